From an optimization exercise on the open Yosys and OpenROAD flow, aimed at small area; shortcuts taken in it are not production practice.
Only simulation tests tie the RTL to the original design; equivalence was not proved.
The runs stand in the order in which they began. Some may have run side by side, so a run need not build on the results above it, and the first need not be the original design.
The series may have gaps, and a smaller design here may also do less where the tests do not look.
Power and IR drop assume default switching activity.

--- flow/design.v ---
	`default_nettype none
module gpr (
	input wire clk,
	input wire reset,
	input wire[4:0] rd_addr_0,
	output wire[31:0] rd_data_0,
	input wire[4:0] rd_addr_1,
	output wire[31:0] rd_data_1,
	input wire we_,
	input wire[4:0] wr_addr,
	input wire[31:0] wr_data
);
reg [31:0] regs [32-1 : 0];
integer i;
assign rd_data_0 = ( (we_ == 1'b0) && (wr_addr == rd_addr_0) ) ? wr_data : regs[rd_addr_0];
assign rd_data_1 = ( (we_ == 1'b0) && (wr_addr == rd_addr_1) ) ? wr_data : regs[rd_addr_1];
always @( posedge clk or posedge reset )
begin
	if(reset == 1'b1)
	begin
		for(i=0; i<32; i=i+1)
		begin
			regs[i] <= 32'h0;
		end
	end
	else
	begin
		if(we_ == 1'b0)
		begin
			regs[wr_addr] <= wr_data;
		end
	end
end
endmodule
--- flow/config.mk ---
export PLATFORM = sky130hd
export DESIGN_NAME = gpr
export DESIGN_NICKNAME = gpr
export VERILOG_FILES = /design/flow/design.v
export SDC_FILE = /design/flow/constraint.sdc
export NUM_CORES = 4
export LEC_CHECK = 0
export CAP_MARGIN = 20
export CORE_MARGIN = 2
export CORE_UTILIZATION = 25
export SLEW_MARGIN = 20
--- flow/constraint.sdc ---
create_clock -name core_clock -period 9.0 [get_ports {clk}]
set_input_delay 1.8000 -clock core_clock [delete_from_list [all_inputs] [get_ports {clk}]]
set_output_delay 1.8000 -clock core_clock [all_outputs]
set_load 0.01 [all_outputs]
--- flow/run.sh ---
#!/bin/bash
# synth_recipe.tcl (not shown) runs the flow's synth.tcl, then flattens the netlist and writes it again
# the make line also repeats each setting of config.mk as NAME=value (left out here)
make -C /OpenROAD-flow-scripts/flow DESIGN_CONFIG=/design/flow/config.mk WORK_HOME=/design/flow/orfs CLKGATE_MAP_FILE= SYNTH_SCRIPT=/design/flow/synth_recipe.tcl finish
==> results of run 1 <==
[tightest hold or removal path, stage by stage (launching register included)]
cell and delay [ns]:
dfrtp_1 0.35, nand2_1 0.05, o21ai_0 0.06
[layout make-up]
cell class	instances	area share [%]
tap	2788	5.677
clock inverter	47	1.012
multi-input combinational	3293	40.48
inverter	15	0.09774
antenna	29	0.1181
timing repair buffer	355	5.457
sequential	1024	41.70
clock buffer	162	5.459
[cell usage in the layout (no fill, tap or decap), types with 14 or more instances in the layout]
cell type	instances
dfrtp_1	1024
mux2_2	766
a22oi_1	700
nand2_1	392
o21ai_0	311
and3_1	209
buf_4	207
nand4_1	127
clkbuf_16	115
clkdlybuf4s50_1	99
nand3_1	91
nor2_1	77
nor2_4	62
nor4_1	56
a2111oi_0	43
a21oi_1	41
a221oi_1	32
nand2_2	30
a22o_1	30
clkbuf_8	30
buf_12	30
diode_2	29
nor3_1	25
a31oi_1	24
a2111oi_2	21
o31ai_1	21
nand2b_1	19
clkinv_2	19
clkbuf_1	17
or3_1	16
inv_1	14
buf_2	14
[power groups by stage]
stage | combinational [mW] | clock, mW | sequential (mW)
floorplan | 1.26 | 0 | 6.07
global placement | 1.90 | 0 | 6.48
detailed placement | 1.96 | 0 | 6.50
CTS | 1.96 | 5.06 | 6.42
global route | 2.12 | 5.23 | 6.54
finish | 2.00 | 5.05 | 6.52
[worst max-delay path by stage]
stage                 startpoint                     end  slack (ns)
floorplan                  reset  regs[0][0]$_DFFE_PP0P_       -6.91
CTS                 rd_addr_1[4]            rd_data_1[1]        0.93
detailed placement  rd_addr_1[4]            rd_data_1[1]        0.97
global route        rd_addr_1[4]           rd_data_1[10]        0.76
finish              rd_addr_1[4]           rd_data_1[10]        0.65
global placement    rd_addr_1[4]            rd_data_1[1]        0.94
[cell families (layout without fill, tap and decap cells)]
family          after synthesis  after routing  synth area share, %
mux                         778            778                16.73
buf+inv                     493            579                4.271
xor+xnor                     10             10               0.1675
simple gates               1204           1204                12.20
other cells                   0             29                    0
compound gates             1301           1301                17.64
flops                      1024           1024                49.00
[stage by stage]
stage | setup WS (ns) | cell area, µm²
floorplan | -6.914 | 52300
global placement | 0.9410 | 57270
detailed placement | 0.9716 | 57410
CTS | 0.9293 | 61380
global route | 0.7616 | 61390
finish | 0.6536 | 61450
[routing by layer]
layer  track usage (%)  wire (µm)  up-vias
met5            0.4363        311        -
met4             19.82      26690       38
met3             10.84      42300     1670
met2             38.69     121600     4860
met1             33.45     109800    24795
li1                  -          -    18296
==> impl_metrics.toml, run 1 <==
[status]
status = "no timing/DRC/antenna violations"

[clocking]
h-tree-depth = 3
path_clk_slew_ns = 0.06
cts.sinks = 1024
tritoncts = "done"
cts_buffers = 114
cts_hold_buffers = 0
clockBufferDepth = 3
post_cts_buffers = 0
ctsResizeCount = 0
root_buffer = "clkbuf_16"
clock_latency_ns = 0.78

[synth]
synth-edff-count = 0
synthFlopType = "dfrtp_1"
syn_inst = 4810
synthArstFlopShare_pct = 100.0
synth_top_area_cell = "dfrtp_1"
synth_nets = 4860
ys_top_cells_by_count = "dfrtp_1 (1024), mux2_2 (766), a22oi_1 (700)"
ys_seq_area_share_pct = 49.00
yosys_warnings = 2
synth_top_area_share_pct = 49.00
syn-cell-area_um2 = 52300
synthMostInstantiatedCell = "dfrtp_1"
synth_area_leaders = "dfrtp_1 (49%), mux2_2 (16%), a22oi_1 (10%)"
ys_seq_elements = 1024
avgSynthCellArea_um2 = 10.87
ys_types = 78

[drt]
drt_pass1_iterations = 9
wl_per_cell_um = 38.98
route.vias.total = 49659
routed_wl_mm = 300.7
route.detailed.drc = 0
via_per_inst = 6.438
ant_nets = 0
drt-initial-drc-count = 9630

[timing]
relSlewSlack_pct = 6.014
worst_slew_pin_slew_ns = 1.407
post-route-period-util_pct = 92.74
hold_viol = 0
rsz0062_at_grt = "false"
setup_viol = 0
fin_hold_ws_ns = 0.4964
max_freq_mhz = 119.8
setup-tns-final_ns = 0
drv_slew = 0
finalCriticalPeriod_ns = 8.346
fin_skew_ns = 0

[finish]
largest_reg_flops = 1024
reg_top3 = "regs: 1024 flops"
nNetsFinal = 4853
instances_no_fill = 7713
final_core_util_pct = 29.62
regArea_um2 = 25620
syn2layout_area_growth_pct = 17.50
drive_gt1_share_pct = 27.98
top_register = "regs"
fillers = 21307
multi_input_area_um2 = 24870

[hold_path]
min_path_cells = 2
min_path_type = "reg -> reg"
min_to = "regs[0][31]$_DFFE_PP0P_"
holdCritStartpoint = "regs[0][31]$_DFFE_PP0P_"

[floorplan]
core_um2 = 207500
dieWidth_um = 461.4
die_area_um2 = 212900
initial_core_util_pct = 25.21
row_count = 167
die_h_um = 461.4
ios = 114

[power_and_ir_drop]
p_sw_share_pct = 30.96
internal-power_mw = 9.369
seqPwrFrac_pct = 48.0
ir_worst_vdd_mv = 0.1546
p_switching_mw = 4.201
power_mw = 13.57
leakage_nw = 26.39
p_clk_share_pct = 37.3
power.density_nw_per_um2 = 220.8
combPwrFrac_pct = 14.7

[grt]
grt_remaining_overflow = 0
grt_start_max_net_pins = 161
grt_pass1_wl_mm = 403.7
grtUsageTotal_pct = 27.35
antenna_found_initial = 33
grt_pass1_vias = 47152

[placed_design]
globalplace.congestion = 1.008
port_buffers = 113
dp_cells = 7474
dp_hpwl_mm = 184.2

[setup_path]
cp_num_cells = 10
crit_chain = "clkdlybuf4s50_1 > buf_4 > or2_1 > nor2_4 > buf_4 > a22oi_1 > nand4_1 > nor4_1 > o22ai_1 > clkdlybuf4s50_1"
rrSetupSlack_ns = 8.07
crit_fanout = 19
crit_type = "in -> out"
cp-end-kind = "output port"
r2r-end = "regs[30][24]$_DFFE_PP0P_"
slowest_delay_ns = 1.15
critPathSlowestCell = "nor2_4"
required_ns = 7.20
start_kind = "input port"
reg2regPathDepth = 1
critPathBufInv = 4
critPathArrivalTime_ns = 6.55
crit_family = "buffers and inverters"
r2r-start = "regs[30][24]$_DFFE_PP0P_"

[flow_run]
maxCapViolCount = 0
==> run 2: changes to the inputs <==
==> flow/design.v (replaced) <==
	`default_nettype none
module gpr (
	input wire clk,
	input wire reset,
	input wire[4:0] rd_addr_0,
	output wire[31:0] rd_data_0,
	input wire[4:0] rd_addr_1,
	output wire[31:0] rd_data_1,
	input wire we_,
	input wire[4:0] wr_addr,
	input wire[31:0] wr_data
);
localparam N = 32;
localparam W = 32;
wire wen = (we_ == 1'b0);
reg [N*W-1:0] regs;
reg [N-1:0] valid;
wire byp_0 = wen && (wr_addr == rd_addr_0);
wire byp_1 = wen && (wr_addr == rd_addr_1);
wire [N:0] sel_0 = {byp_0, ({{(N-1){1'b0}}, 1'b1} << rd_addr_0) & valid & {N{~byp_0}}};
wire [N:0] sel_1 = {byp_1, ({{(N-1){1'b0}}, 1'b1} << rd_addr_1) & valid & {N{~byp_1}}};
wire [N-1:0] row_we;
wire [N-1:0] row_hold;
genvar r, b;
generate
	for (r = 0; r < N; r = r + 1) begin : g_row
		assign row_we[r] = wen && (wr_addr == r);
		assign row_hold[r] = ~row_we[r];
		for (b = 0; b < W; b = b + 1) begin : g_bit
			wire d;
			gpr_ao22 u_hold (.a1(row_we[r]), .a2(wr_data[b]), .b1(row_hold[r]), .b2(regs[r*W+b]), .y(d));
			always @(posedge clk) regs[r*W+b] <= d;
		end
		always @(posedge clk or posedge reset) begin
			if (reset == 1'b1) valid[r] <= 1'b0;
			else if (row_we[r]) valid[r] <= 1'b1;
		end
	end
	for (b = 0; b < W; b = b + 1) begin : g_col
		wire [N:0] col;
		for (r = 0; r < N; r = r + 1) begin : g_c
			assign col[r] = regs[r*W+b];
		end
		assign col[N] = wr_data[b];
		gpr_rdbit u_rd0 (.sel(sel_0), .d(col), .y(rd_data_0[b]));
		gpr_rdbit u_rd1 (.sel(sel_1), .d(col), .y(rd_data_1[b]));
	end
endgenerate
endmodule
module gpr_rdbit (
	input wire [32:0] sel,
	input wire [32:0] d,
	output wire y
);
	wire [10:0] n;
	genvar g;
	generate
		for (g = 0; g < 11; g = g + 1) begin : g_aoi
			gpr_aoi222 u (.a1(sel[3*g]), .a2(d[3*g]), .b1(sel[3*g+1]), .b2(d[3*g+1]),
			              .c1(sel[3*g+2]), .c2(d[3*g+2]), .y(n[g]));
		end
	endgenerate
	wire o0, o1, o2;
	gpr_nand4 u_n0 (.a(n[0]), .b(n[1]), .c(n[2]), .d(n[3]), .y(o0));
	gpr_nand4 u_n1 (.a(n[4]), .b(n[5]), .c(n[6]), .d(n[7]), .y(o1));
	gpr_nand3 u_n2 (.a(n[8]), .b(n[9]), .c(n[10]), .y(o2));
	gpr_or3 u_o (.a(o0), .b(o1), .c(o2), .y(y));
endmodule
module gpr_aoi222 (input wire a1, a2, b1, b2, c1, c2, output wire y);
	assign y = ~((a1 & a2) | (b1 & b2) | (c1 & c2));
endmodule
module gpr_ao22 (input wire a1, a2, b1, b2, output wire y);
	assign y = (a1 & a2) | (b1 & b2);
endmodule
module gpr_nand4 (input wire a, b, c, d, output wire y);
	assign y = ~(a & b & c & d);
endmodule
module gpr_nand3 (input wire a, b, c, output wire y);
	assign y = ~(a & b & c);
endmodule
module gpr_or3 (input wire a, b, c, output wire y);
	assign y = a | b | c;
endmodule
--- a/flow/config.mk
+++ b/flow/config.mk
@@ -8,4 +8,6 @@
 export CAP_MARGIN = 20
 export CORE_MARGIN = 2
-export CORE_UTILIZATION = 25
+export CORE_UTILIZATION = 50
 export SLEW_MARGIN = 20
+export SYNTH_HIERARCHICAL = 1
+export SYNTH_MINIMUM_KEEP_SIZE = 0
==> run 2 against run 1 <==
  * Still clean
  * Register-to-register slack improved by 0.21 ns
  * Synthesized area decreased by 23%
  * First-iteration DRC count increased by 12%
  * Flip-flop and latch count increased by 32
  * Worst hold slack got worse by 0.0014 ns
  * Clock skew unchanged
  * Synthesized cell count decreased by 31%
  * Non-clock buffer count decreased by 62
  * Via count decreased by 16%
  * Core utilization increased by 31 points
  * Final area decreased by 21%
  * Die area decreased by 61%
  * Critical path type unchanged
  * Highest routed layer unchanged
==> impl_metrics.toml, run 2 <==
[setup_path]
worst_path_most_repeated_cell = "clkdlybuf4s50_1"
critPathSlowestCell = "clkdlybuf4s50_1"
critPathArrivalTime_ns = 6.43
slowest_delay_ns = 0.81
crit_fanout = 17
crit_type = "in -> out"
start_kind = "input port"
crit_family = "simple AND/OR/NAND/NOR gates"
required_ns = 7.20
crit_chain = "clkdlybuf4s50_1 > xnor2_1 > nand4_2 > nor3_4 > nor3_2 > buf_4 > a222oi_1 > nand4_1 > or3_1 > clkdlybuf4s50_1"
cp-end-kind = "output port"
critPathBufInv = 3

[synth]
syn_inst = 3338
synth-adder-area-share_pct = 0
yosys_warnings = 7
synthFlopType = "dfxtp_1"
ys_seq_elements = 1056
synthXorXnorAreaFrac_pct = 0.2166
syn-cell-area_um2 = 40430
synth_top_area_share_pct = 50.70
synth_simple_gate_area_share_pct = 6.830
ys_seq_area_share_pct = 52.68
ys_top_cells_by_count = "a22o_1 (1024), dfxtp_1 (1024), a222oi_1 (704)"
synth_top_family_by_area = "compound AO/OA/AOI/OAI gates"
synth_compound_area_share_pct = 39.61
synthArstFlopShare_pct = 3.030
ys_types = 29
synth_top_area_cell = "dfxtp_1"
synth_area_leaders = "dfxtp_1 (51%), a22o_1 (22%), a222oi_1 (17%)"
synth-edff-count = 0
synthMuxAreaShare_pct = 0
avgSynthCellArea_um2 = 12.11
synth_nets = 3388

[clocking]
path_clk_slew_ns = 0.06
h-tree-depth = 3
cts_buffers = 110
tritoncts = "done"
root_buffer = "clkbuf_16"
cts.sinks = 1056
ctsResizeCount = 0
post_cts_buffers = 0
clock_latency_ns = 0.69
cts_hold_buffers = 0
clockBufferDepth = 3

[flow_run]
maxCapViolCount = 0

[finish]
top_register = "regs"
instances_no_fill = 4880
reg_top3 = "regs: 1024 flops, valid: 32 flops"
fillers = 6526
nNetsFinal = 3771
syn2layout_area_growth_pct = 19.69
drive_gt1_share_pct = 11.70
layout_common_cells = "a22o_1 (1024), dfxtp_1 (1024), a222oi_1 (704), buf_4 (175), nand4_1 (132)"
largest_reg_flops = 1024

[timing]
fin_skew_ns = 0
setup_viol = 0
hold_viol = 0
post-route-period-util_pct = 91.49
relSlewSlack_pct = 23.78
fin_hold_ws_ns = 0.4951
finalCriticalPeriod_ns = 8.234
setup-tns-final_ns = 0
layout_setup_ws_ns = 0.7659
max_freq_mhz = 121.4
worst_slew_pin_slew_ns = 1.137
drv_slew = 0
rsz0062_at_grt = "false"

[drt]
route.vias.total = 41899
routed_wl_mm = 203.7
wl_per_cell_um = 41.75
via_per_inst = 8.586
ant_nets = 0
route.detailed.drc = 0
drt_pass1_iterations = 14
drt-initial-drc-count = 10756

[grt]
grt_pass1_vias = 39942
grt_start_max_net_pins = 53
antenna_found_initial = 13
grtUsageTotal_pct = 46.82
grt_remaining_overflow = 0
grt_pass1_wl_mm = 284.0

[status]
status = "no timing/DRC/antenna violations"

[placed_design]
pre_cts_slack_ns = 1.023
dp_hpwl_mm = 118.6
port_buffers = 113
dp_cells = 4666
globalplace.congestion = 1.012

[floorplan]
initial_core_util_pct = 50.36
dieWidth_um = 288.4
ios = 114
die_area_um2 = 83150
core_um2 = 80290
die_h_um = 288.4
row_count = 104

[hold_path]
min_path_type = "reg -> reg"

[power_and_ir_drop]
leakage_nw = 19.60
ir_worst_vdd_mv = 0.1771
power.density_nw_per_um2 = 262.3
==> run 2: kinds of logic (layout without fill, tap and decap cells) <==
kind of cell | after synthesis | after routing
buf+inv | 55 | 530
other cells | 0 | 7
xor+xnor | 10 | 10
flops | 1056 | 1056
compound gates | 1728 | 1728
simple gates | 489 | 489
==> run 2: path summary, 6_finish.rpt <==
| kind | start | endpoint | slack, ns | cells past startpoint |
|---|---|---|---|---|
| worst max register to register | valid[25]$_DFFE_PP0P_ | valid[25]$_DFFE_PP0P_ | 8.28 | 1 |
| min in group asynchronous | reset | valid[11]$_DFFE_PP0P_ | 1.55 | 3 |
| max in group asynchronous | reset | valid[28]$_DFFE_PP0P_ | 7.08 | 3 |
| worst min-delay path | regs[809]$_DFF_P_ | regs[809]$_DFF_P_ | 0.50 | 1 |
| worst min register to register | regs[809]$_DFF_P_ | regs[809]$_DFF_P_ | 0.50 | 1 |
| worst max-delay path | rd_addr_0[0] | rd_data_0[16] | 0.77 | 10 |
==> run 2: final cells by class <==
cell class / instances / area [µm²] / share of cell area, %
clock inverters: 35 / 361.6 / 0.7472
flip-flops and latches: 1056 / 21300 / 44.02
diodes: 7 / 17.52 / 0.03620
clock buffers: 169 / 3421 / 7.069
multi-input cells: 2227 / 19300 / 39.89
well taps: 1060 / 1326 / 2.741
inverters: 33 / 123.9 / 0.2560
repair buffers: 293 / 2540 / 5.249
==> run 2: through the flow <==
step	util, %	total power [mW]	area [µm²]
after CTS	60.18	12.58	48320
after global routing	60.25	13.03	48380
after detailed placement	55.47	7.903	44530
after floorplan	-	7.144	40430
final	60.27	12.69	48390
after global placement	55.46	7.790	44530
==> run 2: metal layers <==
metal	vias to the layer above	wire length (µm)	global-route usage, %
met5	-	37	0
met4	6	16970	32.23
met3	936	35290	19.54
met2	4288	81560	65.43
met1	20348	69860	58.37
li1	16321	-	-
==> run 2: modules after synthesis, one instance, submodules excluded, a selection <==
| module | times used | cells | cell area [µm²] | flip-flops and latches |
|---|---|---|---|---|
| gpr_nand4 | 128 | 1 | 6.256 | 0 |
| gpr | 1 | 1354 | 22890 | 1056 |
| gpr_aoi222 | 704 | 1 | 10.01 | 0 |
| gpr_ao22 | 1024 | 1 | 8.758 | 0 |
| gpr_or3 | 64 | 1 | 6.256 | 0 |
| gpr_nand3 | 64 | 1 | 5.005 | 0 |
==> run 2: power breakdown <==
part	switching [mW]	internal, mW
clock	1.98	2.78
combinational	0.731	0.814
sequential	0.770	5.62
total	3.48	9.22
==> run 3: changes to the inputs <==
==> flow/flow/run.sh (new file) <==
#!/bin/bash
# The standard layout, with two changes:
#  - ports are buffered with the smallest buffer (buf_1);
#  - clock tree synthesis uses small clock buffers and inserts no dummy loads.
set -euo pipefail
bash standard.sh \
  BUFFER_PORTS_ARGS="-buffer_cell sky130_fd_sc_hd__buf_1" \
  CTS_ARGS="-sink_clustering_enable -repair_clock_nets -dont_use_dummy_load -buf_list {sky130_fd_sc_hd__clkbuf_4 sky130_fd_sc_hd__clkbuf_8}" \
  finish > standard_flow.log 2>&1
==> flow/standard.sh (new file) <==
#!/bin/bash
# synth_recipe.tcl (not shown) runs the flow's synth.tcl, then flattens the netlist and writes it again
# the make line also repeats each setting of config.mk as NAME=value (left out here)
make -C /OpenROAD-flow-scripts/flow DESIGN_CONFIG=/design/flow/config.mk WORK_HOME=/design/flow/orfs CLKGATE_MAP_FILE= SYNTH_SCRIPT=/design/flow/synth_recipe.tcl "${@:-finish}"
removed: flow/run.sh
==> run 3 against run 2 <==
  * Total power fell by 11%
  * Combinational power fell by 6%
  * Flip-flop and latch count did not move
  * Highest routed layer unchanged
  * Largest cell class unchanged
  * Critical endpoint is now rd_data_1[15]
  * Clock skew did not move
  * Still clean on timing, DRC and antenna
  * Sequential power barely moved
  * Routed wire length fell by 0.87%
  * Largest power group unchanged
==> impl_metrics.toml, run 3 <==
[setup_path]
r2r-start = "valid[0]$_DFFE_PP0P_"
cp-end-kind = "output port"
critPathArrivalTime_ns = 5.85
r2r-end = "valid[0]$_DFFE_PP0P_"
crit_type = "in -> out"
required_ns = 7.20
start_kind = "input port"
reg2regPathDepth = 1
crit_fanout = 40
rrSetupSlack_ns = 8.27

[clocking]
cts.sinks = 1056
clockBufferDepth = 3
tritoncts = "done"
ctsResizeCount = 0
root_buffer = "clkbuf_8"
clock_latency_ns = 0.83
cts_buffers = 171
cts_hold_buffers = 0
post_cts_buffers = 0
path_clk_slew_ns = 0.06
h-tree-depth = 4

[timing]
layout_setup_ws_ns = 1.352
setup-tns-final_ns = 0
relSlewSlack_pct = 19.23
max_freq_mhz = 130.8
setup_viol = 0
post-route-period-util_pct = 84.98
fin_skew_ns = 0
worst_slew_pin_slew_ns = 1.207
drv_slew = 0
rsz0062_at_grt = "false"
finalCriticalPeriod_ns = 7.648
hold_viol = 0

[finish]
largest_reg_flops = 1024
nNetsFinal = 3814
drive_gt1_share_pct = 11.86
layout_common_cells = "a22o_1 (1024), dfxtp_1 (1024), a222oi_1 (704), clkbuf_8 (171), buf_4 (159)"
reg_top3 = "regs: 1024 flops, valid: 32 flops"
regArea_um2 = 21300
fillers = 6705
top_register = "regs"
instances_no_fill = 4829
syn2layout_area_growth_pct = 14.14
multi_input_area_um2 = 19290

[grt]
grtUsageTotal_pct = 46.59
grt_pass1_vias = 40371
grt_start_max_net_pins = 41
grt_pass1_wl_mm = 281.9
antenna_found_initial = 21
grt_remaining_overflow = 0

[drt]
ant_nets = 0
wl_per_cell_um = 41.82
via_per_inst = 8.637
route.vias.total = 41710
drt_pass1_iterations = 22
routed_wl_mm = 201.9
route.detailed.drc = 0
drt-initial-drc-count = 10214

[floorplan]
die_h_um = 288.4
ios = 114
dieWidth_um = 288.4
row_count = 104
core_um2 = 80290
die_area_um2 = 83150
initial_core_util_pct = 50.36

[hold_path]
min_to = "valid[31]$_DFFE_PP0P_"
min_path_cells = 1
holdCritStartpoint = "valid[31]$_DFFE_PP0P_"
min_path_type = "reg -> reg"

[synth]
ys_types = 29
ys_top_cells_by_count = "a22o_1 (1024), dfxtp_1 (1024), a222oi_1 (704)"
synth_top_area_share_pct = 50.70
synth_top_family_by_area = "compound AO/OA/AOI/OAI gates"
synth-edff-count = 0
synth_compound_area_share_pct = 39.61
synthXorXnorAreaFrac_pct = 0.2166
synth_nets = 3388
ys_seq_elements = 1056
ys_seq_area_share_pct = 52.68
synthMuxAreaShare_pct = 0
synth_simple_gate_area_share_pct = 6.830
yosys_warnings = 7
avgSynthCellArea_um2 = 12.11
synth_area_leaders = "dfxtp_1 (51%), a22o_1 (22%), a222oi_1 (17%)"
synthArstFlopShare_pct = 3.030
syn-cell-area_um2 = 40430
synthFlopType = "dfxtp_1"
syn_inst = 3338
synth_top_area_cell = "dfxtp_1"
synth-adder-area-share_pct = 0

[power_and_ir_drop]
power.density_nw_per_um2 = 244.4
ir_worst_vdd_mv = 0.1612
leakage_nw = 18.68

[status]
status = "no timing/DRC/antenna violations"

[placed_design]
globalplace.congestion = 0.9748
dp_cells = 4649
port_buffers = 113
dp_hpwl_mm = 112.2
pre_cts_slack_ns = 1.583

[flow_run]
maxCapViolCount = 0
## run 3: cell counts after synthesis
No cell type changed its count.
## run 3: metal layers
metal  GRT usage [%]  vias to the layer above  routed length, µm
met1           57.91                    20256              71110
met2           65.87                     4232              81470
li1                -                    16261                  -
met5          0.3409                        -                 42
met3           19.03                      955              33830
met4           31.49                        6              15490
## run 3: critical path, cell delays in order
cell	delay, ns
buf_1	0.06
buf_4	0.28
xnor2_1	0.17
nand4_1	0.17
nor3_4	0.30
buf_4	0.41
buf_4	0.61
nor4b_4	0.10
buf_4	0.33
a222oi_1	0.44
nand3_1	0.48
or3_1	0.49
buf_1	0.14
## run 3: area by class of cell
| cell class | instances | share of cell area [%] |
|---|---|---|
| Antenna cell | 7 | 0.03796 |
| Clock buffer | 171 | 5.100 |
| Inverter | 33 | 0.2684 |
| Multi-Input combinational cell | 2227 | 41.81 |
| Sequential cell | 1056 | 46.16 |
| Tap cell | 1060 | 2.874 |
| Timing Repair Buffer | 275 | 3.758 |
## run 3: modules after synthesis, one instance, submodules excluded, excerpt
module      area, µm²  copies in the design  flops+latches
gpr_or3         6.256                    64              0
gpr_aoi222      10.01                   704              0
gpr_ao22        8.758                  1024              0
gpr             22890                     1           1056
gpr_nand3       5.005                    64              0
gpr_nand4       6.256                   128              0
## run 3: power breakdown
part	switching, mW	internal [mW]	total, mW
logic	0.708	0.732	1.44
clock network	1.78	1.67	3.45
registers	0.768	5.62	6.39
## run 3: cell families (layout without fill, tap and decap cells)
kind of cell	Yosys count	after routing
DFF	1056	1056
xor gates and xnor gates	10	10
and+or+nand+nor	489	489
AOI/OAI and AO/OA	1728	1728
other	0	7
buffers and inverters	55	479
## run 3: metrics by stage
stage	hold WS (ns)	power [mW]	cell area, µm²	util, %
finish	0.4915	11.28	46150	57.48
global route	0.5067	11.63	46140	57.47
CTS	0.4917	11.18	46070	57.39
detailed placement	0.4745	7.806	43720	54.45
global placement	0.4672	7.692	43690	54.42
floorplan	0.4483	7.144	40430	-
## run 3: worst max-delay path by stage
| stage | startpoint | to | slack (ns) | cells after the start |
|---|---|---|---|---|
| final | rd_addr_1[0] | rd_data_1[15] | 1.35 | 13 |
| after global routing | rd_addr_1[0] | rd_data_1[15] | 1.30 | 13 |
| after CTS | rd_addr_0[0] | rd_data_0[5] | 1.56 | 11 |
| after detailed placement | rd_addr_0[0] | rd_data_0[5] | 1.58 | 11 |
| after global placement | rd_addr_0[0] | rd_data_0[9] | 1.62 | 11 |
| after floorplan | rd_addr_1[2] | rd_data_1[0] | 1.67 | 7 |
==> run 4: changes to the inputs <==
==> flow/flow/run.sh (replaced) <==
#!/bin/bash
# The standard layout, with two changes:
#  - ports are buffered with the smallest buffer (buf_1);
#  - clock tree synthesis uses larger sink clusters and inserts no dummy loads.
set -euo pipefail
bash standard.sh \
  BUFFER_PORTS_ARGS="-buffer_cell sky130_fd_sc_hd__buf_1" \
  CTS_ARGS="-sink_clustering_enable -repair_clock_nets -dont_use_dummy_load -buf_list sky130_fd_sc_hd__clkbuf_16 -sink_clustering_size 24 -sink_clustering_max_diameter 80" \
  finish > standard_flow.log 2>&1
--- a/flow/config.mk
+++ b/flow/config.mk
@@ -6,8 +6,8 @@
 export NUM_CORES = 4
 export LEC_CHECK = 0
-export CAP_MARGIN = 20
+export CAP_MARGIN = 0
 export CORE_MARGIN = 2
 export CORE_UTILIZATION = 50
-export SLEW_MARGIN = 20
+export SLEW_MARGIN = 0
 export SYNTH_HIERARCHICAL = 1
 export SYNTH_MINIMUM_KEEP_SIZE = 0
==> run 4 against run 3 <==
  * Still clean
  * Combinational power about the same
  * Critical path depth unchanged
  * Flip-flop and latch count unchanged
  * Non-clock buffer count down 3
  * Die area unchanged
  * Total power down 8.0%
  * Worst hold slack better by 0.0084 ns
  * Global-route usage down 0.84 points
  * Sequential share of layout area up 1.2 points
  * Worst setup slack worse by 0.012 ns
  * Synthesized cell count unchanged
  * First-iteration DRC count down 0.62%
==> impl_metrics.toml, run 4 <==
[synth]
yosys_warnings = 7
ys_seq_elements = 1056
synth_compound_area_share_pct = 39.61
synthXorXnorAreaFrac_pct = 0.2166
synth_area_leaders = "dfxtp_1 (51%), a22o_1 (22%), a222oi_1 (17%)"
synth-adder-area-share_pct = 0
avgSynthCellArea_um2 = 12.11
syn-cell-area_um2 = 40430
synth_top_area_share_pct = 50.70
synth-edff-count = 0
ys_types = 29
synth_simple_gate_area_share_pct = 6.830
synth_top_family_by_area = "compound AO/OA/AOI/OAI gates"
synthFlopType = "dfxtp_1"
synthMuxAreaShare_pct = 0
synthArstFlopShare_pct = 3.030
syn_inst = 3338
synth_nets = 3388
ys_top_cells_by_count = "a22o_1 (1024), dfxtp_1 (1024), a222oi_1 (704)"
ys_seq_area_share_pct = 52.68
synth_top_area_cell = "dfxtp_1"

[drt]
route.detailed.drc = 0
ant_nets = 0
route.vias.total = 41050
wl_per_cell_um = 42.49
drt_pass1_iterations = 14
drt-initial-drc-count = 10151
routed_wl_mm = 200.0
via_per_inst = 8.719

[grt]
grt_pass1_vias = 39365
grt_remaining_overflow = 0
met2_usage_pct = 64.52
grt-busiest-layer = "met2"
grt_start_max_net_pins = 41
grt_pass1_wl_mm = 278.7
use_met1_pct = 58.01
grtUsageTotal_pct = 45.75
antenna_found_initial = 18
globalRouteMet3Util_pct = 16.86

[placed_design]
dp_hpwl_mm = 112.0
globalplace.congestion = 0.9748
port_buffers = 113
pre_cts_slack_ns = 1.585

[clocking]
clock_latency_ns = 0.65
tritoncts = "done"
ctsResizeCount = 0
root_buffer = "clkbuf_16"
clockBufferDepth = 3
cts_buffers = 52
cts_hold_buffers = 0
post_cts_buffers = 0
path_clk_slew_ns = 0.06
h-tree-depth = 2
cts.sinks = 1056

[timing]
setup_viol = 0
hold_viol = 0
max_freq_mhz = 130.6
rsz0062_at_grt = "false"
layout_setup_ws_ns = 1.340
worst_slew_pin_slew_ns = 1.425
relSlewSlack_pct = 4.797
finalCriticalPeriod_ns = 7.660
fin_skew_ns = 0
drv_slew = 0
post-route-period-util_pct = 85.11
setup-tns-final_ns = 0

[setup_path]
start_kind = "input port"
slowest_delay_ns = 0.62
crit_fanout = 40
critPathSlowestCell = "buf_4"
cp-end-kind = "output port"
crit_type = "in -> out"
worst_path_most_repeated_cell = "buf_4"
required_ns = 7.20
crit_chain = "buf_1 > buf_4 > xnor2_1 > nand4_1 > nor3_4 > buf_4 > buf_4 > nor4b_4 > buf_4 > a222oi_1 > nand3_1 > or3_1 > buf_1"
critPathArrivalTime_ns = 5.86

[finish]
layout_common_cells = "a22o_1 (1024), dfxtp_1 (1024), a222oi_1 (704), buf_4 (159), nand4_1 (132)"
drive_gt1_share_pct = 8.901
largest_reg_flops = 1024
nNetsFinal = 3692
top_register = "regs"
reg_top3 = "regs: 1024 flops, valid: 32 flops"
syn2layout_area_growth_pct = 11.33

[flow_run]
maxCapViolCount = 0

[floorplan]
core_um2 = 80290
dieWidth_um = 288.4
row_count = 104
ios = 114
initial_core_util_pct = 50.36
die_h_um = 288.4
die_area_um2 = 83150

[power_and_ir_drop]
power.density_nw_per_um2 = 230.6
leakage_nw = 18.03
ir_worst_vdd_mv = 0.1719
power_mw = 10.38

[hold_path]
min_path_type = "reg -> reg"

[status]
status = "no timing/DRC/antenna violations"
==> run 4: cell counts after synthesis <==
Identical to the previous run, type by type.
==> run 4: worst max-delay path, delay by kind of cell <==
family                    cells  cell delay (ns)
and+or+nand+nor               5             1.51
buffers and inverters         6             1.86
xor gates and xnor gates      1             0.17
AOI/OAI and AO/OA             1             0.46
==> run 4: path summary, 6_finish.rpt <==
| path | endpoint | slack (ns) | depth (start not counted) | start |
|---|---|---|---|---|
| min in group asynchronous | valid[0]$_DFFE_PP0P_ | 1.25 | 3 | reset |
| worst max-delay path | rd_data_1[15] | 1.34 | 13 | rd_addr_1[0] |
| worst min-delay path | valid[31]$_DFFE_PP0P_ | 0.50 | 1 | valid[31]$_DFFE_PP0P_ |
| worst max register to register | valid[0]$_DFFE_PP0P_ | 8.27 | 1 | valid[0]$_DFFE_PP0P_ |
| worst min register to register | valid[31]$_DFFE_PP0P_ | 0.50 | 1 | valid[31]$_DFFE_PP0P_ |
| max in group asynchronous | valid[27]$_DFFE_PP0P_ | 7.36 | 3 | reset |
==> run 4: where the power goes <==
part / leakage, nW / internal [mW] / switching [mW]
clock: 0.641 / 1.03 / 1.54
combinational: 8.51 / 0.731 / 0.707
sequential: 8.89 / 5.61 / 0.767
total: 18.0 / 7.37 / 3.01
==> run 4: per-module statistics from Yosys, one instance, submodules excluded, excerpt <==
module      times used  flip-flops and latches  cell area (µm²)
gpr                  1                    1056            22890
gpr_ao22          1024                       0            8.758
gpr_aoi222         704                       0            10.01
gpr_nand3           64                       0            5.005
gpr_nand4          128                       0            6.256
gpr_or3             64                       0            6.256
==> run 4: layout make-up <==
class                   count  area [µm²]
clock buffers              52        1301
fillers                  6748       35270
diodes                      8       20.02
inverters                  33       123.9
flip-flops and latches   1056       21300
multi-input cells        2227       19280
well taps                1060        1326
repair buffers            272        1659
==> run 4: routing by layer <==
| layer | vias to the layer above | routed length, µm |
|---|---|---|
| li1 | 16057 | - |
| met3 | 882 | 32560 |
| met4 | 14 | 15670 |
| met2 | 4025 | 80710 |
| met1 | 20072 | 71000 |
| met5 | - | 92 |
==> run 4: metrics by stage <==
stage | instances | util, % | hold slack, ns | area [µm²]
6_report | 4708 | 56.07 | 0.5000 | 45010
4_1_cts | 4700 | 56.04 | 0.4932 | 44990
5_1_grt | 4704 | 56.05 | 0.5164 | 45000
3_5_place_dp | 4648 | 54.42 | 0.4745 | 43690
3_3_place_gp | 4648 | 54.42 | 0.4672 | 43690
2_1_floorplan | 3338 | - | 0.4483 | 40430
==> run 4: kinds of logic after synthesis <==
group	after synthesis
compound gates	1728
flops	1056
simple gates	489
buf+inv	55
xor+xnor	10
==> run 5: changes to the inputs <==
==> flow/flow/run.sh (replaced) <==
#!/bin/bash
# The standard layout, with two changes:
#  - ports are buffered with the smallest buffer (buf_1);
#  - clock tree synthesis uses larger sink clusters and inserts no dummy loads;
#  - after global routing, cells on paths with slack are downsized (RECOVER_POWER).
set -euo pipefail
bash standard.sh \
  BUFFER_PORTS_ARGS="-buffer_cell sky130_fd_sc_hd__buf_1" \
  CTS_ARGS="-sink_clustering_enable -repair_clock_nets -dont_use_dummy_load -buf_list sky130_fd_sc_hd__clkbuf_16 -sink_clustering_size 24 -sink_clustering_max_diameter 80" \
  RECOVER_POWER=100 \
  finish > standard_flow.log 2>&1
==> run 5 against run 4 <==
  * Now fails the layout checks on max-capacitance violations, max-slew violations
  * Register-to-register slack worse by 0.09 ns
  * Final area down 0.56%
  * Worst setup slack worse by 0.52 ns
  * Clock power about the same
  * Synthesized area unchanged
  * Flip-flop and latch count unchanged
  * Die area unchanged
  * Combinational power about the same
  * Worst hold slack about the same
  * Via count about the same
  * Routed wire length down 0.15%
  * Cell count about the same
  * Critical path type unchanged
  * Critical endpoint is now rd_data_0[3]
==> impl_metrics.toml, run 5 <==
[drt]
wl_per_cell_um = 42.45
via_per_inst = 8.730
routed_wl_mm = 199.7
ant_nets = 0
route.vias.total = 41073
drt_pass1_iterations = 15
route.detailed.drc = 0
drt-initial-drc-count = 9885

[clocking]
tritoncts = "done"
ctsResizeCount = 0
cts_hold_buffers = 0
clockBufferDepth = 3
root_buffer = "clkbuf_16"
cts_buffers = 52
path_clk_slew_ns = 0.07
clock_latency_ns = 0.65
post_cts_buffers = 0
h-tree-depth = 2
cts.sinks = 1056

[hold_path]
min_to = "valid[31]$_DFFE_PP0P_"
min_path_cells = 1
min_path_type = "reg -> reg"
holdCritStartpoint = "valid[31]$_DFFE_PP0P_"

[synth]
synth_top_area_share_pct = 50.70
synth-edff-count = 0
synthArstFlopShare_pct = 3.030
avgSynthCellArea_um2 = 12.11
synth_area_leaders = "dfxtp_1 (51%), a22o_1 (22%), a222oi_1 (17%)"
synth_compound_area_share_pct = 39.61
synth_simple_gate_area_share_pct = 6.830
ys_top_cells_by_count = "a22o_1 (1024), dfxtp_1 (1024), a222oi_1 (704)"
synth_top_family_by_area = "compound AO/OA/AOI/OAI gates"
synth_top_area_cell = "dfxtp_1"
synthXorXnorAreaFrac_pct = 0.2166
synthFlopType = "dfxtp_1"
synth-adder-area-share_pct = 0
syn-cell-area_um2 = 40430
yosys_warnings = 7
synthMuxAreaShare_pct = 0
ys_types = 29
syn_inst = 3338
synth_nets = 3388
ys_seq_area_share_pct = 52.68
ys_seq_elements = 1056

[timing]
rsz0062_at_grt = "false"
relSlewSlack_pct = -99.56
setup-tns-final_ns = 0
drv_slew = 1624
hold_viol = 0
fin_skew_ns = 0
finalCriticalPeriod_ns = 8.178
post-route-period-util_pct = 90.87
worst_slew_pin_slew_ns = 2.993
fin_hold_ws_ns = 0.5000
layout_setup_ws_ns = 0.8218
setup_viol = 0
max_freq_mhz = 122.3

[power_and_ir_drop]
ir_worst_vdd_mv = 0.1701
leakage_nw = 17.83
power.density_nw_per_um2 = 231.9

[setup_path]
worst_path_most_repeated_cell = "buf_1"
crit_family = "simple AND/OR/NAND/NOR gates"
start_kind = "input port"
r2r-start = "valid[0]$_DFFE_PP0P_"
critPathSlowestCell = "clkbuf_2"
reg2regPathDepth = 1
cp-end-kind = "output port"
critPathBufInv = 4
slowest_delay_ns = 0.76
crit_type = "in -> out"
cp_num_cells = 11
crit_fanout = 32
critPathArrivalTime_ns = 6.38
required_ns = 7.20
r2r-end = "valid[0]$_DFFE_PP0P_"
rrSetupSlack_ns = 8.18
crit_chain = "buf_1 > xnor2_1 > nand4_2 > nor3_4 > buf_4 > nor4_1 > clkbuf_2 > a222oi_1 > nand4_1 > or3_1 > buf_1"

[floorplan]
core_um2 = 80290
ios = 114
die_area_um2 = 83150
initial_core_util_pct = 50.36
dieWidth_um = 288.4
die_h_um = 288.4
row_count = 104

[finish]
regArea_um2 = 21300
syn2layout_area_growth_pct = 10.70
top_register = "regs"
layout_common_cells = "a22o_1 (1024), dfxtp_1 (1024), a222oi_1 (704), nand4_1 (132), buf_4 (104)"
largest_reg_flops = 1024
multi_input_area_um2 = 19240
reg_top3 = "regs: 1024 flops, valid: 32 flops"
nNetsFinal = 3692
fillers = 6802
drive_gt1_share_pct = 7.198

[grt]
grtUsageTotal_pct = 45.75
grt_pass1_wl_mm = 278.7
grt_remaining_overflow = 0
antenna_found_initial = 19
grt_pass1_vias = 39365
grt_start_max_net_pins = 41

[status]
status = "complete, but fails checks"
so.violations = "max-capacitance violations, max-slew violations"

[placed_design]
globalplace.congestion = 0.9748
port_buffers = 113
pre_cts_slack_ns = 1.585
dp_hpwl_mm = 112.0

[flow_run]
maxCapViolCount = 52
-- run 5: changes by cell type in the layout (fill, tap and decap cells not counted), sizes merged --
cell	change
buf	-63
clkbuf	+63
diode	-3
-- run 5: report_power, final --
part / internal, mW / switching (mW) / leakage [nW] / total [mW]
Clock: 1.03 / 1.54 / 0.641 / 2.57
Sequential: 5.61 / 0.764 / 8.89 / 6.37
Combinational: 0.730 / 0.705 / 8.30 / 1.43
Total: 7.37 / 3.01 / 17.8 / 10.4
-- run 5: cell families (layout without fill, tap and decap cells) --
logic type / Yosys count / count (layout)
AND/OR/NAND/NOR: 489 / 489
other: 0 / 5
flip-flops: 1056 / 1056
XOR/XNOR: 10 / 10
buffers and inverters: 55 / 357
AO/OA/AOI/OAI: 1728 / 1728
-- run 5: routing by layer --
metal  vias to the layer above  wire [µm]  global-route usage (%)
li1                      16035          -                       -
met1                     20119      70000                   58.01
met2                      3991      80250                   64.52
met3                       914      32900                   16.86
met4                        14      16490                   31.42
met5                         -         92                       0
-- run 5: cell type report --
cell class	count	area share [%]
antenna	5	0.02795
clock buffer	52	2.907
inverter	33	0.2767
multi-input combinational	2227	42.98
sequential	1056	47.59
tap	1060	2.963
timing repair buffer	272	3.251
-- run 5: per-stage QoR --
stage | cells | area, µm² | total power, mW | utilization [%]
global placement | 4648 | 43690 | 7.692 | 54.42
global route | 4705 | 44760 | 10.70 | 55.75
detailed placement | 4648 | 43690 | 7.806 | 54.42
floorplan | 3338 | 40430 | 7.144 | -
finish | 4705 | 44760 | 10.38 | 55.75
CTS | 4700 | 44990 | 10.28 | 56.04
-- run 5: worst max path at each step --
stage                 startpoint             to  slack, ns
global route        rd_addr_0[0]  rd_data_0[22]       0.88
CTS                 rd_addr_0[0]   rd_data_0[5]       1.58
floorplan           rd_addr_1[2]   rd_data_1[0]       1.67
finish              rd_addr_0[1]   rd_data_0[3]       0.82
global placement    rd_addr_0[0]   rd_data_0[9]       1.62
detailed placement  rd_addr_0[0]   rd_data_0[5]       1.59
-- run 5: per-module statistics from Yosys (local to each module, per instance), a selection --
module | cells inside | times used | flip-flops and latches | area [µm²]
gpr | 1354 | 1 | 1056 | 22890
gpr_ao22 | 1 | 1024 | 0 | 8.758
gpr_aoi222 | 1 | 704 | 0 | 10.01
gpr_nand3 | 1 | 64 | 0 | 5.005
gpr_nand4 | 1 | 128 | 0 | 6.256
gpr_or3 | 1 | 64 | 0 | 6.256
==> run 6: changes to the inputs <==
==> flow/design.v (replaced) <==
	`default_nettype none
module gpr (
	input wire clk,
	input wire reset,
	input wire[4:0] rd_addr_0,
	output wire[31:0] rd_data_0,
	input wire[4:0] rd_addr_1,
	output wire[31:0] rd_data_1,
	input wire we_,
	input wire[4:0] wr_addr,
	input wire[31:0] wr_data
);
localparam N = 32;
localparam W = 32;
wire wen = (we_ == 1'b0);
reg [N*W-1:0] regs;
reg [N-1:0] valid;
wire [3:0] wlo, rlo_0, rlo_1;
wire [7:0] whi, rhi_0, rhi_1;
genvar j;
generate
	for (j = 0; j < 4; j = j + 1) begin : g_lo
		assign wlo[j]   = wen && (wr_addr[1:0] == j);
		assign rlo_0[j] = (rd_addr_0[1:0] == j);
		assign rlo_1[j] = (rd_addr_1[1:0] == j);
	end
	for (j = 0; j < 8; j = j + 1) begin : g_hi
		assign whi[j]   = (wr_addr[4:2] == j);
		assign rhi_0[j] = (rd_addr_0[4:2] == j);
		assign rhi_1[j] = (rd_addr_1[4:2] == j);
	end
endgenerate
localparam G = 1;         
localparam GW = W / G;     
wire [N-1:0] valid_nxt;
wire [G*N-1:0] row_we, row_hold, sel_0, sel_1;
genvar r, b, h;
generate
	for (r = 0; r < N; r = r + 1) begin : g_row
		assign valid_nxt[r] = valid[r] | (wlo[r%4] & whi[r/4]);
		for (h = 0; h < G; h = h + 1) begin : g_grp
			gpr_nand2 u_hold (.a(wlo[r%4]), .b(whi[r/4]), .y(row_hold[h*N+r]));
			gpr_inv u_we (.a(row_hold[h*N+r]), .y(row_we[h*N+r]));
			gpr_and3 u_s0 (.a(rlo_0[r%4]), .b(rhi_0[r/4]), .c(valid_nxt[r]), .y(sel_0[h*N+r]));
			gpr_and3 u_s1 (.a(rlo_1[r%4]), .b(rhi_1[r/4]), .c(valid_nxt[r]), .y(sel_1[h*N+r]));
		end
		always @(posedge clk or posedge reset) begin
			if (reset == 1'b1) valid[r] <= 1'b0;
			else valid[r] <= valid_nxt[r];
		end
	end
	for (b = 0; b < W; b = b + 1) begin : g_col
		localparam HB = (b / GW) * N;
		wire [N-1:0] col;   
		for (r = 0; r < N; r = r + 1) begin : g_bit
			gpr_ao22 u_hold (.a1(row_we[HB+r]), .a2(wr_data[b]), .b1(row_hold[HB+r]), .b2(regs[r*W+b]), .y(col[r]));
			always @(posedge clk) regs[r*W+b] <= col[r];
		end
		gpr_rdbit u_rd0 (.sel(sel_0[HB+N-1:HB]), .d(col), .y(rd_data_0[b]));
		gpr_rdbit u_rd1 (.sel(sel_1[HB+N-1:HB]), .d(col), .y(rd_data_1[b]));
	end
endgenerate
endmodule
module gpr_rdbit (
	input wire [31:0] sel,
	input wire [31:0] d,
	output wire y
);
	wire [10:0] n;
	wire o0, o1, o2;
	genvar g;
	generate
		for (g = 0; g < 10; g = g + 1) begin : g_aoi
			gpr_aoi222 u (.a1(sel[3*g]), .a2(d[3*g]), .b1(sel[3*g+1]), .b2(d[3*g+1]),
			              .c1(sel[3*g+2]), .c2(d[3*g+2]), .y(n[g]));
		end
	endgenerate
	gpr_nand4 u_n0 (.a(n[0]), .b(n[1]), .c(n[2]), .d(n[3]), .y(o0));
	gpr_aoi221 u_last (.a1(sel[30]), .a2(d[30]), .b1(sel[31]), .b2(d[31]), .c1(o0), .y(n[10]));
	gpr_nand4 u_n1 (.a(n[4]), .b(n[5]), .c(n[6]), .d(n[7]), .y(o1));
	gpr_nand3 u_n2 (.a(n[8]), .b(n[9]), .c(n[10]), .y(o2));
	gpr_or2 u_o (.a(o1), .b(o2), .y(y));
endmodule
module gpr_aoi222 (input wire a1, a2, b1, b2, c1, c2, output wire y);
	assign y = ~((a1 & a2) | (b1 & b2) | (c1 & c2));
endmodule
module gpr_aoi221 (input wire a1, a2, b1, b2, c1, output wire y);
	assign y = ~((a1 & a2) | (b1 & b2) | c1);
endmodule
module gpr_nand2 (input wire a, b, output wire y);
	assign y = ~(a & b);
endmodule
module gpr_inv (input wire a, output wire y);
	assign y = ~a;
endmodule
module gpr_and3 (input wire a, b, c, output wire y);
	assign y = a & b & c;
endmodule
module gpr_ao22 (input wire a1, a2, b1, b2, output wire y);
	assign y = (a1 & a2) | (b1 & b2);
endmodule
module gpr_nand4 (input wire a, b, c, d, output wire y);
	assign y = ~(a & b & c & d);
endmodule
module gpr_nand3 (input wire a, b, c, output wire y);
	assign y = ~(a & b & c);
endmodule
module gpr_or2 (input wire a, b, output wire y);
	assign y = a | b;
endmodule
==> flow/flow/run.sh (replaced) <==
#!/bin/bash
# The standard layout, with these changes:
#  - after synthesis, every combinational cell is set to the smallest drive
#    strength of its family (downsize.tcl); placement repair sizes up or
#    buffers what needs more drive. Flip-flops keep their synthesized types;
#  - ports are buffered with the smallest buffer (buf_1);
#  - clock tree synthesis uses larger sink clusters and inserts no dummy loads.
set -euo pipefail
ARGS=(
  BUFFER_PORTS_ARGS="-buffer_cell sky130_fd_sc_hd__buf_1"
  CTS_ARGS="-sink_clustering_enable -repair_clock_nets -dont_use_dummy_load -buf_list sky130_fd_sc_hd__clkbuf_16 -sink_clustering_size 24 -sink_clustering_max_diameter 80"
)
bash standard.sh "${ARGS[@]}" synth > synth.log 2>&1
R=orfs/results/sky130hd/gpr/base
PLATFORM_DIR="$FLOW_HOME/platforms/sky130hd" ODB_IN=$R/1_synth.odb ODB_OUT=$R/1_synth.odb \
  openroad -no_init -exit flow/downsize.tcl > downsize.log 2>&1
bash standard.sh "${ARGS[@]}" finish > layout.log 2>&1
==> flow/flow/downsize.tcl (new file) <==
# Set every combinational cell of the synthesized netlist to the smallest
# drive strength of its cell family (same function and pins); flip-flops and
# other sequential cells keep the type synthesis gave them. The placement
# repair then sizes up or buffers whatever needs more drive.
set P $::env(PLATFORM_DIR)
read_lef $P/lef/sky130_fd_sc_hd.tlef
read_lef $P/lef/sky130_fd_sc_hd_merged.lef
read_db $::env(ODB_IN)
set db [ord::get_db]
array set best {}
foreach lib [$db getLibs] {
  foreach m [$lib getMasters] {
    set n [$m getName]
    if {![regexp {^(sky130_fd_sc_hd__[a-z0-9]+)_([0-9]+)$} $n -> fam drv]} continue
    if {[string match *lpflow* $n] || [string match *probe* $n]} continue
    set a [expr {[$m getWidth] * [$m getHeight]}]
    if {![info exists best($fam)] || $a < [lindex $best($fam) 1] || ($a == [lindex $best($fam) 1] && $drv == 1)} {
      set best($fam) [list $m $a]
    }
  }
}
set n 0
foreach inst [[ord::get_db_block] getInsts] {
  set m [$inst getMaster]
  set name [$m getName]
  if {![regexp {^(sky130_fd_sc_hd__[a-z0-9]+)_([0-9]+)$} $name -> fam drv]} continue
  if {[regexp {^sky130_fd_sc_hd__(df|dl|sdf|edf|sedf|conb|tap|fill|decap|clkdly|dlygate|dlymetal)} $name]} continue
  if {![info exists best($fam)]} continue
  set bm [lindex $best($fam) 0]
  if {[$bm getName] ne $name} {
    $inst swapMaster $bm
    incr n
  }
}
puts "downsize: swapped $n cells"
write_db $::env(ODB_OUT)
--- a/flow/config.mk
+++ b/flow/config.mk
@@ -6,8 +6,8 @@
 export NUM_CORES = 4
 export LEC_CHECK = 0
-export CAP_MARGIN = 0
+export CAP_MARGIN = 20
 export CORE_MARGIN = 2
 export CORE_UTILIZATION = 50
-export SLEW_MARGIN = 0
+export SLEW_MARGIN = 20
 export SYNTH_HIERARCHICAL = 1
 export SYNTH_MINIMUM_KEEP_SIZE = 0
==> run 6 against run 5 <==
  * Cell count fell by 2.1%
  * Via count fell by 3.6%
  * First-iteration DRC count fell by 2.6%
  * Sequential power fell by 8.3%
  * Critical path depth rose by 2
  * Worst hold slack got worse by 0.023 ns
  * Sequential share of layout area rose by 0.67 points
  * Non-clock buffer count fell by 16
  * Final area fell by 1.4%
  * Clock skew did not move
  * The run now finishes clean
==> impl_metrics.toml, run 6 <==
[status]
status = "no timing/DRC/antenna violations"

[drt]
route.detailed.drc = 0
ant_nets = 0
drt_pass1_iterations = 14
drt-initial-drc-count = 9626
routed_wl_mm = 184.5
route.vias.total = 39582
wl_per_cell_um = 40.04
via_per_inst = 8.592

[setup_path]
r2r-end = "valid[14]$_DFF_PP0_"
cp-end-kind = "output port"
crit_fanout = 19
critPathBufInv = 5
r2r-start = "valid[14]$_DFF_PP0_"
rrSetupSlack_ns = 8.28
critPathArrivalTime_ns = 6.31
crit_start = "we_"
start_kind = "input port"
crit_family = "simple AND/OR/NAND/NOR gates"
crit_path_end = "rd_data_0[19]"
reg2regPathDepth = 1
required_ns = 7.20
critPathSlowestCell = "nand2_1"
slowest_delay_ns = 0.78
crit_type = "in -> out"
crit_chain = "buf_1 > nand3b_1 > inv_1 > nand2_1 > inv_1 > buf_4 > a22o_1 > a222oi_1 > nand4_1 > a221oi_1 > nand3_1 > or2_1 > buf_1"
cp_num_cells = 13

[timing]
fin_skew_ns = 0
worst_slew_pin_slew_ns = 1.303
rsz0062_at_grt = "false"
setup-tns-final_ns = 0
hold_viol = 0
drv_slew = 0
max_freq_mhz = 123.2
setup_viol = 0
relSlewSlack_pct = 13.16
finalCriticalPeriod_ns = 8.114
post-route-period-util_pct = 90.15

[floorplan]
die_h_um = 286.6
die_area_um2 = 82120
row_count = 103
initial_core_util_pct = 50.53
core_um2 = 79000
dieWidth_um = 286.6
ios = 114

[power_and_ir_drop]
ir_worst_vdd_mv = 0.1512
leakage_nw = 17.99
power.density_nw_per_um2 = 236.0

[grt]
grt-busiest-layer = "met2"
grt_start_max_net_pins = 34
antenna_found_initial = 10
met2_usage_pct = 64.79
grt_pass1_vias = 38524
use_met1_pct = 55.13
grt_pass1_wl_mm = 263.3
grt_remaining_overflow = 0
grtUsageTotal_pct = 42.61
globalRouteMet3Util_pct = 11.43

[clocking]
ctsResizeCount = 0
post_cts_buffers = 0
tritoncts = "done"
cts.sinks = 1056
clock_latency_ns = 0.66
cts_hold_buffers = 0
h-tree-depth = 2
cts_buffers = 53
path_clk_slew_ns = 0.07
clockBufferDepth = 3
root_buffer = "clkbuf_16"

[synth]
yosys_warnings = 7
synth_nets = 3297
avgSynthCellArea_um2 = 12.29
syn_inst = 3247
syn-cell-area_um2 = 39920

[finish]
syn2layout_area_growth_pct = 10.55
drive_gt1_share_pct = 6.749
reg_top3 = "regs: 1024 flops, valid: 32 flops"
largest_reg_flops = 1024
layout_common_cells = "a22o_1 (1024), dfxtp_1 (1024), a222oi_1 (640), buf_4 (141), nand4_1 (128)"
top_register = "regs"
instances_no_fill = 4607
nNetsFinal = 3608

[placed_design]
port_buffers = 113
globalplace.congestion = 0.9088
dp_hpwl_mm = 105.0
dp_cells = 4552

[hold_path]
min_path_type = "reg -> reg"

[flow_run]
maxCapViolCount = 0
==> run 6: report_power, final <==
| group | internal, mW | total, mW | leakage, nW | switching (mW) |
|---|---|---|---|---|
| sequential | 5.59 | 5.84 | 8.89 | 0.253 |
| combinational | 0.792 | 1.98 | 8.45 | 1.19 |
| clock | 1.05 | 2.60 | 0.653 | 1.55 |
==> run 6: how the worst min path moves through the flow <==
stage,start,to,slack [ns],depth (start not counted)
after floorplan,valid[0]$_DFF_PP0_,valid[0]$_DFF_PP0_,0.43,1
after global placement,valid[4]$_DFF_PP0_,valid[4]$_DFF_PP0_,0.44,1
after detailed placement,valid[8]$_DFF_PP0_,valid[8]$_DFF_PP0_,0.45,1
after CTS,valid[8]$_DFF_PP0_,valid[8]$_DFF_PP0_,0.47,1
after global routing,valid[6]$_DFF_PP0_,valid[6]$_DFF_PP0_,0.50,1
final,valid[10]$_DFF_PP0_,valid[10]$_DFF_PP0_,0.48,1
==> run 6: layer usage <==
layer	vias to the layer above	share of wire [%]	wire [µm]
met4	6	5.8	10650
met1	19519	36	67260
met5	-	0.037	69
met3	790	15	26870
li1	15662	-	-
met2	3605	43	79640
==> run 6: area by class of cell <==
cell class                 count  area, µm²
antenna                        1      2.502
clock buffer                  53       1326
fill                        6642      34870
inverter                      41      153.9
multi-input combinational   2150      18520
sequential                  1056      21300
tap                         1050       1314
timing repair buffer         256       1518
==> run 6: stage by stage <==
step	hold slack (ns)	cell area [µm²]	util [%]	power [mW]	setup slack (ns)
final	0.4771	44130	55.87	10.42	0.8863
after global routing	0.5006	44130	55.86	10.74	0.7913
after CTS	0.4672	44110	55.84	10.32	1.219
after detailed placement	0.4513	42790	54.16	7.811	1.235
after global placement	0.4413	42790	54.16	7.687	1.298
after floorplan	0.4297	39920	-	7.171	2.590
==> run 7: changes to the inputs <==
--- a/flow/design.v
+++ b/flow/design.v
@@ -68,5 +68,4 @@
 );
 	wire [10:0] n;
-	wire o0, o1, o2;
 	genvar g;
 	generate
@@ -76,15 +75,16 @@
 		end
 	endgenerate
+	gpr_aoi22 u_last (.a1(sel[30]), .a2(d[30]), .b1(sel[31]), .b2(d[31]), .y(n[10]));
+	wire o0, o1, o2;
 	gpr_nand4 u_n0 (.a(n[0]), .b(n[1]), .c(n[2]), .d(n[3]), .y(o0));
-	gpr_aoi221 u_last (.a1(sel[30]), .a2(d[30]), .b1(sel[31]), .b2(d[31]), .c1(o0), .y(n[10]));
 	gpr_nand4 u_n1 (.a(n[4]), .b(n[5]), .c(n[6]), .d(n[7]), .y(o1));
 	gpr_nand3 u_n2 (.a(n[8]), .b(n[9]), .c(n[10]), .y(o2));
-	gpr_or2 u_o (.a(o1), .b(o2), .y(y));
+	gpr_or3 u_o (.a(o0), .b(o1), .c(o2), .y(y));
 endmodule
 module gpr_aoi222 (input wire a1, a2, b1, b2, c1, c2, output wire y);
 	assign y = ~((a1 & a2) | (b1 & b2) | (c1 & c2));
 endmodule
-module gpr_aoi221 (input wire a1, a2, b1, b2, c1, output wire y);
-	assign y = ~((a1 & a2) | (b1 & b2) | c1);
+module gpr_aoi22 (input wire a1, a2, b1, b2, output wire y);
+	assign y = ~((a1 & a2) | (b1 & b2));
 endmodule
 module gpr_nand2 (input wire a, b, output wire y);
@@ -106,5 +106,5 @@
 	assign y = ~(a & b & c);
 endmodule
-module gpr_or2 (input wire a, b, output wire y);
-	assign y = a | b;
+module gpr_or3 (input wire a, b, c, output wire y);
+	assign y = a | b | c;
 endmodule
--- a/flow/flow/run.sh
+++ b/flow/flow/run.sh
@@ -9,5 +9,5 @@
 ARGS=(
   BUFFER_PORTS_ARGS="-buffer_cell sky130_fd_sc_hd__buf_1"
-  CTS_ARGS="-sink_clustering_enable -repair_clock_nets -dont_use_dummy_load -buf_list sky130_fd_sc_hd__clkbuf_16 -sink_clustering_size 24 -sink_clustering_max_diameter 80"
+  CTS_ARGS="-sink_clustering_enable -repair_clock_nets -dont_use_dummy_load -buf_list sky130_fd_sc_hd__clkbuf_16 -sink_clustering_size 26 -sink_clustering_max_diameter 100"
 )
 bash standard.sh "${ARGS[@]}" synth > synth.log 2>&1
==> run 7 against run 6 <==
  * Still clean
  * Final area is 0.29% lower
  * Total power shrank 1.8%
  * Core utilization is 0.16 points lower
  * Cell count grew 0.22%
  * Synthesized cell count stayed put
  * Combinational power hardly changed
  * Clock power is 7% lower
  * Sequential power hardly changed
  * Fmax rose by 4.4%
  * Critical path depth shrank 1
  * Clock skew unchanged
  * Largest power group unchanged
==> impl_metrics.toml, run 7 <==
[clocking]
tritoncts = "done"
root_buffer = "clkbuf_16"
cts_buffers = 46
h-tree-depth = 2
clock_latency_ns = 0.64
cts.sinks = 1056
post_cts_buffers = 0
ctsResizeCount = 0
clockBufferDepth = 3
path_clk_slew_ns = 0.10
cts_hold_buffers = 0

[grt]
grt_remaining_overflow = 0
use_met1_pct = 58.51
antenna_found_initial = 6
grt_pass1_wl_mm = 275.2
grt_start_max_net_pins = 34
globalRouteMet3Util_pct = 16.49
met2_usage_pct = 63.31
grtUsageTotal_pct = 45.41
grt-busiest-layer = "met2"
grt_pass1_vias = 38761

[synth]
syn_inst = 3247
avgSynthCellArea_um2 = 12.27
yosys_warnings = 7
ys_top_cells_by_count = "a22o_1 (1024), dfxtp_1 (1024), a222oi_1 (640)"
synth_top_area_share_pct = 51.02
synth-edff-count = 0
synth_top_area_cell = "dfxtp_1"
synth_area_leaders = "dfxtp_1 (51%), a22o_1 (22%), a222oi_1 (16%)"
ys_types = 24
ys_chip_area_um2 = 40180
ys_seq_elements = 1056
ys_seq_area_share_pct = 53.01
synth_nets = 3297
synthFlopType = "dfxtp_1"
synthArstFlopShare_pct = 3.030
syn-cell-area_um2 = 39840

[timing]
rsz0062_at_grt = "false"
finalCriticalPeriod_ns = 7.775
worst_slew_pin_slew_ns = 1.303
setup_viol = 0
setup-tns-final_ns = 0
post-route-period-util_pct = 86.39
fin_hold_ws_ns = 0.4749
max_freq_mhz = 128.6
hold_viol = 0
fin_skew_ns = 0
layout_setup_ws_ns = 1.225
relSlewSlack_pct = 13.16
drv_slew = 0

[drt]
routed_wl_mm = 196.3
via_per_inst = 8.677
route.vias.total = 40061
drt_pass1_iterations = 14
wl_per_cell_um = 42.52
ant_nets = 0
route.detailed.drc = 0
drt-initial-drc-count = 9997

[setup_path]
critPathArrivalTime_ns = 5.98
critPathSlowestCell = "nand4_1"
required_ns = 7.20
cp-end-kind = "output port"
crit_start = "we_"
crit_chain = "buf_1 > nand3b_1 > inv_1 > nand2_1 > buf_4 > inv_1 > buf_4 > a22o_1 > a222oi_1 > nand4_1 > or3_1 > buf_1"
r2r-start = "valid[23]$_DFF_PP0_"
start_kind = "input port"
slowest_delay_ns = 0.60
crit_fanout = 33
crit_type = "in -> out"

[finish]
final_area_um2 = 44000
top_register = "regs"
largest_reg_flops = 1024
nNetsFinal = 3615
fillers = 6637
final_core_util_pct = 55.70
drive_gt1_share_pct = 6.792
instances_no_fill = 4617
reg_top3 = "regs: 1024 flops, valid: 32 flops"
layout_common_cells = "a22o_1 (1024), dfxtp_1 (1024), a222oi_1 (640), buf_4 (155), nand4_1 (128)"
syn2layout_area_growth_pct = 10.45

[placed_design]
dp_cells = 4567
dp_hpwl_mm = 113.8
dpl_cell_area_um2 = 42830
port_buffers = 113
globalplace.congestion = 0.9461
pre_cts_slack_ns = 1.478

[floorplan]
dieWidth_um = 286.3
core_um2 = 79000
ios = 114
initial_core_util_pct = 50.43
die_area_um2 = 81960
die_h_um = 286.3
row_count = 103

[power_and_ir_drop]
p_sw_share_pct = 28.80
leakage_nw = 18.10
power_mw = 10.24
p_clk_share_pct = 23.7
p_switching_mw = 2.948
ir_worst_vdd_mv = 0.1539
internal-power_mw = 7.288
seqPwrFrac_pct = 57.1
combPwrFrac_pct = 19.2
power.density_nw_per_um2 = 232.6

[status]
status = "no timing/DRC/antenna violations"

[flow_run]
maxCapViolCount = 0

[hold_path]
holdCritStartpoint = "valid[7]$_DFF_PP0_"
min_path_type = "reg -> reg"
## run 7: changes by cell type in the layout (fill, tap and decap cells not counted), sizes merged
cell and change:
a221oi -64, or3 +64, or2 -64, inv -1, diode +3, clkinv +1
buf +4, clkbuf +3, a22oi +64
## run 7: cells by family after synthesis
family | Yosys count | synth area share (%)
and+or+nand+nor | 390 | 5.751
buffers and inverters | 41 | 0.3830
AOI/OAI and AO/OA | 1760 | 40.85
DFF | 1056 | 53.01
## run 7: final cells by class
cell class / count / area [µm²] / share of cell area [%]
antenna: 4 / 10.01 / 0.02275
clock buffer: 46 / 1151 / 2.616
inverter: 41 / 153.9 / 0.3497
multi-input combinational: 2150 / 18440 / 41.91
sequential: 1056 / 21300 / 48.40
tap: 1050 / 1314 / 2.985
timing repair buffer: 270 / 1635 / 3.716
## run 7: path summary, 6_finish.rpt
path	to	slack, ns	cells after the start
worst max-delay path	rd_data_0[29]	1.23	12
worst min-delay path	valid[7]$_DFF_PP0_	0.47	1
worst max register to register	valid[23]$_DFF_PP0_	8.24	1
worst min register to register	valid[7]$_DFF_PP0_	0.47	1
max in group asynchronous	valid[14]$_DFF_PP0_	7.36	3
min in group asynchronous	valid[10]$_DFF_PP0_	1.28	3
## run 7: critical path, delay by kind of cell
| kind | cells | cell delay (ns) |
|---|---|---|
| buffers and inverters | 6 | 1.91 |
| AOI/OAI and AO/OA | 2 | 0.63 |
| and+or+nand+nor | 4 | 1.61 |
## run 7: power by group through the flow
stage                     logic, mW  clock network, mW  registers [mW]
after detailed placement       1.86                  0            5.93
after CTS                      1.88               2.43            5.83
final                          1.96               2.43            5.84
after global placement         1.77                  0            5.92
after floorplan                1.28                  0            5.87
after global routing           2.05               2.57            5.91
## run 7: routing by layer
metal / share of wire, % / vias up
met5: 0.0066 / -
met2: 40 / 4070
met1: 35 / 19505
li1: - / 15672
met4: 8.1 / 2
met3: 17 / 812
## run 7: modules after synthesis (local to each module, per instance), excerpt
| module | flip-flops and latches | times used |
|---|---|---|
| gpr_aoi22 | 0 | 64 |
| gpr_ao22 | 0 | 1024 |
| gpr_nand4 | 0 | 128 |
| gpr_and3 | 0 | 64 |
| gpr_or3 | 0 | 64 |
| gpr_nand3 | 0 | 64 |
| gpr_inv | 0 | 32 |
| gpr_nand2 | 0 | 32 |
==> run 8: changes to the inputs <==
--- a/flow/flow/run.sh
+++ b/flow/flow/run.sh
@@ -9,5 +9,5 @@
 ARGS=(
   BUFFER_PORTS_ARGS="-buffer_cell sky130_fd_sc_hd__buf_1"
-  CTS_ARGS="-sink_clustering_enable -repair_clock_nets -dont_use_dummy_load -buf_list sky130_fd_sc_hd__clkbuf_16 -sink_clustering_size 26 -sink_clustering_max_diameter 100"
+  CTS_ARGS="-sink_clustering_enable -repair_clock_nets -dont_use_dummy_load -buf_list sky130_fd_sc_hd__clkbuf_8 -sink_clustering_size 16 -sink_clustering_max_diameter 80"
 )
 bash standard.sh "${ARGS[@]}" synth > synth.log 2>&1
==> run 8 against run 7 <==
  * Via count rose by 1.1%
  * Final area decreased by 0.18%
  * Total power is 1.1% lower
  * Largest power group unchanged
  * Die area stayed put
  * Synthesized cell count did not move
  * Critical path type unchanged
==> impl_metrics.toml, run 8 <==
[status]
status = "no timing/DRC/antenna violations"

[finish]
regArea_um2 = 21300
reg_top3 = "regs: 1024 flops, valid: 32 flops"
nNetsFinal = 3645
instances_no_fill = 4655
syn2layout_area_growth_pct = 10.25
final_area_um2 = 43920
fillers = 6649
top_register = "regs"
drive_gt1_share_pct = 7.570
largest_reg_flops = 1024
multi_input_area_um2 = 18450
layout_common_cells = "a22o_1 (1024), dfxtp_1 (1024), a222oi_1 (640), buf_4 (155), nand4_1 (128)"

[clocking]
h-tree-depth = 3
cts_buffers = 76
root_buffer = "clkbuf_8"
cts.sinks = 1056
ctsResizeCount = 0
cts_hold_buffers = 0
clock_latency_ns = 0.72
clockBufferDepth = 3
post_cts_buffers = 0
path_clk_slew_ns = 0.08
tritoncts = "done"

[timing]
drv_slew = 0
hold_viol = 0
finalCriticalPeriod_ns = 7.765
max_freq_mhz = 128.8
post-route-period-util_pct = 86.28
layout_setup_ws_ns = 1.235
fin_skew_ns = 0
setup_viol = 0
setup-tns-final_ns = 0
relSlewSlack_pct = 13.10
rsz0062_at_grt = "false"
worst_slew_pin_slew_ns = 1.303
fin_hold_ws_ns = 0.4730

[drt]
drt-initial-drc-count = 10212
wl_per_cell_um = 42.46
routed_wl_mm = 197.7
route.vias.total = 40505
via_per_inst = 8.701
route.detailed.drc = 0
drt_pass1_iterations = 12
ant_nets = 0

[synth]
synth-edff-count = 0
ys_top_cells_by_count = "a22o_1 (1024), dfxtp_1 (1024), a222oi_1 (640)"
synthXorXnorAreaFrac_pct = 0
ys_types = 24
ys_seq_elements = 1056
syn_inst = 3247
synth_top_area_share_pct = 51.02
yosys_warnings = 7
syn-cell-area_um2 = 39840
synth_area_leaders = "dfxtp_1 (51%), a22o_1 (22%), a222oi_1 (16%)"
synthFlopType = "dfxtp_1"
synthArstFlopShare_pct = 3.030
avgSynthCellArea_um2 = 12.27
synth_simple_gate_area_share_pct = 5.751
synthMuxAreaShare_pct = 0
synth_compound_area_share_pct = 40.85
ys_seq_area_share_pct = 53.01
synth_top_area_cell = "dfxtp_1"
synth_nets = 3297
synth_top_family_by_area = "compound AO/OA/AOI/OAI gates"
synth-adder-area-share_pct = 0
ys_chip_area_um2 = 40180

[setup_path]
cp-end-kind = "output port"
r2r-start = "valid[23]$_DFF_PP0_"
crit_type = "in -> out"
required_ns = 7.20
r2r-end = "valid[23]$_DFF_PP0_"
rrSetupSlack_ns = 8.25
start_kind = "input port"
critPathArrivalTime_ns = 5.97
reg2regPathDepth = 1
crit_fanout = 20

[placed_design]
port_buffers = 113
dp_cells = 4567
pre_cts_slack_ns = 1.478
globalplace.congestion = 0.9461
dpl_cell_area_um2 = 42830
dp_hpwl_mm = 113.8

[hold_path]
min_to = "valid[0]$_DFF_PP0_"
holdCritStartpoint = "valid[0]$_DFF_PP0_"
min_path_cells = 1
min_path_type = "reg -> reg"

[floorplan]
die_area_um2 = 81960
initial_core_util_pct = 50.43
dieWidth_um = 286.3
die_h_um = 286.3
ios = 114
core_um2 = 79000
row_count = 103

[flow_run]
maxCapViolCount = 0

[power_and_ir_drop]
ir_worst_vdd_mv = 0.1292
leakage_nw = 18.09
power.density_nw_per_um2 = 230.4

[grt]
grt_remaining_overflow = 0
grt_start_max_net_pins = 34
grt_pass1_vias = 39084
grt_pass1_wl_mm = 276.7
antenna_found_initial = 9
grtUsageTotal_pct = 45.70
[run 8: cell types whose count changed in the layout (fill, tap and decap cells not counted)]
| cell | change |
|---|---|
| clkbuf_8 | +76 |
| clkbuf_16 | -46 |
| nand2_2 | -1 |
| diode_2 | +8 |
| nand2_4 | +1 |
[run 8: power by group]
group | internal [mW] | switching, mW | leakage [nW]
registers | 5.59 | 0.249 | 8.89
logic | 0.776 | 1.19 | 8.66
clock network | 0.762 | 1.55 | 0.546
total | 7.13 | 2.99 | 18.1
[run 8: metal layers]
metal | vias up | global-route usage [%] | routed length, µm
met2 | 4163 | 63.53 | 79030
met1 | 19720 | 58.38 | 70640
met3 | 885 | 17.19 | 32640
met5 | - | 0.2326 | 11
met4 | 2 | 31.71 | 15330
li1 | 15735 | - | -
[run 8: logic make-up after synthesis]
logic type | count (synthesis)
flip-flops | 1056
AO/OA/AOI/OAI | 1760
AND/OR/NAND/NOR | 390
buffers and inverters | 41
[run 8: per-module statistics from Yosys, one instance, submodules excluded, a selection]
module	times used	flip-flops and latches
gpr_aoi22	64	0
gpr_ao22	1024	0
gpr_nand3	64	0
gpr_nand2	32	0
gpr_inv	32	0
gpr_aoi222	640	0
[run 8: cell type report]
type / instances / share of cell area [%]
clock buffer: 76 / 2.381
multi-input combinational: 2150 / 41.99
inverter: 41 / 0.3504
sequential: 1056 / 48.49
timing repair buffer: 270 / 3.723
antenna: 12 / 0.06836
tap: 1050 / 2.991
[run 8: stage by stage]
step	power, mW	utilization [%]
detailed placement	7.794	54.22
finish	10.12	55.60
floorplan	7.148	-
global route	10.42	55.57
global placement	7.686	54.16
CTS	10.01	55.55
[run 8: how the worst max path moves through the flow]
stage	start	endpoint	slack (ns)	depth (start not counted)
finish	we_	rd_data_1[17]	1.23	12
global route	we_	rd_data_1[17]	1.24	12
CTS	we_	rd_data_0[17]	1.46	12
detailed placement	we_	rd_data_0[17]	1.48	12
global placement	wr_addr[4]	rd_data_1[14]	1.32	8
floorplan	wr_addr[1]	rd_data_0[0]	2.74	8
[run 8: worst max-delay path, stage by stage]
cell	delay, ns
buf_1	0.13
nand3b_1	0.23
inv_1	0.29
nand2_1	0.83
buf_4	0.34
inv_1	0.07
buf_4	0.25
a22o_1	0.31
a222oi_1	0.48
nand4_1	0.51
or3_1	0.53
buf_1	0.15

[separate check: timing with driven ports]
No port has a modelled driver above. Below, the same layouts with a new extraction and two added sets of constraints. Step 1 sets driving cells, clkbuf_16 on the clock port and buf_2 on the other inputs (assumed; they add their load-dependent delay and slew). Step 2 adds t to the input delays and takes it off the output delays; t is the mean of the earliest and latest rising clock arrival at the registers after step 1. Input paths then give back, and output paths get back, about the clock's delay inside the block. a / b / c = ideal / step 1 / step 2; a / b = the first two.
run | t, ns | setup WS [ns] | hold WS [ns] | worst setup path at the end | clock arrival spread, ns
run 1 | 0.853 | 0.654 / 0.630 / 0.630 | 0.496 / 0.496 / 0.496 | input to output | 0.030 / 0.031
run 2 | 0.756 | 0.766 / 0.738 / 0.738 | 0.495 / 0.495 / 0.495 | input to output | 0.028 / 0.029
run 3 | 0.904 | 1.352 / 1.267 / 1.267 | 0.492 / 0.492 / 0.492 | input to output | 0.078 / 0.077
run 4 | 0.718 | 1.340 / 1.263 / 1.263 | 0.500 / 0.500 / 0.500 | input to output | 0.043 / 0.043
run 5 | 0.722 | 0.822 / 0.760 / 0.760 | 0.500 / 0.500 / 0.500 | input to output | 0.044 / 0.043
run 6 | 0.710 | 0.886 / 0.860 / 0.860 | 0.477 / 0.477 / 0.477 | input to output | 0.064 / 0.065
run 7 | 0.706 | 1.225 / 1.201 / 1.201 | 0.475 / 0.475 / 0.475 | input to output | 0.060 / 0.060
run 8 | 0.772 | 1.235 / 1.211 / 1.211 | 0.473 / 0.473 / 0.473 | input to output | 0.084 / 0.084
The setup slack of run 3, which loses most, moves by -0.085 ns with the drivers and by -0.085 ns with both steps.
